What follows belongs to an exercise in optimizing a design on an open flow for a short achievable clock period and few clock cycles; a production flow would make more cautious choices. Function was checked by simulation only, so behaviour that the tests miss may differ from the original. The runs stand in the order in which they began. Some may have run side by side, so a run need not build on the results above it, and the first need not be the original design. Some runs may be left out. An edit can pass the tests and still lose a function that they never use. Power figures rest on the tool's default switching activity, not on a simulated workload.

[flow/run.sh]
#!/bin/bash
# synth_recipe.tcl (not shown) runs the flow's synth.tcl, then flattens the netlist and writes it again
# the make line also repeats each setting of config.mk as NAME=value (left out here)
make -C /OpenROAD-flow-scripts/flow DESIGN_CONFIG=/design/flow/config.mk WORK_HOME=/design/flow/orfs CLKGATE_MAP_FILE= SYNTH_SCRIPT=/design/flow/synth_recipe.tcl finish
[flow/design.v]
module Alu(ALUCtrl,ALUSrcA,ALUSrc2,zeroflag,EX_alu_out);
    input [4:0] ALUCtrl;
    input [31:0] ALUSrcA,ALUSrc2;
    output logic zeroflag;
    output logic [31:0] EX_alu_out;
    always @(ALUSrcA or ALUSrc2 or ALUCtrl) begin
        case (ALUCtrl)
            5'b00000:begin
                EX_alu_out=ALUSrcA+ALUSrc2;
                zeroflag=1'b0;
            end
            5'b00001:begin
                EX_alu_out=ALUSrcA-ALUSrc2;
                zeroflag=1'b0;
            end
            5'b00010:begin
                EX_alu_out=ALUSrcA<<ALUSrc2[4:0];
                zeroflag=1'b0;
            end
            5'b00011:begin
                EX_alu_out=($signed(ALUSrcA)<$signed(ALUSrc2))?1:0;
                zeroflag=1'b0;
            end
            5'b00100:begin
                EX_alu_out=(ALUSrcA<ALUSrc2)?1:0;
                zeroflag=1'b0;
            end
            5'b00101:begin
                EX_alu_out=ALUSrcA^ALUSrc2;
                zeroflag=1'b0;
            end
            5'b00110:begin
                EX_alu_out=ALUSrcA>>ALUSrc2[4:0];
                zeroflag=1'b0;
            end
            5'b00111:begin
                EX_alu_out=$signed(ALUSrcA)>>>ALUSrc2[4:0];
                zeroflag=1'b0;
            end
            5'b01000:begin
                EX_alu_out=ALUSrcA|ALUSrc2;
                zeroflag=1'b0;
            end
            5'b01001:begin
                EX_alu_out=ALUSrcA&ALUSrc2;
                zeroflag=1'b0;
            end
            5'b01010:begin
                if(ALUSrcA==ALUSrc2) zeroflag=1'b1;
                else zeroflag=1'b0;
                EX_alu_out=32'b0;
            end
            5'b01011:begin
                if(ALUSrcA!=ALUSrc2) zeroflag=1'b1;
                else zeroflag=1'b0;
                EX_alu_out=32'b0;
            end
            5'b01100:begin
                if($signed(ALUSrcA)<$signed(ALUSrc2)) zeroflag=1'b1;
                else zeroflag=1'b0;
                EX_alu_out=32'b0;
            end
            5'b01101:begin
                if($signed(ALUSrcA)>=$signed(ALUSrc2)) zeroflag=1'b1;
                else zeroflag=1'b0;
                EX_alu_out=32'b0;
            end
            5'b01110:begin
                if(ALUSrcA<ALUSrc2) zeroflag=1'b1;
                else zeroflag=1'b0;
                EX_alu_out=32'b0;
            end
            5'b01111:begin
                if(ALUSrcA>=ALUSrc2) zeroflag=1'b1;
                else zeroflag=1'b0;
                EX_alu_out=32'b0;
            end
            5'b10000:begin
                EX_alu_out=ALUSrc2;
                zeroflag=1'b0;
            end
            5'b10001:begin
                EX_alu_out=(ALUSrcA+ALUSrc2)&{28'hfffffff,4'b1110};
                zeroflag=1'b0;
            end
            default:begin
                zeroflag=1'b0;
                EX_alu_out=32'b0;
            end
        endcase    
    end
endmodule
module AluCtrl(EX_Aluop,EX_funct3,EX_funct7,ALUCtrl);
    input [2:0] EX_Aluop;
    input [2:0] EX_funct3;
    input [6:0] EX_funct7;
    output logic[4:0] ALUCtrl;
    always @(*) begin
        case(EX_Aluop)
            3'b000:begin
                case (EX_funct3)
                    3'b000:begin
                        if(EX_funct7==7'b0000000) ALUCtrl=5'b00000;  
                        else ALUCtrl=5'b00001;  
                    end
                    3'b001:begin
                        ALUCtrl=5'b00010;  
                    end
                    3'b010:begin
                        ALUCtrl=5'b00011;  
                    end
                    3'b011:begin
                        ALUCtrl=5'b00100;  
                    end
                    3'b100:begin
                        ALUCtrl=5'b00101;  
                    end
                    3'b101:begin
                        if(EX_funct7==7'b0000000) ALUCtrl=5'b00110;  
                        else ALUCtrl=5'b00111;  
                    end
                    3'b110:begin
                        ALUCtrl=5'b01000;  
                    end
                    3'b111:begin
                        ALUCtrl=5'b01001;  
                    end
                endcase
            end
            3'b001:begin
                ALUCtrl=5'b00000;  
            end
            3'b010:begin
                case (EX_funct3)
                    3'b000:begin
                        ALUCtrl=5'b00000;  
                    end
                    3'b010:begin
                        ALUCtrl=5'b00011;  
                    end
                    3'b011:begin
                        ALUCtrl=5'b00100;  
                    end
                    3'b100:begin
                        ALUCtrl=5'b00101;  
                    end
                    3'b110:begin
                        ALUCtrl=5'b01000;  
                    end
                    3'b111:begin
                        ALUCtrl=5'b01001;  
                    end
                    3'b001:begin
                        ALUCtrl=5'b00010;  
                    end
                    3'b101:begin
                        if(EX_funct7==7'b0000000) ALUCtrl=5'b00110;  
                        else ALUCtrl=5'b00111;  
                    end
                endcase
            end
            3'b100:begin
                case(EX_funct3)
                    3'b000:begin 
                        ALUCtrl=5'b01010;  
                    end
                    3'b001:begin
                        ALUCtrl=5'b01011;  
                    end
                    3'b100:begin
                        ALUCtrl=5'b01100;  
                    end
                    3'b101:begin
                        ALUCtrl=5'b01101;  
                    end
                    3'b110:begin
                        ALUCtrl=5'b01110;  
                    end
                    3'b111:begin
                        ALUCtrl=5'b01111;  
                    end
                    default:begin
                        ALUCtrl=5'd0;
                    end
                endcase
            end
            3'b101:begin
                ALUCtrl=5'b10000;  
            end
            3'b011:begin
                ALUCtrl=5'b10001;  
            end
            default:begin
                        ALUCtrl=5'd0;
            end
        endcase
    end
endmodule
module BranchCtrl(jump,zeroflag,Branch_Ctrl);
    input [1:0] jump;
    input zeroflag;
    output logic[1:0] Branch_Ctrl;
    always @(*) begin
        case(jump)
            2'b00:begin  
                Branch_Ctrl=2'b10;
            end
            2'b01:begin  
                if(zeroflag) Branch_Ctrl=2'b01;
                else Branch_Ctrl=2'b10;
            end
            2'b10:begin  
                Branch_Ctrl=2'b00;
            end
            2'b11:begin  
                Branch_Ctrl=2'b01;
            end
        endcase
    end
endmodule
module Control_unit(op,funct3,imm,jump,ImmType,Aluop,Alusrc,Memread,Memwrite,Memtoreg,Regwrite,PCtoregsrc,RDsrc);
    input [6:0] op;
    input [2:0] funct3;
    input [31:0] imm;
    output logic [1:0] jump;
    output logic [2:0] ImmType;
    output logic [2:0] Aluop;
    output logic Alusrc,Memread,Memwrite,Memtoreg,Regwrite,PCtoregsrc,RDsrc; 
    always @(*) begin
        case(op) 
            7'b0110011:begin  
                jump=2'b00;
                ImmType=3'b000;
                Aluop=3'b000;
                Alusrc=1'b0;
                Memread=1'b0;
                Memwrite=1'b0;
                Memtoreg=1'b0;
                Regwrite=1'b1;
                PCtoregsrc=1'b0;
                RDsrc=1'b1;
            end
            7'b0000011:begin  
                jump=2'b00;
                ImmType=3'b000;
                Aluop=3'b001;
                Alusrc=1'b1;
                Memread=1'b1;
                Memwrite=1'b0;
                Memtoreg=1'b1;
                Regwrite=1'b1;
                PCtoregsrc=1'b0;
                RDsrc=1'b1;
            end
            7'b0010011:begin  
                jump=2'b00;
                ImmType=3'b000;
                Aluop=3'b010;
                Alusrc=1'b1;
                Memread=1'b0;
                Memwrite=1'b0;
                Memtoreg=1'b0;
                Regwrite=1'b1;
                PCtoregsrc=1'b0;
                RDsrc=1'b1;
            end
            7'b1100111:begin  
                jump=2'b10;
                ImmType=3'b000;
                Aluop=3'b011;
                Alusrc=1'b1;
                Memread=1'b0;
                Memwrite=1'b0;
                Memtoreg=1'b0;
                Regwrite=1'b1;
                PCtoregsrc=1'b1;
                RDsrc=1'b0;
            end
            7'b0100011:begin  
                jump=2'b00;
                ImmType=3'b001;
                Aluop=3'b001;
                Alusrc=1'b1;
                Memread=1'b0;
                Memwrite=1'b1;
                Memtoreg=1'b0;
                Regwrite=1'b0;
                PCtoregsrc=1'b0;
                RDsrc=1'b1;
            end
            7'b1100011:begin  
                jump=2'b01;
                ImmType=3'b010;
                Aluop=3'b100;
                Alusrc=1'b0;
                Memread=1'b0;
                Memwrite=1'b0;
                Memtoreg=1'b0;
                Regwrite=1'b0;
                PCtoregsrc=1'b0;
                RDsrc=1'b1;
            end
            7'b0010111:begin  
                jump=2'b00;
                ImmType=3'b011;
                Aluop=3'b001;
                Alusrc=1'b1;
                Memread=1'b0;
                Memwrite=1'b0;
                Memtoreg=1'b0;
                Regwrite=1'b1;
                PCtoregsrc=1'b0;
                RDsrc=1'b0;
            end
            7'b0110111:begin  
                jump=2'b00;
                ImmType=3'b011;
                Aluop=3'b101;
                Alusrc=1'b1;
                Memread=1'b0;
                Memwrite=1'b0;
                Memtoreg=1'b0;
                Regwrite=1'b1;
                PCtoregsrc=1'b0;
                RDsrc=1'b1;
            end
            7'b1101111:begin  
                jump=2'b11;
                ImmType=3'b100;
                Aluop=3'b110;
                Alusrc=1'b1;
                Memread=1'b0;
                Memwrite=1'b0;
                Memtoreg=1'b0;
                Regwrite=1'b1;
                PCtoregsrc=1'b1;
                RDsrc=1'b0;
            end
            default:begin
                jump=2'b00;
                ImmType=3'b000;
                Aluop=3'b000;
                Alusrc=1'b0;
                Memread=1'b0;
                Memwrite=1'b0;
                Memtoreg=1'b0;
                Regwrite=1'b0;
                PCtoregsrc=1'b0;
                RDsrc=1'b0;
            end
        endcase
    end
endmodule
module EXMEM(
    clk,rst,
    EX_Memread,EX_Memwrite,EX_Memtoreg,EX_Regwrite,EX_PCtoregsrc,EX_RDsrc,
    pc_to_reg,
    EX_alu_out,
    EX_forward_rs2_data,
    EX_rd_addr,
    EX_op,
    EX_funct3,
    MEM_Memread,MEM_Memwrite,MEM_Memtoreg,MEM_Regwrite,MEM_PCtoregsrc,MEM_RDsrc,
    MEM_pc_to_reg,
    MEM_alu_out,
    MEM_forward_rs2_data,
    MEM_rd_addr,
    MEM_op,
    MEM_funct3
);
    input clk,rst;
    input EX_Memread,EX_Memwrite,EX_Memtoreg,EX_Regwrite,EX_PCtoregsrc,EX_RDsrc;
    input [31:0] pc_to_reg;
    input [31:0] EX_alu_out;
    input [31:0] EX_forward_rs2_data;
    input [4:0] EX_rd_addr;
    input [6:0] EX_op;
    input [2:0] EX_funct3;
    output logic MEM_Memread,MEM_Memwrite,MEM_Memtoreg,MEM_Regwrite,MEM_PCtoregsrc,MEM_RDsrc;
    output logic [31:0] MEM_pc_to_reg;
    output logic [31:0] MEM_alu_out;
    output logic [31:0] MEM_forward_rs2_data;
    output logic [4:0] MEM_rd_addr;
    output logic [6:0] MEM_op;
    output logic [2:0] MEM_funct3;
    always @(posedge clk or posedge rst) begin
        if(rst) begin
            MEM_Memread<=1'b0;
            MEM_Memwrite<=1'b0;
            MEM_Memtoreg<=1'b0;
            MEM_Regwrite<=1'b0;
            MEM_PCtoregsrc<=1'b0;
            MEM_RDsrc<=1'b0;
            MEM_pc_to_reg<=32'b0;
            MEM_alu_out<=32'b0;
            MEM_forward_rs2_data<=32'b0;
            MEM_rd_addr<=5'b0;
            MEM_op<=7'b0;
            MEM_funct3<=3'b0;
        end
        else begin
            MEM_Memread<=EX_Memread;
            MEM_Memwrite<=EX_Memwrite;
            MEM_Memtoreg<=EX_Memtoreg;
            MEM_Regwrite<=EX_Regwrite;
            MEM_PCtoregsrc<=EX_PCtoregsrc;
            MEM_RDsrc<=EX_RDsrc;
            MEM_pc_to_reg<=pc_to_reg;
            MEM_alu_out<=EX_alu_out;
            MEM_forward_rs2_data<=EX_forward_rs2_data;
            MEM_rd_addr<=EX_rd_addr;
            MEM_op<=EX_op;
            MEM_funct3<=EX_funct3;
        end
    end
endmodule
module Forward_unit(EX_rs1_addr,EX_rs2_addr,MEM_rd_addr,WB_rd_addr,MEM_Regwrite,WB_Regwrite,WB_Memtoreg,WB_Memwrite,forwardrs1src,forwardrs2src,forwardRDsrc);
    input [4:0] EX_rs1_addr,EX_rs2_addr,MEM_rd_addr,WB_rd_addr;
    input MEM_Regwrite,WB_Regwrite,WB_Memtoreg,WB_Memwrite;
    output logic [1:0] forwardrs1src,forwardrs2src;
    output logic forwardRDsrc;
    always @(*) begin
        if((MEM_rd_addr==EX_rs1_addr)&&MEM_rd_addr!=5'b0&&MEM_Regwrite) forwardrs1src=2'b01;
        else if((WB_rd_addr==EX_rs1_addr)&&WB_rd_addr!=5'b0&&WB_Regwrite) forwardrs1src=2'b10;
        else forwardrs1src=2'b00;
    end
    always @(*) begin
        if((MEM_rd_addr==EX_rs2_addr)&&MEM_rd_addr!=5'b0&&MEM_Regwrite) forwardrs2src=2'b01;
        else if((WB_rd_addr==EX_rs2_addr)&&WB_rd_addr!=5'b0&&WB_Regwrite) forwardrs2src=2'b10;
        else forwardrs2src=2'b00;
    end
endmodule
module Hazard_unit(Branch_Ctrl,EX_Memread,EX_rd_addr,rs1,rs2,ImmType,flush,EX_flush,IFIDwrite,PCwrite);
    input [1:0] Branch_Ctrl;
    input EX_Memread;
    input [4:0] EX_rd_addr;
    input [4:0] rs1,rs2;
    input [2:0] ImmType;
    output logic flush,EX_flush,IFIDwrite,PCwrite;
    always @(*) begin
        if(Branch_Ctrl!=2'b10) begin
            flush=1'b1;
            EX_flush=1'b1;
            IFIDwrite=1'b1;
            PCwrite=1'b1;
        end
        else if((EX_rd_addr==rs1||EX_rd_addr==rs2)&&EX_Memread) begin
            flush=1'b0;
            EX_flush=1'b1;
            IFIDwrite=1'b0;
            PCwrite=1'b0;
        end
        else begin
            flush=1'b0;
            EX_flush=1'b0;
            IFIDwrite=1'b1;
            PCwrite=1'b1;
        end
    end
endmodule
module IDEX(
    clk,rst,flush,
    Aluop,Alusrc,Memread,Memwrite,Memtoreg,Regwrite,PCtoregsrc,RDsrc,
    RS1data,RS2data,
    ID_pc,
    imm,
    funct3,funct7,
    rs1,rs2,rd,
    EX_Aluop,EX_Alusrc,EX_Memread,EX_Memwrite,EX_Memtoreg,EX_Regwrite,EX_PCtoregsrc,EX_RDsrc,
    EX_rs1_data,EX_rs2_data,
    EX_pc,
    EX_imm,
    EX_funct3,EX_funct7,
    EX_rs1_addr,EX_rs2_addr,EX_rd_addr,
    jump,EX_jump,
    op,EX_op
    );
    input clk,rst,flush;
    input [2:0] Aluop;
    input Alusrc,Memread,Memwrite,Memtoreg,Regwrite,PCtoregsrc,RDsrc;
    input [31:0] RS1data,RS2data;
    input [31:0] ID_pc;
    input [31:0] imm;
    input [2:0] funct3;
    input [6:0] funct7;
    input [4:0] rs1,rs2,rd;
    input [1:0] jump;
    input [6:0] op;
    output logic [2:0] EX_Aluop;
    output logic EX_Alusrc,EX_Memread,EX_Memwrite,EX_Memtoreg,EX_Regwrite,EX_PCtoregsrc,EX_RDsrc;
    output logic [31:0] EX_rs1_data,EX_rs2_data;
    output logic [31:0] EX_pc;
    output logic [31:0] EX_imm;
    output logic [2:0] EX_funct3;
    output logic [6:0] EX_funct7;
    output logic [4:0] EX_rs1_addr,EX_rs2_addr,EX_rd_addr;
    output logic [1:0] EX_jump;
    output logic [6:0] EX_op;
    always @(posedge clk or posedge rst) begin
        if(rst) begin
            EX_Aluop<=3'd0;
            EX_Alusrc<=1'b0;
            EX_Memread<=1'b0;
            EX_Memwrite<=1'b0;
            EX_Memtoreg<=1'b0;
            EX_Regwrite<=1'b0;
            EX_PCtoregsrc<=1'b0;
            EX_RDsrc<=1'b0;
            EX_rs1_data<=32'd0;
            EX_rs2_data<=32'd0;
            EX_pc<=32'd0;
            EX_imm<=32'd0;
            EX_funct3<=3'd0;
            EX_funct7<=7'd0;
            EX_rs1_addr<=5'd0;
            EX_rs2_addr<=5'd0;
            EX_rd_addr<=5'd0;
            EX_jump<=2'd0;
            EX_op<=7'd0;
        end
        else begin
            if(flush) begin
                EX_Aluop<=3'd0;
                EX_Alusrc<=1'b0;
                EX_Memread<=1'b0;
                EX_Memwrite<=1'b0;
                EX_Memtoreg<=1'b0;
                EX_Regwrite<=1'b0;
                EX_PCtoregsrc<=1'b0;
                EX_RDsrc<=1'b0;
                EX_jump<=2'd0;
                EX_op<=7'd0;
            end
            else begin
                EX_Aluop<=Aluop;
                EX_Alusrc<=Alusrc;
                EX_Memread<=Memread;
                EX_Memwrite<=Memwrite;
                EX_Memtoreg<=Memtoreg;
                EX_Regwrite<=Regwrite;
                EX_PCtoregsrc<=PCtoregsrc;
                EX_RDsrc<=RDsrc;
                EX_jump<=jump;
                EX_op<=op;
            end
            EX_rs1_data<=RS1data;
            EX_rs2_data<=RS2data;
            EX_pc<=ID_pc;
            EX_imm<=imm;
            EX_funct3<=funct3;
            EX_funct7<=funct7;
            EX_rs1_addr<=rs1;
            EX_rs2_addr<=rs2;
            EX_rd_addr<=rd;
        end
    end
endmodule
module IFID(clk,rst,pc_out,inst,IFIDwrite,ID_pc,ID_inst);
    input clk,rst;
    input [31:0] pc_out,inst;
    input IFIDwrite;
    output logic [31:0] ID_pc,ID_inst;
    always @(posedge clk or posedge rst) begin
        if(rst) begin
            ID_pc<=0;
            ID_inst<=0;
        end
        else begin
            if(IFIDwrite) begin
                ID_pc<=pc_out;
                ID_inst<=inst;
            end
        end
    end
endmodule
module Imm_gen(ImmType,ID_inst,imm);
    input [2:0] ImmType;
    input [31:0] ID_inst;
    output logic[31:0] imm;
    always @(*) begin
        case(ImmType)
            3'b000:begin  
                imm={{20{ID_inst[31]}},ID_inst[31:20]};
            end
            3'b001:begin  
                imm={{20{ID_inst[31]}},ID_inst[31:25],ID_inst[11:7]};
            end
            3'b010:begin  
                imm={{19{ID_inst[31]}},ID_inst[31],ID_inst[7],ID_inst[30:25],ID_inst[11:8],1'b0};
            end
            3'b011:begin  
                imm={ID_inst[31:12],12'b0};
            end
            3'b100:begin  
                imm={{12{ID_inst[31]}},ID_inst[19:12],ID_inst[20],ID_inst[30:21],1'b0};
            end
            default:begin
                imm=0;
            end
        endcase
    end
endmodule
module MEMWB(
    clk,rst,
    MEM_Memread,MEM_Memwrite,MEM_Memtoreg,MEM_Regwrite,MEM_PCtoregsrc,MEM_RDsrc,
    MEM_rd_data,
    MEM_data_out,
    MEM_rd_addr,
    MEM_op,
    MEM_funct3,
    WB_Memread,WB_Memwrite,WB_Memtoreg,WB_Regwrite,WB_PCtoregsrc,WB_RDsrc,
    WB_rrd_data,
    WB_data_out,
    WB_rd_addr,
    WB_op,
    WB_funct3
);
    input clk,rst;
    input MEM_Memread,MEM_Memwrite,MEM_Memtoreg,MEM_Regwrite,MEM_PCtoregsrc,MEM_RDsrc;
    input [31:0] MEM_rd_data;
    input [31:0] MEM_data_out;
    input [4:0] MEM_rd_addr;
    input [6:0] MEM_op;
    input [2:0] MEM_funct3;
    output logic WB_Memread,WB_Memwrite,WB_Memtoreg,WB_Regwrite,WB_PCtoregsrc,WB_RDsrc;
    output logic [31:0] WB_rrd_data;
    output logic [31:0] WB_data_out;
    output logic [4:0] WB_rd_addr;
    output logic [6:0] WB_op;
    output logic [2:0] WB_funct3;
    always @(posedge clk or posedge rst) begin
        if(rst) begin
            WB_Memread<=1'b0;
            WB_Memwrite<=1'b0;
            WB_Memtoreg<=1'b0;
            WB_Regwrite<=1'b0;
            WB_PCtoregsrc<=1'b0;
            WB_RDsrc<=1'b0;
            WB_rrd_data<=32'd0;
            WB_data_out<=32'd0;
            WB_rd_addr<=5'd0;
            WB_op<=7'd0;
            WB_funct3<=3'd0;
        end
        else begin
            WB_Memread<=MEM_Memread;
            WB_Memwrite<=MEM_Memwrite;
            WB_Memtoreg<=MEM_Memtoreg;
            WB_Regwrite<=MEM_Regwrite;
            WB_PCtoregsrc<=MEM_PCtoregsrc;
            WB_RDsrc<=MEM_RDsrc;
            WB_rrd_data<=MEM_rd_data;
            WB_data_out<=MEM_data_out;
            WB_rd_addr<=MEM_rd_addr;
            WB_op<=MEM_op;
            WB_funct3<=MEM_funct3;
        end
    end
endmodule
module Mux(forward,rs_data,MEM_rd_data,WB_rd_data,ALUSrc);
    input [1:0] forward;
    input [31:0] rs_data,MEM_rd_data,WB_rd_data;
    output logic [31:0] ALUSrc;
    always @(*) begin
        case(forward)
            2'b00:begin
                ALUSrc=rs_data;
            end
            2'b01:begin
                ALUSrc=MEM_rd_data;
            end
            2'b10:begin
                ALUSrc=WB_rd_data;
            end
            default:begin
                ALUSrc=0;
            end
        endcase
    end
endmodule
module PC(clk,rst,pc_in,PCwrite,pc_out);
    input clk,rst,PCwrite;
    input [31:0] pc_in;
    output logic[31:0] pc_out;
    always @(posedge clk or posedge rst) begin
        if(rst) begin
            pc_out<=0;
        end
        else begin
            if(PCwrite) pc_out<=pc_in;
        end
    end
endmodule
module Regfile(clk,rst,WB_Regwrite,rs1,rs2,WB_rd_addr,WB_rd_data,WB_op,WB_funct3,RS1data,RS2data);
     input clk;
     input rst;
     input WB_Regwrite;
     input [4:0] WB_rd_addr;
     input [31:0] WB_rd_data;
     input [4:0] rs1,rs2;
     input [6:0] WB_op;
     input [2:0] WB_funct3;
     output logic [31:0] RS1data,RS2data;
     logic[31:0] reg_file[31:0];
     logic wb_en;
     assign wb_en=WB_Regwrite&&WB_rd_addr!=5'b0;
     always@(posedge clk or posedge rst) begin
        if(rst) begin
            for(int i=0;i<32;i++) begin
                reg_file[i]<=0;
            end
        end
        else begin
            if(wb_en) begin
                reg_file[WB_rd_addr]<=WB_rd_data;
            end
        end
    end
    assign RS1data=(wb_en&&WB_rd_addr==rs1)?WB_rd_data:reg_file[rs1];
    assign RS2data=(wb_en&&WB_rd_addr==rs2)?WB_rd_data:reg_file[rs2];
endmodule
module top(
    input  logic        clk,
    input  logic        rst,
    output logic [13:0] im_addr,
    input  logic [31:0] im_rdata,
    output logic        dm_cs,
    output logic        dm_oe,
    output logic [3:0]  dm_web,
    output logic [13:0] dm_addr,
    output logic [31:0] dm_wdata,
    input  logic [31:0] dm_rdata
);
    logic [31:0] pc_in,pc_out,pc_add4;
    logic [31:0] inst,instr;
    logic flush,IFIDwrite,PCwrite;
    assign pc_add4=pc_out+4;
    PC pc(clk,rst,pc_in,PCwrite,pc_out);
    logic [1:0] Branch_Ctrl;
    assign im_addr=pc_out[15:2];
    assign instr=im_rdata;
    always @(*) begin
        if(flush) begin
            inst=0;
        end
        else begin
            inst=instr;
        end
    end
    logic [1:0] jump;
    logic zeroflag;
    logic [31:0] ID_inst;
    logic [31:0] ID_pc;
    logic[4:0] rd,rs1,rs2;
    logic[2:0] funct3;
    logic[6:0] funct7;
    logic[31:0] imm;
    logic[2:0] ImmType;
    logic[31:0] RS1data,RS2data;
    IFID ifid(clk,rst,pc_out,inst,IFIDwrite,ID_pc,ID_inst);
    always @(*) begin
        if(flush) begin
            rd=5'd0;
            rs1=5'd0;
            rs2=5'd0;
            funct3=3'd0;
            funct7=7'd0;
        end
        else begin
            rd=ID_inst[11:7];
            rs1=ID_inst[19:15];
            rs2=ID_inst[24:20];
            funct3=ID_inst[14:12];
            funct7=ID_inst[31:25];
        end
    end
    Imm_gen imm_gen(ImmType,ID_inst,imm);
    logic [2:0] Aluop;
    logic Alusrc,Memread,Memwrite,Memtoreg,Regwrite,PCtoregsrc,RDsrc;
    logic [3:0] mmwrite;
    Control_unit control(ID_inst[6:0],funct3,imm,jump,ImmType,Aluop,Alusrc,Memread,Memwrite,Memtoreg,Regwrite,PCtoregsrc,RDsrc);
    logic [31:0] EX_alu_out;
    logic [31:0] EX_pc;
    logic [31:0] EX_imm;
    logic [31:0] EX_rs1_data,EX_rs2_data;
    logic [2:0] EX_funct3;
    logic [6:0] EX_funct7;
    logic [1:0] EX_jump;
    logic EX_flush;
    logic [4:0] EX_rs1_addr,EX_rs2_addr,EX_rd_addr;
    logic [2:0] EX_Aluop;
    logic EX_Alusrc,EX_Memread,EX_Memwrite,EX_Memtoreg,EX_Regwrite,EX_PCtoregsrc,EX_RDsrc;
    logic [31:0] EX_forward_rs2_data;
    logic [6:0] EX_op;
    logic [3:0] EX_mmwrite;
    IDEX idex(
        clk,rst,EX_flush,
        Aluop,Alusrc,Memread,Memwrite,Memtoreg,Regwrite,PCtoregsrc,RDsrc,
        RS1data,RS2data,
        ID_pc,
        imm,
        funct3,funct7,
        rs1,rs2,rd,
        EX_Aluop,EX_Alusrc,EX_Memread,EX_Memwrite,EX_Memtoreg,EX_Regwrite,EX_PCtoregsrc,EX_RDsrc,
        EX_rs1_data,EX_rs2_data,
        EX_pc,
        EX_imm,
        EX_funct3,EX_funct7,
        EX_rs1_addr,EX_rs2_addr,EX_rd_addr,
        jump,EX_jump,
        ID_inst[6:0],EX_op
        );
    BranchCtrl branchctrl(EX_jump,zeroflag,Branch_Ctrl);
    logic [4:0] ALU_Ctrl;
    AluCtrl aluctrl(EX_Aluop,EX_funct3,EX_funct7,ALU_Ctrl);
    logic [1:0] forwardrs1src,forwardrs2src;
    logic forwardRDsrc;
    logic [31:0] ALUSrcA,ALUSrcB;
    logic [31:0] pc_to_reg;
    assign pc_to_reg=EX_PCtoregsrc?(EX_pc+4):(EX_pc+EX_imm);
    logic MEM_Memread,MEM_Memwrite,MEM_Memtoreg,MEM_Regwrite,MEM_PCtoregsrc,MEM_RDsrc;
    logic [31:0] MEM_rd_data;
    logic [4:0] MEM_rd_addr;
    logic [31:0] MEM_pc_to_reg,MEM_alu_out;
    logic [31:0] MEM_data_in,MEM_data_out;
    logic [31:0] MEM_forward_rs2_data;
    logic [6:0] MEM_op;
    logic [2:0] MEM_funct3;
    logic [3:0] MEM_mmwrite;
    assign EX_forward_rs2_data=ALUSrcB;
    EXMEM exmem(
        clk,rst,
        EX_Memread,EX_Memwrite,EX_Memtoreg,EX_Regwrite,EX_PCtoregsrc,EX_RDsrc,
        pc_to_reg,
        EX_alu_out,
        EX_forward_rs2_data,
        EX_rd_addr,
        EX_op,
        EX_funct3,
        MEM_Memread,MEM_Memwrite,MEM_Memtoreg,MEM_Regwrite,MEM_PCtoregsrc,MEM_RDsrc,
        MEM_pc_to_reg,
        MEM_alu_out,
        MEM_forward_rs2_data,
        MEM_rd_addr,
        MEM_op,
        MEM_funct3
    );
    logic WB_Memread,WB_Memwrite,WB_Memtoreg,WB_Regwrite,WB_PCtoregsrc,WB_RDsrc;
    logic [4:0] WB_rd_addr;
    logic [31:0] WB_rrd_data;
    logic [31:0] WB_rd_data;
    logic [31:0] WB_data_out;
    logic [6:0] WB_op;
    logic [2:0] WB_funct3;
    assign MEM_rd_data=MEM_RDsrc?MEM_alu_out:MEM_pc_to_reg;
    MEMWB memwb(
        clk,rst,
        MEM_Memread,MEM_Memwrite,MEM_Memtoreg,MEM_Regwrite,MEM_PCtoregsrc,MEM_RDsrc,
        MEM_rd_data,
        MEM_data_out,
        MEM_rd_addr,
        MEM_op,
        MEM_funct3,
        WB_Memread,WB_Memwrite,WB_Memtoreg,WB_Regwrite,WB_PCtoregsrc,WB_RDsrc,
        WB_rrd_data,
        WB_data_out,
        WB_rd_addr,
        WB_op,
        WB_funct3
    );
    logic [31:0] WB_ld_shift;
    logic [31:0] WB_ld_data;
    assign WB_ld_shift=WB_data_out>>{WB_rrd_data[1:0],3'b000};
    always @(*) begin
        case(WB_funct3)
            3'b000:WB_ld_data={{24{WB_ld_shift[7]}},WB_ld_shift[7:0]};
            3'b001:WB_ld_data=WB_rrd_data[1]?{{16{WB_data_out[31]}},WB_data_out[31:16]}:{{16{WB_data_out[15]}},WB_data_out[15:0]};
            3'b100:WB_ld_data={24'd0,WB_ld_shift[7:0]};
            3'b101:WB_ld_data=WB_rrd_data[1]?{16'd0,WB_data_out[31:16]}:{16'd0,WB_data_out[15:0]};
            default:WB_ld_data=WB_data_out;
        endcase
    end
    assign WB_rd_data=WB_Memtoreg?WB_ld_data:WB_rrd_data;
    logic [1:0] c_b;
    logic c_h;
    assign c_b=MEM_alu_out%4;
    assign c_h=MEM_alu_out[31:1]%2;
    always @(*) begin
        if(MEM_Memwrite) begin
        MEM_data_in=0;
        case(MEM_funct3) 
            3'b000:begin
                case (c_b)
                    2'b00:begin
                        MEM_data_in[7:0]=MEM_forward_rs2_data[7:0];
                        mmwrite=4'b1110;
                    end 
                    2'b01:begin
                        MEM_data_in[15:8]=MEM_forward_rs2_data[7:0];
                        mmwrite=4'b1101;
                    end 
                    2'b10:begin
                        MEM_data_in[23:16]=MEM_forward_rs2_data[7:0];
                        mmwrite=4'b1011;
                    end 
                    2'b11:begin
                        MEM_data_in[31:24]=MEM_forward_rs2_data[7:0];
                        mmwrite=4'b0111;
                    end 
                endcase
            end
            3'b001:begin
                if(c_h) begin
                    MEM_data_in[31:16]=MEM_forward_rs2_data[15:0]; 
                    mmwrite=4'b0011;  
                end
                else begin
                    MEM_data_in[15:0]=MEM_forward_rs2_data[15:0]; 
                    mmwrite=4'b1100;
                end
            end
            default:begin
                MEM_data_in=MEM_forward_rs2_data;
                mmwrite=4'b0000;
            end
        endcase
        end
        else begin
            MEM_data_in=0;
            mmwrite=4'b1111;
        end
    end
    logic chip;
    assign chip=MEM_Memread|MEM_Memwrite;
    assign dm_cs=chip;
    assign dm_oe=MEM_Memread;
    assign dm_web=mmwrite;
    assign dm_addr=MEM_alu_out[15:2];
    assign dm_wdata=MEM_data_in;
    assign MEM_data_out=dm_rdata;
    Hazard_unit hu(Branch_Ctrl,EX_Memread,EX_rd_addr,rs1,rs2,ImmType,flush,EX_flush,IFIDwrite,PCwrite);
    Regfile regfile(clk,rst,WB_Regwrite,rs1,rs2,WB_rd_addr,WB_rd_data,WB_op,WB_funct3,RS1data,RS2data);
    Forward_unit fu(EX_rs1_addr,EX_rs2_addr,MEM_rd_addr,WB_rd_addr,MEM_Regwrite,WB_Regwrite,WB_Memtoreg,MEM_Memwrite,forwardrs1src,forwardrs2src,forwardRDsrc);
    Mux mux1(forwardrs1src,EX_rs1_data,MEM_rd_data,WB_rd_data,ALUSrcA);
    Mux mux2(forwardrs2src,EX_rs2_data,MEM_rd_data,WB_rd_data,ALUSrcB);
    logic [31:0] ALUSrc2;
    assign ALUSrc2 = EX_Alusrc?EX_imm:ALUSrcB;
    Alu alu(ALU_Ctrl,ALUSrcA,ALUSrc2,zeroflag,EX_alu_out);
    always @(*) begin
        case(Branch_Ctrl)
            2'b00:begin
                pc_in=EX_alu_out;
            end
            2'b01:begin
                pc_in=EX_pc+EX_imm;
            end
            2'b10:begin
                pc_in=pc_add4;
            end
            default:begin
                pc_in=0;
            end
        endcase
    end
endmodule
[flow/constraint.sdc]
create_clock -name core_clock -period 11.0 [get_ports {clk}]
set_input_delay 2.2000 -clock core_clock [delete_from_list [all_inputs] [get_ports {clk}]]
set_output_delay 2.2000 -clock core_clock [all_outputs]
set_load 0.01 [all_outputs]
[flow/config.mk]
export PLATFORM = sky130hd
export DESIGN_NAME = top
export DESIGN_NICKNAME = top
export VERILOG_FILES = /design/flow/design.v
export SDC_FILE = /design/flow/constraint.sdc
export NUM_CORES = 4
export LEC_CHECK = 0
export CAP_MARGIN = 20
export CORE_MARGIN = 2
export CORE_UTILIZATION = 30
export SLEW_MARGIN = 20
==> impl_metrics.env, run 1 <==
export IMPL_status="finished clean"
export IMPL_antenna_found_initial=73
export IMPL_ir_worst_vdd_mv=0.1849
export IMPL_clk_path_buf_depth=3
export IMPL_clk_pin_slew_ns=0.06
export IMPL_period_minus_slack_ns=9.767
export IMPL_crit_path_end_kind="register"
export IMPL_worstPathRequired_ns=11.81
export IMPL_place_gp_congestion=1.092
export IMPL_ant_nets=0
export IMPL_fmax_ghz=0.1024
export IMPL_viasPerCell=6.799
export IMPL_final_setup_skew_ns=0.1002
export IMPL_synth_avg_cell_area_sq_um=8.908
export IMPL_worstPathArrival_ns=10.58
export IMPL_synth_enable_flop_cells=0
export IMPL_start_util_pct=30.18
export IMPL_top_layer_used="met5"
export IMPL_drv_cap=0
export IMPL_postLayoutCoreUtil_pct=35.06
export IMPL_final_nets=9085
export IMPL_post_cts_resized=0
export IMPL_dr_wl_met2_microns=216100
export IMPL_cts_buffers=168
export IMPL_wl_per_cell_microns=42.52
export IMPL_maxSlewViolCount=0
export IMPL_regMostFlops="regfile.reg_file"
export IMPL_synth_area_leaders="dfrtp_1 46%, o21ai_0 7.6%, nand2_1 6.6%, a22oi_1 4.2%, clkbuf_1 3.1%"
export IMPL_yosysMostFrequentCell="dfrtp_1"
export IMPL_ys_types=102
export IMPL_max_slew_margin_pct=12.65
export IMPL_post_route_drc_count=0
export IMPL_first_pass_iters=11
export IMPL_leakage_uw=0.03850
export IMPL_async_flop_share_pct=100.0
export IMPL_portBuffers=131
export IMPL_core_area_sq_um=265100
export IMPL_grt_overflow=0
export IMPL_hold_path_class="register to register"
export IMPL_worst_slew_pin_slew_ns=1.307
export IMPL_critPathKind="register to register"
export IMPL_h_tree_depth=4
export IMPL_largest_reg_flops=1024
export IMPL_synthToLayoutAreaGrowth_pct=16.17
export IMPL_drtIter0Drc=15793
export IMPL_wl_microns=537000
export IMPL_drt_met1_wl_microns=192800
export IMPL_cts_hold_buf=0
export IMPL_power_density_nw_per_um2=187.3
export IMPL_syn_inst=8980
export IMPL_cts_root_buf="clkbuf_16"
export IMPL_syn_area_sq_um=80000
export IMPL_synth_seq_cells=1466
export IMPL_synth_nets=9179
export IMPL_cts_num_sinks=1466
export IMPL_synth_seq_area_share_pct=45.86
export IMPL_ys_warn_count=16
export IMPL_yosys_area_top_type_share_pct=45.86
export IMPL_die_w_microns=520.4
export IMPL_synthFlopType="dfrtp_1"
export IMPL_dieArea_sq_um=270800
export IMPL_rsz0062_at_grt="false"
export IMPL_dr_total_vias=85845
export IMPL_track_usage_pct=38.31
export IMPL_wl_met3_microns=73390
export IMPL_drive_above_1_share_pct=11.40
export IMPL_clock_latency_ns=0.89
export IMPL_grt_pass1_vias=78082
export IMPL_die_y_microns=520.4
export IMPL_cts_setup_buffers=0
export IMPL_final_hold_violation_count=0
export IMPL_setup_viol=0
export IMPL_ys_top_cells_by_count="1466 x dfrtp_1, 1400 x nand2_1, 1207 x o21ai_0"
export IMPL_top_level_ports=132
export IMPL_fin_crit_sh_pct=88.79
export IMPL_grt_start_max_net_pins=170
export IMPL_n_fill_cell=27024
export IMPL_grt_pass1_wl_microns=710900
export IMPL_startpoint_type="register"
export IMPL_tritoncts="done"
export IMPL_path_max_fanout=37
export IMPL_hpwl_microns=370000
export IMPL_yosysTopAreaCell="dfrtp_1"
export IMPL_rows=189
export IMPL_setup_tns_final_ns=0
==> worst max-delay path, stage by stage (launching register included) <==
cell and delay [ns]:
dfrtp_1 1.08, or4_4 0.28, o21a_1 0.21, and4_1 0.61
nand2_1 0.60, o21ai_0 1.02, ha_1 0.49, nand4_1 0.32
nor4b_2 0.54, nand2_1 0.14, o211ai_1 0.81, and3_1 0.89
nor2_4 0.14, buf_12 0.25, nor3_4 0.95, buf_4 0.46
a22oi_1 0.12, nand2_1 0.10, o32a_1 0.37, mux2_2 0.23
==> power by group <==
part / total [uW] / internal (uW) / switching [uW]
clock: 6020 / 3430 / 2600
combinational: 4680 / 1240 / 3440
sequential: 6700 / 5970 / 737
total: 17400 / 10600 / 6770
==> layout make-up <==
cell class              count  area [sq um]  area share [%]
multi-input cells        6517         40460           43.54
repair buffers            564          4747           5.108
clock buffers             232          4838           5.206
well taps                3533          4420           4.757
clock inverters            71         940.9           1.012
flip-flops and latches   1466         36700           39.49
inverters                 169         640.6          0.6893
diodes                     75         187.7          0.2020
==> cell usage in the layout (no fill, tap or decap), drive strengths merged, types with 54 or more instances in the layout <==
cell / netlist / final
o221ai: 64 / 64
buf: 170 / 432
mux2: 55 / 55
o211ai: 131 / 131
nand2: 1400 / 1400
a22o: 168 / 168
clkdlybuf4s50: 0 / 131
nor3: 122 / 122
a31oi: 84 / 84
a222oi: 89 / 89
a21o: 54 / 54
nor2b: 73 / 73
a21oi: 386 / 386
diode: 0 / 75
mux2i: 190 / 190
a221oi: 199 / 199
ha: 130 / 130
xnor2: 76 / 76
a22oi: 446 / 446
nand4: 63 / 63
o21ai: 1231 / 1231
inv: 162 / 173
dfrtp: 1466 / 1466
nand3: 170 / 170
clkbuf: 658 / 233
nor2: 531 / 531
o22ai: 110 / 110
==> cell families (layout without fill, tap and decap cells) <==
logic type	after synthesis	after routing	synth area share, %
AOI/OAI and AO/OA	3421	3421	28.54
muxes	247	247	3.228
DFF	1466	1466	45.86
other	0	75	0
xor gates and xnor gates	114	114	1.248
buffers and inverters	997	1036	4.994
and+or+nand+nor	2602	2602	14.02
adders and majority gates	133	133	2.108
==> path summary, 6_finish.rpt <==
path	cells past startpoint	start	slack [ns]	to
min in group asynchronous	2	rst	1.83	memwb.WB_funct3[2]$_DFF_PP0_
setup reg to reg	19	memwb.WB_rd_addr[3]$_DFF_PP0_	1.23	idex.EX_rs2_data[21]$_DFF_PP0_
hold / removal	0	idex.EX_RDsrc$_DFF_PP0_	0.35	exmem.MEM_RDsrc$_DFF_PP0_
max in group asynchronous	4	rst	6.94	regfile.reg_file[0][15]$_DFFE_PP0P_
setup / recovery	19	memwb.WB_rd_addr[3]$_DFF_PP0_	1.23	idex.EX_rs2_data[21]$_DFF_PP0_
hold reg to reg	0	idex.EX_RDsrc$_DFF_PP0_	0.35	exmem.MEM_RDsrc$_DFF_PP0_
==> per-layer routing <==
metal	GRT usage, %	vias to the layer above
li1	-	33012
met2	53.76	8046
met4	30.78	36
met3	16.40	2566
met5	1.035	-
met1	45.37	42185
==> through the flow <==
stage	setup WS, ns	power [uW]	cell area [sq um]	std cells	hold WS (ns)
3_3_place_gp	1.573	11160	86800	12243	0.3332
3_5_place_dp	1.680	11160	86840	12245	0.3363
2_1_floorplan	-11.50	8804	80000	8980	0.3312
5_1_grt	1.170	17730	92780	12567	0.3631
4_1_cts	1.657	17120	92620	12548	0.3509
6_report	1.233	17400	92930	12627	0.3494
Testbench counts, summed over its fixed seeds: cycles 133,607.
==> inputs of run 2 (changes only) <==
==> flow/design.v (replaced) <==
module add32(
    input  logic [31:0] a,
    input  logic [31:0] b,
    input  logic        cin,
    output logic [31:0] sum,
    output logic        cout
);
    logic [32:0] g0, p0, g1, p1, g2, p2, g3, p3, g4, p4, g5, p5, g6;
    assign g0 = {a & b, cin};
    assign p0 = {a ^ b, 1'b0};
    always_comb begin
        for (int i = 0; i < 33; i++) begin
            g1[i] = (i >= 1)  ? (g0[i] | (p0[i] & g0[i-1]))  : g0[i];
            p1[i] = (i >= 1)  ? (p0[i] & p0[i-1])            : p0[i];
        end
        for (int i = 0; i < 33; i++) begin
            g2[i] = (i >= 2)  ? (g1[i] | (p1[i] & g1[i-2]))  : g1[i];
            p2[i] = (i >= 2)  ? (p1[i] & p1[i-2])            : p1[i];
        end
        for (int i = 0; i < 33; i++) begin
            g3[i] = (i >= 4)  ? (g2[i] | (p2[i] & g2[i-4]))  : g2[i];
            p3[i] = (i >= 4)  ? (p2[i] & p2[i-4])            : p2[i];
        end
        for (int i = 0; i < 33; i++) begin
            g4[i] = (i >= 8)  ? (g3[i] | (p3[i] & g3[i-8]))  : g3[i];
            p4[i] = (i >= 8)  ? (p3[i] & p3[i-8])            : p3[i];
        end
        for (int i = 0; i < 33; i++) begin
            g5[i] = (i >= 16) ? (g4[i] | (p4[i] & g4[i-16])) : g4[i];
            p5[i] = (i >= 16) ? (p4[i] & p4[i-16])           : p4[i];
        end
        for (int i = 0; i < 33; i++) begin
            g6[i] = (i >= 32) ? (g5[i] | (p5[i] & g5[i-32])) : g5[i];
        end
    end
    assign sum  = p0[32:1] ^ g6[31:0];
    assign cout = g6[32];
endmodule
module top(
    input  logic        clk,
    input  logic        rst,
    output logic [13:0] im_addr,
    input  logic [31:0] im_rdata,
    output logic        dm_cs,
    output logic        dm_oe,
    output logic [3:0]  dm_web,
    output logic [13:0] dm_addr,
    output logic [31:0] dm_wdata,
    input  logic [31:0] dm_rdata
);
    localparam int NB = 16;           
    localparam int IB = 4;            
    localparam int TB = 6;            
    logic [31:1] pc;
    logic        D_valid, D_pred, D_sredir;
    logic [31:1] D_ptgt;
    logic [31:0] D_off;
    logic [31:0] D_instr;
    logic [31:1] D_pc, D_pc4;
    logic        E_valid, E_pred, E_we;
    logic [31:1] E_ptgt;
    logic [4:0]  E_rd;
    logic [31:0] E_rs1v, E_rs2v, E_bv, E_pass;
    logic        E_fA, E_fB, E_fS;    
    logic        E_sub, E_sra;
    logic        E_r_add, E_r_sll, E_r_slt, E_r_sltu, E_r_xor, E_r_sr, E_r_or, E_r_and, E_r_pass;
    logic        E_br, E_jal, E_jalr, E_load, E_store;
    logic        E_b_eq, E_b_ne, E_b_lt, E_b_ge, E_b_ltu, E_b_geu;
    logic [2:0]  E_f3;
    logic [31:1] E_pc, E_pc4, E_tgt;
    logic        M_we, M_load;
    logic [4:0]  M_rd;
    logic [31:0] M_res;
    logic [1:0]  M_lane;
    logic [2:0]  M_f3;
    logic        W_we;
    logic [4:0]  W_rd;
    logic [31:0] W_res;
    logic        U_v, U_taken, U_jal, U_hit;
    logic [31:1] U_pc, U_tgt;
    logic [31:1] pc4;
    assign pc4 = {pc[31:2] + 30'd1, pc[1]};
    assign im_addr = pc[15:2];
    logic [NB-1:0]     btb_v;
    logic [1:0]        btb_ctr [NB];
    logic [TB:0]       btb_tag [NB];
    logic [15:1]       btb_tgt [NB];
    logic [TB:0]   f_tag;
    assign f_tag = {pc[IB+TB+1:IB+2], pc[1]};
    logic [NB-1:0] f_hit;
    logic          f_pred;
    logic [15:1]   f_tgt;
    always_comb begin
        f_pred = 1'b0;
        f_tgt  = '0;
        for (int i = 0; i < NB; i++) begin
            f_hit[i] = btb_v[i] && (pc[IB+1:2] == IB'(i)) && (btb_tag[i] == f_tag);
            f_pred = f_pred | (f_hit[i] & btb_ctr[i][1]);
            f_tgt  = f_tgt  | ({15{f_hit[i]}} & btb_tgt[i]);
        end
    end
    logic [4:0]  f_op;
    assign f_op = im_rdata[6:2];
    logic [31:0] f_off;
    always_comb begin
        if (f_op == 5'b11000)
            f_off = {{19{im_rdata[31]}}, im_rdata[31], im_rdata[7], im_rdata[30:25], im_rdata[11:8], 1'b0};
        else if (f_op == 5'b11011)
            f_off = {{11{im_rdata[31]}}, im_rdata[31], im_rdata[19:12], im_rdata[20], im_rdata[30:21], 1'b0};
        else
            f_off = {im_rdata[31:12], 12'b0};
    end
    logic f_static;
    assign f_static = !f_pred && (f_op == 5'b11011 || (f_op == 5'b11000 && im_rdata[31]));
    logic [7:0]  ld_b;
    logic [15:0] ld_h;
    logic [31:0] ld_v;
    always_comb begin
        case (M_lane)
            2'b00: ld_b = dm_rdata[7:0];
            2'b01: ld_b = dm_rdata[15:8];
            2'b10: ld_b = dm_rdata[23:16];
            default: ld_b = dm_rdata[31:24];
        endcase
        ld_h = M_lane[1] ? dm_rdata[31:16] : dm_rdata[15:0];
        case (M_f3)
            3'b000: ld_v = {{24{ld_b[7]}}, ld_b};
            3'b001: ld_v = {{16{ld_h[15]}}, ld_h};
            3'b100: ld_v = {24'd0, ld_b};
            3'b101: ld_v = {16'd0, ld_h};
            default: ld_v = dm_rdata;
        endcase
    end
    logic [4:0] d_op;
    assign d_op = D_instr[6:2];
    logic d_load, d_opimm, d_auipc, d_store, d_opr, d_lui, d_br, d_jalr, d_jal;
    assign d_load  = d_op == 5'b00000;
    assign d_opimm = d_op == 5'b00100;
    assign d_auipc = d_op == 5'b00101;
    assign d_store = d_op == 5'b01000;
    assign d_opr   = d_op == 5'b01100;
    assign d_lui   = d_op == 5'b01101;
    assign d_br    = d_op == 5'b11000;
    assign d_jalr  = d_op == 5'b11001;
    assign d_jal   = d_op == 5'b11011;
    logic [4:0] d_rd, d_rs1, d_rs2;
    logic [2:0] d_f3;
    assign d_rd  = D_instr[11:7];
    assign d_rs1 = D_instr[19:15];
    assign d_rs2 = D_instr[24:20];
    assign d_f3  = D_instr[14:12];
    logic [31:0] imm_i, imm_s, imm_b, imm_u, imm_j;
    assign imm_i = {{20{D_instr[31]}}, D_instr[31:20]};
    assign imm_s = {{20{D_instr[31]}}, D_instr[31:25], D_instr[11:7]};
    assign imm_b = {{19{D_instr[31]}}, D_instr[31], D_instr[7], D_instr[30:25], D_instr[11:8], 1'b0};
    assign imm_u = {D_instr[31:12], 12'b0};
    assign imm_j = {{11{D_instr[31]}}, D_instr[31], D_instr[19:12], D_instr[20], D_instr[30:21], 1'b0};
    logic [31:0] d_imm;
    assign d_imm = d_store ? imm_s : d_lui ? imm_u : imm_i;
    logic [31:0] d_tgt_full;
    logic        d_tgt_co;
    add32 u_dtgt(.a({D_pc, 1'b0}), .b(D_off), .cin(1'b0), .sum(d_tgt_full), .cout(d_tgt_co));
    logic [31:1] d_tgt;
    assign d_tgt = d_tgt_full[31:1];
    logic d_we, d_use1, d_use2, d_bimm;
    assign d_we   = (d_rd != 5'd0) && !(d_br || d_store);
    assign d_use1 = !(d_lui || d_auipc || d_jal);
    assign d_use2 = d_opr || d_store || d_br;
    assign d_bimm = !(d_opr || d_br);
    logic [31:0] rf [1:31];
    logic [31:0] d_rs1v, d_rs2v;
    assign d_rs1v = (d_rs1 == 5'd0) ? 32'd0 : rf[d_rs1];
    assign d_rs2v = (d_rs2 == 5'd0) ? 32'd0 : rf[d_rs2];
    logic stall;
    assign stall = D_valid && E_valid && E_load && E_we &&
                   ((d_use1 && d_rs1 == E_rd) || (d_use2 && d_rs2 == E_rd));
    logic e_fw;
    assign e_fw = E_valid && E_we;
    logic [31:0] m_val;
    assign m_val = M_load ? ld_v : M_res;
    logic d_fA, d_fS;
    assign d_fA = e_fw && E_rd == d_rs1;
    assign d_fS = e_fw && E_rd == d_rs2;
    logic [31:0] d_av, d_sv;
    always_comb begin
        if (M_we && M_rd == d_rs1)      d_av = m_val;
        else if (W_we && W_rd == d_rs1) d_av = W_res;
        else                            d_av = d_rs1v;
        if (M_we && M_rd == d_rs2)      d_sv = m_val;
        else if (W_we && W_rd == d_rs2) d_sv = W_res;
        else                            d_sv = d_rs2v;
    end
    logic        d_jfast;
    logic [31:0] d_jtgt;
    logic        d_jtgt_co;
    assign d_jfast = d_jalr && e_fw && E_rd == d_rs1 && E_r_pass;
    add32 u_djalr(.a(E_pass), .b(imm_i), .cin(1'b0), .sum(d_jtgt), .cout(d_jtgt_co));
    logic d_redir;
    assign d_redir = D_valid && !stall && (D_sredir || d_jfast);
    logic [31:1] d_rtgt;
    assign d_rtgt = d_jalr ? d_jtgt[31:1] : d_tgt;
    logic d_arith;
    assign d_arith = d_opr || d_opimm;
    logic r_add, r_sll, r_slt, r_sltu, r_xor, r_sr, r_or, r_and, r_pass;
    assign r_add  = (d_arith && d_f3 == 3'b000) || d_load || d_store;
    assign r_sll  = d_arith && d_f3 == 3'b001;
    assign r_slt  = d_arith && d_f3 == 3'b010;
    assign r_sltu = d_arith && d_f3 == 3'b011;
    assign r_xor  = d_arith && d_f3 == 3'b100;
    assign r_sr   = d_arith && d_f3 == 3'b101;
    assign r_or   = d_arith && d_f3 == 3'b110;
    assign r_and  = d_arith && d_f3 == 3'b111;
    assign r_pass = d_lui || d_auipc || d_jal || d_jalr;
    logic [31:0] d_pass;
    assign d_pass = d_lui ? imm_u : d_auipc ? d_tgt_full : {D_pc4, 1'b0};
    logic [31:0] A, B, S;
    assign A = E_fA ? M_res : E_rs1v;
    assign B = E_fB ? M_res : E_bv;
    assign S = E_fS ? M_res : E_rs2v;
    logic [31:0] sum, dif;
    logic        sum_co, dif_co;
    add32 u_add(.a(A), .b(B ^ {32{E_sub}}), .cin(E_sub), .sum(sum), .cout(sum_co));
    add32 u_cmp(.a(A), .b(~B), .cin(1'b1), .sum(dif), .cout(dif_co));
    logic eq, ltu, lt;
    assign eq  = A == B;
    assign ltu = !dif_co;
    assign lt  = (A[31] != B[31]) ? A[31] : ltu;
    logic [31:0] sll_r, sr_r;
    assign sll_r = A << B[4:0];
    assign sr_r  = 32'($signed({E_sra & A[31], A}) >>> B[4:0]);
    logic [31:0] res, res_o;
    assign res_o = ({32{E_r_sll}}  & sll_r) |
                 ({32{E_r_slt}}  & {31'd0, lt})  |
                 ({32{E_r_sltu}} & {31'd0, ltu}) |
                 ({32{E_r_xor}}  & (A ^ B)) |
                 ({32{E_r_sr}}   & sr_r)  |
                 ({32{E_r_or}}   & (A | B)) |
                 ({32{E_r_and}}  & (A & B)) |
                 ({32{E_r_pass}} & E_pass);
    assign res = ({32{E_r_add}} & sum) | res_o;
    logic cond;
    assign cond = (E_b_eq && eq) || (E_b_ne && !eq) || (E_b_lt && lt) ||
                  (E_b_ge && !lt) || (E_b_ltu && ltu) || (E_b_geu && !ltu);
    logic taken;
    assign taken = E_jal || (E_br && cond);
    logic e_tgtok;
    assign e_tgtok = E_ptgt == E_tgt;
    logic e_brv, e_jr, e_jbad, e_nbad;
    assign e_brv  = E_valid && E_br;
    assign e_jr   = E_valid && E_jalr && !E_pred;
    assign e_jbad = E_valid && E_jal && !(E_pred && e_tgtok);
    assign e_nbad = E_valid && E_pred && !(E_br || E_jal || E_jalr);
    logic redir_T, redir_N;
    assign redir_T = e_brv ? !(E_pred && e_tgtok) : (e_jr || e_jbad || e_nbad);
    assign redir_N = e_brv ? E_pred               : (e_jr || e_jbad || e_nbad);
    logic ex_redir;
    assign ex_redir = cond ? redir_T : redir_N;
    logic [31:1] tgt_T, tgt_N, tgt_X;
    assign tgt_X = e_jr ? sum[31:1] : e_jbad ? E_tgt : E_pc4;
    assign tgt_T = e_brv ? E_tgt  : tgt_X;
    assign tgt_N = e_brv ? E_pc4  : tgt_X;
    logic [31:0] st_data;
    logic [3:0]  st_web;
    always_comb begin
        case (E_f3[1:0])
            2'b00: begin
                st_data = {4{S[7:0]}};
                st_web  = ~(4'b0001 << sum[1:0]);
            end
            2'b01: begin
                st_data = {2{S[15:0]}};
                st_web  = sum[1] ? 4'b0011 : 4'b1100;
            end
            default: begin
                st_data = S;
                st_web  = 4'b0000;
            end
        endcase
    end
    logic [31:1] npc, npc_n, npc_T, npc_N;
    always_comb begin
        if (stall)         npc_n = pc;
        else if (d_redir)  npc_n = d_rtgt;
        else if (f_pred)   npc_n = {pc[31:16], f_tgt};
        else               npc_n = pc4;
    end
    assign npc_T = redir_T ? tgt_T : npc_n;
    assign npc_N = redir_N ? tgt_N : npc_n;
    assign npc = cond ? npc_T : npc_N;
    always_ff @(posedge clk or posedge rst) begin
        if (rst) begin
            pc      <= '0;
            D_valid <= 1'b0;
            E_valid <= 1'b0;
            M_we    <= 1'b0;
            W_we    <= 1'b0;
            U_v     <= 1'b0;
            dm_cs   <= 1'b0;
            dm_oe   <= 1'b0;
            btb_v   <= '0;
        end else begin
            pc      <= npc;
            D_valid <= ex_redir ? 1'b0 : stall ? D_valid : !d_redir;
            E_valid <= D_valid && !stall && !ex_redir;
            M_we    <= E_valid && E_we;
            W_we    <= M_we;
            U_v     <= E_valid && (E_br || E_jal);
            dm_cs   <= E_valid && (E_load || E_store);
            dm_oe   <= E_valid && E_load;
            if (U_v && !U_hit && U_taken)
                btb_v[U_pc[IB+1:2]] <= 1'b1;
        end
    end
    always_ff @(posedge clk or posedge rst) begin
        if (rst) begin
            for (int i = 1; i < 32; i++) rf[i] <= 32'd0;
        end else if (W_we) begin
            rf[W_rd] <= W_res;
        end
    end
    always_ff @(posedge clk) begin
        if (!stall) begin
            D_instr <= im_rdata;
            D_pc    <= pc;
            D_pc4   <= pc4;
            D_pred  <= f_pred;
            D_ptgt  <= {pc[31:16], f_tgt};
            D_off   <= f_off;
            D_sredir <= f_static;
        end
        E_pred  <= d_jalr ? d_jfast : (D_pred || D_sredir);
        E_ptgt  <= D_pred ? D_ptgt : d_tgt;
        E_we    <= d_we;
        E_rd    <= d_rd;
        E_rs1v  <= d_av;
        E_rs2v  <= d_sv;
        E_bv    <= d_bimm ? d_imm : d_sv;
        E_pass  <= d_pass;
        E_fA    <= d_fA;
        E_fS    <= d_fS;
        E_fB    <= d_fS && !d_bimm;
        E_sub   <= d_opr && D_instr[30] && d_f3 == 3'b000;
        E_sra   <= D_instr[30];
        E_r_add <= r_add;  E_r_sll <= r_sll;   E_r_slt <= r_slt;
        E_r_sltu <= r_sltu; E_r_xor <= r_xor;  E_r_sr  <= r_sr;
        E_r_or  <= r_or;   E_r_and <= r_and;   E_r_pass <= r_pass;
        E_br    <= d_br;
        E_jal   <= d_jal;
        E_jalr  <= d_jalr;
        E_load  <= d_load;
        E_store <= d_store;
        E_b_eq  <= d_f3 == 3'b000;
        E_b_ne  <= d_f3 == 3'b001;
        E_b_lt  <= d_f3 == 3'b100;
        E_b_ge  <= d_f3 == 3'b101;
        E_b_ltu <= d_f3 == 3'b110;
        E_b_geu <= d_f3 == 3'b111;
        E_f3    <= d_f3;
        E_pc    <= D_pc;
        E_pc4   <= D_pc4;
        E_tgt   <= d_tgt;
        M_rd    <= E_rd;
        M_res   <= res;
        M_load  <= E_load;
        M_lane  <= sum[1:0];
        M_f3    <= E_f3;
        dm_addr <= sum[15:2];
        dm_wdata <= st_data;
        dm_web  <= (E_valid && E_store) ? st_web : 4'b1111;
        U_pc    <= E_pc;
        U_tgt   <= E_tgt;
        U_taken <= taken;
        U_jal   <= E_jal;
        U_hit   <= btb_v[E_pc[IB+1:2]] && btb_tag[E_pc[IB+1:2]] == {E_pc[IB+TB+1:IB+2], E_pc[1]};
        W_rd    <= M_rd;
        W_res   <= M_load ? ld_v : M_res;
        if (U_v) begin
            if (U_hit) begin
                if (U_taken && btb_ctr[U_pc[IB+1:2]] != 2'b11)
                    btb_ctr[U_pc[IB+1:2]] <= btb_ctr[U_pc[IB+1:2]] + 2'd1;
                else if (!U_taken && btb_ctr[U_pc[IB+1:2]] != 2'b00)
                    btb_ctr[U_pc[IB+1:2]] <= btb_ctr[U_pc[IB+1:2]] - 2'd1;
            end else if (U_taken) begin
                btb_tag[U_pc[IB+1:2]] <= {U_pc[IB+TB+1:IB+2], U_pc[1]};
                btb_tgt[U_pc[IB+1:2]] <= U_tgt[15:1];
                btb_ctr[U_pc[IB+1:2]] <= U_jal ? 2'b11 : 2'b10;
            end
        end
    end
endmodule
==> flow/flow/run.sh (new file) <==
#!/bin/bash
# The standard layout (standard.sh: the same make targets and scripts),
# with two knobs changed through the environment:
#  * SETUP_SLACK_MARGIN: repair_timing keeps a 7 ns setup margin, so it
#    keeps working on the critical paths past the 11 ns constraint;
#  * ADDER_MAP_FILE empty: yosys does not turn XORs into sky130 half/full
#    adder cells, which ABC cannot optimise through; ABC maps them instead.
# Register names and types are those of the standard synthesis.
set -euo pipefail
export SETUP_SLACK_MARGIN=7.0
export ADDER_MAP_FILE=
bash standard.sh > standard.log 2>&1
==> flow/standard.sh (new file) <==
#!/bin/bash
# synth_recipe.tcl (not shown) runs the flow's synth.tcl, then flattens the netlist and writes it again
# the make line also repeats each setting of config.mk as NAME=value (left out here)
make -C /OpenROAD-flow-scripts/flow DESIGN_CONFIG=/design/flow/config.mk WORK_HOME=/design/flow/orfs CLKGATE_MAP_FILE= SYNTH_SCRIPT=/design/flow/synth_recipe.tcl "${@:-finish}"
--- a/flow/config.mk
+++ b/flow/config.mk
@@ -5,6 +5,7 @@
 export SDC_FILE = /design/flow/constraint.sdc
 export NUM_CORES = 4
 export LEC_CHECK = 0
+export ABC_CLOCK_PERIOD_IN_PS = 3000
 export CAP_MARGIN = 20
 export CORE_MARGIN = 2
 export CORE_UTILIZATION = 30
removed: flow/run.sh
==> run 2 against run 1 <==
  * Area after synthesis rose by 24%
  * Clock-buffer cell count rose by 60
  * Design area rose by 29%
  * Critical endpoint is now pc[30]$_DFF_PP0_
  * Register-to-register slack improved by 5.6 ns
  * Highest routed layer unchanged
==> impl_metrics.env, run 2 <==
export IMPL_tritoncts="done"
export IMPL_p_seq_share_pct=44.3
export IMPL_yosys_area_share_simple_pct=8.696
export IMPL_grt_pass1_wl_microns=645900
export IMPL_clk_pin_slew_ns=0.07
export IMPL_path_max_fanout=12
export IMPL_syn_area_sq_um=99310
export IMPL_yosysTopAreaCell="dfrtp_1"
export IMPL_post_route_drc_count=0
export IMPL_ys_top_cells_by_count="1075 x mux2_2, 1046 x dfrtp_1, 570 x clkbuf_1"
export IMPL_yosys_area_top_type_share_pct=26.36
export IMPL_rows=211
export IMPL_max_slew_margin_pct=18.06
export IMPL_first_pass_iters=14
export IMPL_multiInputGateArea_sq_um=48890
export IMPL_leakage_uw=0.04747
export IMPL_synth_top_family_by_area="compound AO/OA/AOI/OAI gates"
export IMPL_power_total_uw=24400
export IMPL_hpwl_microns=280000
export IMPL_fin_crit_sh_pct=38.14
export IMPL_final_common_cell="mux2_2"
export IMPL_cts_num_sinks=1992
export IMPL_start_util_pct=30.09
export IMPL_status="finished clean"
export IMPL_hold_depth=0
export IMPL_wl_per_cell_microns=34.46
export IMPL_rsz0062_at_grt="true"
export IMPL_async_flop_share_pct=52.51
export IMPL_dr_total_vias=88156
export IMPL_hp_start="E_f3[2]$_DFF_P_"
export IMPL_worstPathArrival_ns=4.94
export IMPL_power_density_nw_per_um2=204.3
export IMPL_critPathKind="register to register"
export IMPL_register_area_sq_um=50400
export IMPL_top_level_ports=132
export IMPL_synth_area_leaders="dfrtp_1 26%, edfxtp_1 16%, mux2_2 12%, dfxtp_1 8.5%, a22oi_1 3.7%"
export IMPL_fmax_ghz=0.2383
export IMPL_grt_pass1_vias=83170
export IMPL_ant_nets=0
export IMPL_p_clk_share_pct=30.9
export IMPL_final_nets=9160
export IMPL_final_hold_violation_count=0
export IMPL_synth_nets=9005
export IMPL_synthFlopType="dfrtp_1"
export IMPL_regToRegSetupSlack_ns=6.80
export IMPL_setup_viol=0
export IMPL_dieArea_sq_um=335600
export IMPL_synth_enable_flop_cells=522
export IMPL_reg2reg_depth=19
export IMPL_wl_microns=470600
export IMPL_n_fill_cell=32002
export IMPL_drtIter0Drc=15487
export IMPL_portBuffers=129
export IMPL_cts_hold_buf=0
export IMPL_hold_path_class="register to register"
export IMPL_core_area_sq_um=330000
export IMPL_synthAdderAreaFrac_pct=0.5367
export IMPL_maxSlewViolCount=0
export IMPL_track_usage_pct=26.87
export IMPL_h_tree_depth=4
export IMPL_syn_inst=8939
export IMPL_drive_above_1_share_pct=27.87
export IMPL_die_y_microns=579.4
export IMPL_grt_overflow=0
export IMPL_p_switching_uw=8497
export IMPL_holdPathEnd="M_f3[2]$_DFF_P_"
export IMPL_regToRegStartpoint="E_fB$_DFF_P_"
export IMPL_worst_slew_pin_slew_ns=1.229
export IMPL_synth_xor_area_share_pct=3.690
export IMPL_final_setup_skew_ns=0.1281
export IMPL_clock_latency_ns=0.96
export IMPL_antenna_found_initial=47
export IMPL_synth_avg_cell_area_sq_um=11.11
export IMPL_crit_path_end_kind="register"
export IMPL_final_cell_mix="1060 x mux2_2, 1036 x dfrtp_1, 522 x edfxtp_1"
export IMPL_ir_worst_vdd_mv=0.1665
export IMPL_period_minus_slack_ns=4.196
export IMPL_yosysMostFrequentCell="mux2_2"
export IMPL_regMostFlops="rf"
export IMPL_p_int_uw=15900
export IMPL_p_sw_share_pct=34.83
export IMPL_synth_seq_cells=1992
export IMPL_synth_seq_area_share_pct=50.69
export IMPL_muxShareOfSynthArea_pct=14.94
export IMPL_ys_warn_count=3
export IMPL_drv_cap=0
export IMPL_synthToLayoutAreaGrowth_pct=20.26
export IMPL_ys_types=103
export IMPL_worstPathRequired_ns=11.74
export IMPL_clk_path_buf_depth=4
export IMPL_cts_buffers=215
export IMPL_cts_root_buf="clkbuf_16"
export IMPL_die_w_microns=579.4
export IMPL_hold_slack_ns=0.2772
export IMPL_viasPerCell=6.455
export IMPL_synth_compound_area_share_pct=17.97
export IMPL_pwr_share_comb_pct=24.8
export IMPL_r2r_end="pc[30]$_DFF_PP0_"
export IMPL_place_gp_congestion=0.9678
export IMPL_startpoint_type="register"
export IMPL_largest_reg_flops=992
export IMPL_grt_start_max_net_pins=175
-- run 2: changes by cell type in the layout (fill, tap and decap cells not counted), moves of 130 or more --
cell	change
mux2_2	+1005
nand2_1	-917
o21ai_0	-889
edfxtp_1	+522
dfrtp_1	-421
dfxtp_1	+398
xnor2_1	+175
ha_1	-130
-- run 2: worst max path at each step --
stage,startpoint,endpoint
2_1_floorplan,rst,D_valid$_DFFE_PP0P_
5_1_grt,E_fA$_DFF_P_,pc[26]$_DFF_PP0_
6_report,E_fB$_DFF_P_,pc[30]$_DFF_PP0_
4_1_cts,E_fA$_DFF_P_,pc[30]$_DFF_PP0_
3_5_place_dp,E_fA$_DFF_P_,pc[30]$_DFF_PP0_
3_3_place_gp,E_fB$_DFF_P_,pc[30]$_DFF_PP0_
-- run 2: what timing repair did --
action                                 4_1_cts  5_1_grt
buffers inserted                           154       99
setup endpoints to repair                  363      356
pin swaps                                   64       83
endpoints found under the hold margin        0        0
resized for setup                          426      254
cloned                                      28        7
-- run 2: kinds of logic (layout without fill, tap and decap cells) --
group / count (synthesis) / count (layout)
compound gates: 2494 / 2494
xor+xnor: 416 / 416
fa+ha+maj: 53 / 53
buf+inv: 866 / 1181
flops: 1992 / 1992
mux: 1282 / 1285
other cells: 0 / 31
simple gates: 1836 / 1840
-- run 2: worst max-delay path, stage by stage (launching register included) --
cell and delay, ns:
dfxtp_4 0.37, buf_12 0.16, buf_16 0.22, inv_16 0.08
nor2_4 0.31, buf_4 0.20, nor4_4 0.04, buf_4 0.17
nor4_4 0.28, nand2_4 0.16, or4_4 0.62, a31oi_4 0.18
mux2_4 0.19, buf_6 0.13, buf_12 0.11, buf_4 0.15
a22oi_1 0.10, o221ai_2 0.24, o22ai_1 0.14, nor3_1 0.22
-- run 2: metal layers --
layer,global-route usage [%],part of all wire [%],vias to the layer above
met5,0.2269,0.065,-
met4,18.47,8.9,44
met3,10.49,14,2250
met2,37.61,40,7628
met1,33.83,37,43753
li1,-,-,34481
-- run 2: layout make-up --
type	instances	area share (%)
multi-input combinational	6088	40.94
timing repair inverter	1	0.007334
clock buffer	292	5.114
clock inverter	92	0.8832
antenna	31	0.06496
tap	4366	4.574
timing repair buffer	684	5.836
inverter	112	0.3803
sequential	1992	42.20
-- run 2: stage by stage --
stage / std cells / setup slack [ns] / cell area (sq um) / setup TNS [ns] / utilization (%)
3_5_place_dp: 12954 / 4.348 / 106200 / 0 / 32.17
3_3_place_gp: 12953 / 4.370 / 106100 / 0 / 32.16
2_1_floorplan: 8939 / -5.622 / 99330 / -5880.26 / -
4_1_cts: 13520 / 6.901 / 117000 / 0 / 35.47
6_report: 13658 / 6.804 / 119400 / 0 / 36.19
5_1_grt: 13630 / 6.765 / 119400 / 0 / 36.17
-- run 2: power by group through the flow --
| stage | Combinational (uW) | Sequential, uW | Clock [uW] |
|---|---|---|---|
| after floorplan | 3500 | 9980 | 0 |
| after global placement | 5050 | 10800 | 0 |
| after detailed placement | 5110 | 10800 | 0 |
| after CTS | 5620 | 10700 | 7540 |
| after global routing | 6300 | 10900 | 7840 |
| final | 6060 | 10800 | 7530 |
Testbench counts for the RTL of run 2, summed over its fixed seeds: cycles 111,533.
==> inputs of run 3 (changes only) <==
==> flow/flow/run.sh (replaced) <==
#!/bin/bash
# The standard layout (standard.sh: the same make targets and scripts),
# with two knobs changed through the environment:
#  * SETUP_SLACK_MARGIN: repair_timing keeps a 7.5 ns setup margin, so it
#    keeps working on the critical paths past the 11 ns constraint;
#  * ADDER_MAP_FILE empty: yosys does not turn XORs into sky130 half/full
#    adder cells, which ABC cannot optimise through; ABC maps them instead.
# Register names and types are those of the standard synthesis.
set -euo pipefail
export SETUP_SLACK_MARGIN=7.5
export ADDER_MAP_FILE=
bash standard.sh > standard.log 2>&1
--- a/flow/config.mk
+++ b/flow/config.mk
@@ -8,5 +8,6 @@
 export ABC_CLOCK_PERIOD_IN_PS = 3000
 export CAP_MARGIN = 20
 export CORE_MARGIN = 2
-export CORE_UTILIZATION = 30
+export CORE_UTILIZATION = 45
+export CTS_CLUSTER_SIZE = 30
 export SLEW_MARGIN = 20
==> run 3 against run 2 <==
  * Highest routed layer unchanged
  * Clock power increased by 3.3%
  * Still clean
  * Design area grew 1.0%
  * Setup slack better by 0.085 ns
  * Critical path depth decreased by 5
  * Via count is 0.66% higher
  * First-iteration DRC count increased by 6.1%
  * Routed wire length down 0.67%
  * Global-route usage grew 13 points
  * Total power increased by 2.6%
  * Non-clock buffer count up 128
  * Synthesized cell count stayed put
==> impl_metrics.env, run 3 <==
export IMPL_place_gp_congestion=0.9794
export IMPL_placed_cells=11446
export IMPL_tritoncts="done"
export IMPL_synth_area_leaders="dfrtp_1 26%, edfxtp_1 16%, mux2_2 12%, dfxtp_1 8.5%, a22oi_1 3.7%"
export IMPL_crit_chain="xor2_1 -> nor4_1 -> nand2_1 -> or4_1 -> o21a_1 -> o21ai_4 -> a31oi_1 -> mux2_4 -> buf_12 -> or2_4 -> buf_12 -> buf_12 -> a32oi_1 -> o211ai_1"
export IMPL_hold_depth=0
export IMPL_status="finished clean"
export IMPL_max_slew_margin_pct=18.56
export IMPL_antenna_found_initial=33
export IMPL_h_tree_depth=4
export IMPL_grt_pass1_wl_microns=639900
export IMPL_syn_inst=8939
export IMPL_yosys_area_top_type_share_pct=26.36
export IMPL_startpoint_type="register"
export IMPL_synth_nets=9005
export IMPL_dieArea_sq_um=224500
export IMPL_ys_top_cells_by_count="1075 x mux2_2, 1046 x dfrtp_1, 570 x clkbuf_1"
export IMPL_drv_cap=0
export IMPL_die_y_microns=473.8
export IMPL_p_switching_uw=8650
export IMPL_worstPathArrival_ns=4.86
export IMPL_grt_pass1_vias=83328
export IMPL_yosysTopAreaCell="dfrtp_1"
export IMPL_p_seq_share_pct=43.0
export IMPL_grt_start_max_net_pins=153
export IMPL_pwr_share_comb_pct=25.9
export IMPL_maxSlewViolCount=0
export IMPL_final_common_cell="mux2_2"
export IMPL_drtIter0Drc=16430
export IMPL_fmax_ghz=0.2433
export IMPL_reg2reg_depth=14
export IMPL_first_pass_iters=10
export IMPL_ant_nets=0
export IMPL_rows=172
export IMPL_ir_worst_vdd_mv=0.1679
export IMPL_power_total_uw=25040
export IMPL_synthFlopType="dfrtp_1"
export IMPL_post_route_drc_count=0
export IMPL_dr_total_vias=88736
export IMPL_synth_avg_cell_area_sq_um=11.11
export IMPL_syn_area_sq_um=99310
export IMPL_crit_path_end_kind="register"
export IMPL_synth_enable_flop_cells=522
export IMPL_ys_types=103
export IMPL_final_hold_violation_count=0
export IMPL_critPathKind="register to register"
export IMPL_p_clk_share_pct=31.1
export IMPL_period_minus_slack_ns=4.110
export IMPL_cts_buffers=212
export IMPL_p_int_uw=16390
export IMPL_final_nets=9287
export IMPL_path_common_cell="buf_12"
export IMPL_track_usage_pct=40.01
export IMPL_clk_path_buf_depth=3
export IMPL_final_setup_skew_ns=0.08160
export IMPL_largest_reg_flops=992
export IMPL_drive_above_1_share_pct=31.33
export IMPL_crit_path_max_incr_delay_ns=0.59
export IMPL_cts_hold_buf=0
export IMPL_clk_pin_slew_ns=0.06
export IMPL_portBuffers=129
export IMPL_synthToLayoutAreaGrowth_pct=21.50
export IMPL_regToRegSetupSlack_ns=6.89
export IMPL_setup_tns_final_ns=0
export IMPL_die_w_microns=473.8
export IMPL_path_max_fanout=8
export IMPL_fin_crit_sh_pct=37.36
export IMPL_start_util_pct=45.24
export IMPL_power_density_nw_per_um2=207.5
export IMPL_worstPathRequired_ns=11.75
export IMPL_core_area_sq_um=219500
export IMPL_hold_slack_ns=0.3560
export IMPL_rsz0062_at_grt="true"
export IMPL_hold_path_class="register to register"
export IMPL_p_sw_share_pct=34.55
export IMPL_leakage_uw=0.04881
export IMPL_worst_slew_pin_slew_ns=1.222
export IMPL_wl_per_cell_microns=38.04
export IMPL_cts_num_sinks=1992
export IMPL_yosysMostFrequentCell="mux2_2"
export IMPL_synth_seq_cells=1992
export IMPL_final_cells=12288
export IMPL_setup_viol=0
export IMPL_synth_seq_area_share_pct=50.69
export IMPL_viasPerCell=7.221
export IMPL_top_level_ports=132
export IMPL_cts_root_buf="clkbuf_16"
export IMPL_regMostFlops="rf"
export IMPL_ys_warn_count=3
export IMPL_grt_overflow=0
export IMPL_clock_latency_ns=0.92
export IMPL_async_flop_share_pct=52.51
export IMPL_final_cell_mix="1069 x mux2_2, 1035 x dfrtp_1, 522 x edfxtp_1"
export IMPL_wl_microns=467500
export IMPL_slowest_stage="or4_1"
export IMPL_hpwl_microns=270900
## run 3: area by class of cell
type / count / area [sq um]
Antenna cell: 19 / 47.55
Clock buffer: 292 / 6071
Clock inverter: 99 / 1439
Fill cell: 18493 / 98850
Inverter: 112 / 469.2
Multi-Input combinational cell: 6088 / 49820
Sequential cell: 1992 / 50440
Tap cell: 2871 / 3592
Timing Repair Buffer: 812 / 8755
Timing Repair inverter: 3 / 22.52
## run 3: final timing paths
kind                                     from                endpoint
min in group asynchronous                 rst  rf[31][10]$_DFFE_PP0P_
setup / recovery            E_tgt[15]$_DFF_P_        pc[31]$_DFF_PP0_
hold / removal             D_pc4[2]$_DFFE_PN_        E_pc4[2]$_DFF_P_
max in group asynchronous                 rst   rf[9][29]$_DFFE_PP0P_
hold reg to reg            D_pc4[2]$_DFFE_PN_        E_pc4[2]$_DFF_P_
setup reg to reg            E_tgt[15]$_DFF_P_        pc[31]$_DFF_PP0_
## run 3: per-layer routing
| layer | global-route usage [%] | share of wire [%] |
|---|---|---|
| met5 | 0.5408 | 0.079 |
| met4 | 26.75 | 8.5 |
| met3 | 14.61 | 15 |
| met2 | 56.25 | 41 |
| met1 | 51.31 | 36 |
## run 3: through the flow
stage | setup slack [ns] | instance area, sq um | utilization [%]
after floorplan | -5.622 | 99330 | -
after global placement | 4.410 | 104200 | 47.46
after detailed placement | 4.374 | 104200 | 47.47
after CTS | 7.088 | 117800 | 53.68
after global routing | 6.885 | 120600 | 54.95
final | 6.890 | 120700 | 54.97
## run 3: worst max-delay path, delay by kind of cell, from the launching register on
family	cells	cell delay, ns
and+or+nand+nor	4	1.48
AOI/OAI and AO/OA	5	0.87
muxes	1	0.33
xor gates and xnor gates	1	0.26
buffers and inverters	3	0.45
DFF	1	0.56
## run 3: logic make-up after synthesis
family	count (synthesis)	synth area share (%)
compound gates	2494	17.97
flops	1992	50.69
simple gates	1836	8.696
mux	1282	14.94
buf+inv	866	3.474
xor+xnor	416	3.690
fa+ha+maj	53	0.5367
## run 3: what timing repair did
action / in CTS / in global routing
resized for setup: 994 / 335
setup buffers: 261 / 125
gates cloned: 33 / 13
setup endpoints to repair: 911 / 647
pin swaps: 164 / 159
## run 3: power groups by stage
stage                     Combinational (uW)  Sequential [uW]  Clock [uW]
final                                   6490            10800        7780
after global routing                    6730            10900        8100
after CTS                               5980            10700        7780
after detailed placement                5090            10800           0
after global placement                  5030            10700           0
after floorplan                         3500             9980           0
==> inputs of run 4 (changes only) <==
--- a/flow/design.v
+++ b/flow/design.v
@@ -58,7 +58,7 @@
     logic [31:0] D_instr;
     logic [31:1] D_pc, D_pc4;
     logic        E_valid, E_pred, E_we;
-    logic [31:1] E_ptgt;
+    logic        E_tgtok;
     logic [4:0]  E_rd;
     logic [31:0] E_rs1v, E_rs2v, E_bv, E_pass;
     logic        E_fA, E_fB, E_fS;    
@@ -244,7 +244,7 @@
     logic taken;
     assign taken = E_jal || (E_br && cond);
     logic e_tgtok;
-    assign e_tgtok = E_ptgt == E_tgt;
+    assign e_tgtok = E_tgtok;
     logic e_brv, e_jr, e_jbad, e_nbad;
     assign e_brv  = E_valid && E_br;
     assign e_jr   = E_valid && E_jalr && !E_pred;
@@ -329,7 +329,7 @@
             D_sredir <= f_static;
         end
         E_pred  <= d_jalr ? d_jfast : (D_pred || D_sredir);
-        E_ptgt  <= D_pred ? D_ptgt : d_tgt;
+        E_tgtok <= !D_pred || D_ptgt == d_tgt;
         E_we    <= d_we;
         E_rd    <= d_rd;
         E_rs1v  <= d_av;
==> run 4 against run 3 <==
  * Area after synthesis shrank 0.94%
  * First-iteration DRC count grew 3.1%
  * Die area shrank 0.93%
  * Critical path depth rose by 4
==> impl_metrics.env, run 4 <==
export IMPL_worstPathArrival_ns=4.89
export IMPL_ys_top_cells_by_count="1051 x mux2_2, 1046 x dfrtp_1, 558 x clkbuf_1"
export IMPL_yosysTopAreaCell="dfrtp_1"
export IMPL_maxSlewViolCount=0
export IMPL_hp_start="E_f3[2]$_DFF_P_"
export IMPL_power_density_nw_per_um2=199.1
export IMPL_top_level_ports=132
export IMPL_worst_slew_pin_slew_ns=1.282
export IMPL_fin_crit_sh_pct=37.55
export IMPL_grt_start_max_net_pins=153
export IMPL_clk_path_buf_depth=3
export IMPL_leakage_uw=0.04878
export IMPL_fin_ws_ns=6.870
export IMPL_synthFlopType="dfrtp_1"
export IMPL_async_flop_share_pct=53.31
export IMPL_synth_avg_cell_area_sq_um=11.14
export IMPL_final_cells=12223
export IMPL_hold_path_class="register to register"
export IMPL_final_nets=9218
export IMPL_yosys_area_top_type_share_pct=26.61
export IMPL_clock_latency_ns=0.93
export IMPL_postPlaceCellArea_sq_um=103300
export IMPL_power_total_uw=23870
export IMPL_largest_reg_flops=992
export IMPL_wl_per_cell_microns=38.95
export IMPL_regMostFlops="rf"
export IMPL_clk_pin_slew_ns=0.06
export IMPL_drive_above_1_share_pct=31.97
export IMPL_track_usage_pct=40.77
export IMPL_place_gp_congestion=0.9799
export IMPL_grt_pass1_vias=82754
export IMPL_grt_overflow=0
export IMPL_final_cell_mix="1041 x mux2_2, 1033 x dfrtp_1, 522 x edfxtp_1"
export IMPL_ys_types=107
export IMPL_core_area_sq_um=217200
export IMPL_crit_path_end_kind="register"
export IMPL_synth_seq_cells=1962
export IMPL_max_slew_margin_pct=14.54
export IMPL_synth_seq_area_share_pct=50.56
export IMPL_crit_start="E_fA$_DFF_P_"
export IMPL_die_w_microns=471.6
export IMPL_cts_num_sinks=1962
export IMPL_syn_inst=8828
export IMPL_critPathKind="register to register"
export IMPL_cts_buffers=210
export IMPL_worstPathRequired_ns=11.76
export IMPL_final_common_cell="mux2_2"
export IMPL_final_area_sq_um=119900
export IMPL_dp_worst_setup_slack_ns=4.291
export IMPL_hpwl_microns=273600
export IMPL_syn_area_sq_um=98370
export IMPL_rsz0062_at_grt="true"
export IMPL_synth_enable_flop_cells=522
export IMPL_grt_pass1_wl_microns=646100
export IMPL_final_setup_skew_ns=0.06814
export IMPL_drtIter0Drc=16943
export IMPL_synth_area_leaders="dfrtp_1 27%, edfxtp_1 16%, mux2_2 12%, dfxtp_1 8.0%, a22oi_1 3.1%"
export IMPL_dr_total_vias=89010
export IMPL_placed_cells=11341
export IMPL_tritoncts="done"
export IMPL_ys_warn_count=3
export IMPL_cts_hold_buf=0
export IMPL_period_minus_slack_ns=4.131
export IMPL_synth_nets=8894
export IMPL_ir_worst_vdd_mv=0.1740
export IMPL_first_pass_iters=9
export IMPL_portBuffers=129
export IMPL_status="finished clean"
export IMPL_setup_viol=0
export IMPL_h_tree_depth=4
export IMPL_die_y_microns=471.6
export IMPL_yosysMostFrequentCell="mux2_2"
export IMPL_startpoint_type="register"
export IMPL_rows=171
export IMPL_ant_nets=0
export IMPL_dieArea_sq_um=222400
export IMPL_fmax_ghz=0.2421
export IMPL_final_hold_violation_count=0
export IMPL_synthToLayoutAreaGrowth_pct=21.92
export IMPL_path_max_fanout=7
export IMPL_antenna_found_initial=41
export IMPL_start_util_pct=45.30
export IMPL_drv_cap=0
export IMPL_cts_root_buf="clkbuf_16"
export IMPL_hold_slack_ns=0.3367
export IMPL_regToRegStartpoint="E_fA$_DFF_P_"
export IMPL_post_route_drc_count=0
export IMPL_wl_microns=476100
export IMPL_viasPerCell=7.282
## run 4: cell count changes after synthesis, sizes merged, moves of 15 or more
| cell | change |
|---|---|
| a22oi | -76 |
| a22o | +35 |
| dfxtp | -30 |
| a221oi | +25 |
| nand2 | -25 |
| xnor2 | -24 |
| o21ai | +22 |
| mux2 | -16 |
| a21oi | +15 |
| a32oi | +15 |
## run 4: where the power goes
part           internal, uW  switching (uW)  total [uW]
clock                  4240            3170        7410
sequential             8830            1590       10400
combinational          2580            3470        6040
total                 15600            8230       23900
## run 4: worst max-delay path, cell delays in order (launching register included)
cell and delay (ns):
dfxtp_4 0.45, buf_16 0.19, buf_16 0.15, mux2i_1 0.21
buf_4 0.17, a211oi_2 0.05, a21oi_2 0.26, o31ai_4 0.13
a221oi_4 0.48, o22ai_2 0.18, a211oi_4 0.26, mux2i_4 0.30
buf_12 0.15, nor2b_4 0.05, buf_12 0.13, nor2_8 0.13
nor2_4 0.08, nor4b_4 0.16, or4_1 0.48
## run 4: per-stage QoR
step	TNS, ns	utilization [%]
6_report	0	55.23
4_1_cts	0	53.37
2_1_floorplan	-5880.26	-
3_5_place_dp	0	47.56
5_1_grt	0	55.21
3_3_place_gp	0	47.56
## run 4: worst paths after layout
check / to / slack, ns / cells past startpoint
hold / removal: M_f3[2]$_DFF_P_ / 0.34 / 0
hold reg to reg: M_f3[2]$_DFF_P_ / 0.34 / 0
min in group asynchronous: rf[29][2]$_DFFE_PP0P_ / 1.72 / 2
setup reg to reg: pc[28]$_DFF_PP0_ / 6.87 / 18
setup / recovery: pc[28]$_DFF_PP0_ / 6.87 / 18
max in group asynchronous: rf[23][21]$_DFFE_PP0P_ / 7.74 / 4
## run 4: cell type report
type	instances	area (sq um)
multi-input cells	6023	49540
clock buffers	311	6170
well taps	2854	3571
inverters	103	424.2
repair buffers	850	9320
clock inverters	84	969.7
fillers	18260	97230
flip-flops and latches	1962	49840
diodes	34	85.08
repair inverters	2	15.01
## run 4: routing by layer
metal	GRT usage [%]	vias up	routed length, microns
li1	-	34426	-
met1	51.77	44215	171500
met2	56.96	8006	191600
met3	16.38	2315	72260
met4	26.83	48	40080
met5	0.8220	-	645
## run 4: cell families (layout without fill, tap and decap cells)
logic type / Yosys count / count (layout) / synth area share (%)
xor gates and xnor gates: 403 / 403 / 3.602
AOI/OAI and AO/OA: 2501 / 2501 / 18.23
other: 0 / 34 / 0
adders and majority gates: 54 / 54 / 0.5571
buffers and inverters: 848 / 1350 / 3.484
muxes: 1258 / 1260 / 14.89
and+or+nand+nor: 1802 / 1805 / 8.679
DFF: 1962 / 1962 / 50.56
## run 4: repair_timing
action / CTS / global route
pin swaps: 106 / 228
buffers inserted: 228 / 172
gates cloned: 38 / 15
gates resized for setup: 870 / 521
endpoints found under the setup margin: 1138 / 591
Testbench counts for the RTL of run 4, summed over its fixed seeds: cycles 111,533.

[port drivers added, routing unchanged]
The results above use ideal ports. As a check the final layouts listed here were re-extracted and re-timed, cells and wires unchanged.
Step 1 sets driving cells, clkbuf_16 on the clock port and buf_2 on the other inputs (assumed; they add their load-dependent delay and slew).
Step 2 adds t to the input delays and takes it off the output delays; t is the mean of the earliest and latest rising clock arrival at the registers after step 1. Input paths then give back, and output paths get back, about the clock's delay inside the block.
Three values: ideal, step 1, step 2; two values: the first two.
run | t (ns) | setup WS [ns] | cell pins on the clock port's net
run 1 | 0.933 | 1.233 / 1.233 / 1.233 | 1
run 2 | 0.999 | 6.804 / 6.804 / 6.064 | 1
run 3 | 0.962 | 6.890 / 6.890 / 6.582 | 1
run 4 | 0.985 | 6.870 / 6.870 / 6.524 | 1
After both steps setup and hold are still met in every run listed. The setup slack of run 2, which loses most, moves by 0.000 ns with the drivers and by -0.740 ns with both steps.
